Background: an optimization exercise with open tools, aiming at small area. Do not read the settings as production practice.
Where RTL was checked, it was by simulation tests only, not by an equivalence proof against the original.
Order is by start time. A run may have started before the one above it ended, and the first run may already hold edits.
Not every run is shown, and edits may drop behaviour that the tests do not exercise.
The RTL of run 1 was laid out without a check of its function.

`design.v`:
```
`timescale 1ns / 1ps
module dff (
input logic clk, enable, 
input logic [15:0] inData,
output logic [15:0] outData
);
always_ff @(posedge clk)
begin
    if(enable)
        outData <= inData;
end
endmodule
`timescale 1ns / 1ps
(* use_dsp = "yes" *)
module filter (
input logic clk, enable,
input logic signed [15:0] inData,
output logic signed [15:0] outData
);
logic signed [15:0] b [0:31];
localparam logic [511:0] B_INIT = {16'h0063, 16'h008a, 16'h00da, 16'h0162, 16'h022c, 16'h033f, 16'h0499, 16'h0633, 
            16'h07ff, 16'h09e8, 16'h0bd4, 16'h0da9, 16'h0f4b, 16'h109e, 16'h118e, 16'h120a, 
            16'h120a, 16'h118e, 16'h109e, 16'h0f4b, 16'h0da9, 16'h0bd4, 16'h09e8, 16'h07ff, 
            16'h0633, 16'h0499, 16'h033f, 16'h022c, 16'h0162, 16'h00da, 16'h008a, 16'h0063};
genvar k;
generate
    for (k=0; k<32; k++)
        begin: Coef_Block
            assign b[k] = B_INIT[511-16*k -: 16];
        end
endgenerate
logic signed [15:0] x [0:31];
logic signed [31:0] mul [0:31];
logic signed [32:0] sumInt1 [0:7];
logic signed [33:0] sumInt2 [0:1];
logic signed [34:0] sum;
genvar i;
dff DFF(clk, enable, inData, x[0]);
generate
    for (i=1; i<32; i++) 
        begin: FlipFlop_Block
            dff DFF(clk, enable, x[i-1], x[i]);
        end
endgenerate
always @(posedge clk)
begin
    for(int i=0;i<32;i++)
        mul[i] <= x[i]*b[i];
end
always @(posedge clk)
begin
    sumInt1[0] <= mul[0]+mul[1]+mul[2]+mul[3];
    sumInt1[1] <= mul[4]+mul[5]+mul[6]+mul[7];
    sumInt1[2] <= mul[8]+mul[9]+mul[10]+mul[11];
    sumInt1[3] <= mul[12]+mul[13]+mul[14]+mul[15];
    sumInt1[4] <= mul[16]+mul[17]+mul[18]+mul[19];
    sumInt1[5] <= mul[20]+mul[21]+mul[22]+mul[23];
    sumInt1[6] <= mul[24]+mul[25]+mul[26]+mul[27];
    sumInt1[7] <= mul[28]+mul[29]+mul[30]+mul[31];
end
always @(posedge clk)
begin
    sumInt2[0] <= sumInt1[0]+sumInt1[1]+sumInt1[2]+sumInt1[3];
    sumInt2[1] <= sumInt1[4]+sumInt1[5]+sumInt1[6]+sumInt1[7];
end
always @(posedge clk)
begin
    sum <= sumInt2[0]+sumInt2[1];
end
assign outData = sum[31:16];
endmodule
```
`run.sh`:
```
#!/bin/bash
# synth_recipe.tcl (not shown) runs the flow's synth.tcl, then flattens the netlist and writes it again
# the make line also repeats each setting of config.mk as NAME=value (left out here)
make -C /OpenROAD-flow-scripts/flow DESIGN_CONFIG=/design/flow/config.mk WORK_HOME=/design/flow/orfs CLKGATE_MAP_FILE= SYNTH_SCRIPT=/design/flow/synth_recipe.tcl finish
```
`config.mk`:
```
export PLATFORM = sky130hd
export DESIGN_NAME = filter
export DESIGN_NICKNAME = filter
export VERILOG_FILES = /design/flow/design.v
export SDC_FILE = /design/flow/constraint.sdc
export NUM_CORES = 4
export LEC_CHECK = 0
export CAP_MARGIN = 20
export CORE_MARGIN = 2
export CORE_UTILIZATION = 45
export SLEW_MARGIN = 20
```
`constraint.sdc`:
```
create_clock -name core_clock -period 6.5 [get_ports {clk}]
set_input_delay 1.3000 -clock core_clock [delete_from_list [all_inputs] [get_ports {clk}]]
set_output_delay 1.3000 -clock core_clock [all_outputs]
set_load 0.01 [all_outputs]
```
==> flow_summary.ini, run 1 <==
[run_status]
status = complete, no violations

[clock_network]
ctsHtreeMaxLevel = 4
clk_latency_ps = 920
cts.sinks = 1710
cts-root-buf = clkbuf_16
cts_buffers = 208
clk_pin_slew_ps = 60
cts_tree = yes
cts_buffer_depth = 4

[synth]
synth_edf_count = 512
yosysSeqAreaShare_pct = 23.8
synthFlopType = dfxtp_1
synthTopCellsByArea = fa_1 27%, ha_1 22%, dfxtp_1 14%
yosysMostFrequentCell = inv_1
yosys.cell_types.count = 88
netlist_instances = 15400
synth_warnings = 11
yosysTopAreaCellShare_pct = 27.0
async_reset_ff_share_pct = 0
ys_ff_latch = 1710
syn_avg_cell_area_um2 = 10.8
synth_area_mm2 = 0.166
syn_nets = 20500
yosys.area.top_type = fa_1
synth_common_cells = 3475 x inv_1, 2878 x ha_1, 2237 x fa_1, 1198 x dfxtp_1, 829 x xnor2_1

[drt]
drc = 0
vias_per_cell = 4.98
first_pass_iters = 5
vias = 103000
finalWirelength_mm = 383
wl_per_cell_um = 18.5
drtAntennaViolNets = 0
drt_iter0_drc = 5023

[cells_and_area]
drive_gt1_share_pct = 3.43
post-route-util_pct = 49.0
nets = 20800
final_cells = 20600
synthToLayoutAreaGrowth_pct = 8.31

[timing]
fmax_mhz = 169
setup_tns_ps = 0
period_needed_ps = 5920
rsz0062_at_grt = no
setup-violations-final = 0
setup_ws_ps = 578
worst_slew_pin_slew_ps = 1130
slew_viol_final = 0
period_share_pct = 91.1
finalHoldViolations = 0
skew_ps = 55.3
worst_slew_margin_rel_pct = 24.4

[critical_path]
cpPeakStageDelay_ps = 680
path_max_fanout = 6
worstPathCellList = inv_1 -> fa_1 -> fa_1 -> fa_1 -> inv_1 -> fa_1 -> inv_1 -> fa_1 -> inv_1 -> ha_1 -> a21o_1 -> a21oi_1 -> a21bo_2 -> a31oi_1 -> o41ai_2 -> o21ai_0 -> o41ai_2 -> o21ai_0 -> a21oi_1 -> xor2_1
path_common_cell = fa_1
cp_slowest_cell = fa_1
crit_type = reg2reg
rr_worst_depth = 20
worstPathArrival_ps = 6750
cp-start-kind = flop
cp_data_required_time_ps = 7330
end_kind = flop

[placed_design]
io_buffers = 33
dp_slack_ps = 511
place_hpwl_mm = 320
place.gp.congestion = 0.877
place_inst = 20200

[global_routing]
grt_pass1_vias = 109000
grt_start_max_net_pins = 130
grt_overflow_total = 0
antenna_found_initial = 17
gr-usage-all-layers_pct = 21.2
grt_pass1_wl_mm = 617

[floorplan]
start_util_pct = 45.2
fp.dieH_um = 611
coreArea_mm2 = 0.366
dieArea_mm2 = 0.373
io_pins = 34
dieWidth_um = 611
rows = 222

[worst_hold_path]
worstHoldPathCells = 0
hold_class = reg2reg

[run]
max-cap-violations = 0
==> cell type report <==
type | count | area, um2
Fill cell | 33400 | 187000
Multi-Input combinational cell | 10200 | 113000
Sequential cell | 1710 | 39400
Inverter | 3478 | 13100
Tap cell | 4816 | 6030
Clock buffer | 271 | 5960
Clock inverter | 117 | 1110
Timing Repair Buffer | 84 | 756
Antenna cell | 6 | 15.0
==> critical path: cells and delay by family (launching register included) <==
family / cells / cell delay, ps
buffers and inverters: 4 / 310
adder cells (fa/ha/maj): 6 / 3030
XOR/XNOR: 1 / 160
flip-flops: 1 / 400
AO/OA/AOI/OAI: 9 / 1940
==> through the flow <==
stage                     hold slack [ps]  instance area [um2]
after floorplan                       310               166000
after global routing                  346               179000
final                                 327               179000
after detailed placement              316               172000
after CTS                             330               179000
after global placement                313               172000
==> registers in the layout (all words and copies together), names as in the netlist <==
register,count
mul,862
FlipFlop_Block.DFF.outData,496
sumInt1,256
sumInt2,64
DFF.outData,16
sum,16
==> layout by cell type (no fill, tap or decap), types with 25 or more instances in the layout <==
| cell | Yosys | layout |
|---|---|---|
| clkbuf_1 | 27 | 30 |
| a21boi_0 | 25 | 25 |
| a31oi_1 | 93 | 93 |
| or2_2 | 53 | 53 |
| buf_4 | 0 | 48 |
| nand2_1 | 375 | 375 |
| o21a_1 | 99 | 99 |
| nand3_1 | 152 | 152 |
| nand2b_1 | 98 | 98 |
| inv_1 | 3475 | 3475 |
| a21oi_1 | 683 | 683 |
| a21o_1 | 281 | 281 |
| fa_1 | 2237 | 2237 |
| a211oi_1 | 75 | 75 |
| nand4_1 | 36 | 36 |
| edfxtp_1 | 512 | 512 |
| nor2_1 | 518 | 518 |
| mux2i_1 | 38 | 38 |
| and2_1 | 40 | 40 |
| clkinv_2 | 0 | 31 |
| and3_1 | 114 | 114 |
| o21ai_0 | 357 | 357 |
| o31ai_1 | 29 | 29 |
| or3_1 | 75 | 75 |
| nor2b_1 | 109 | 109 |
| xnor2_1 | 829 | 829 |
| clkbuf_16 | 0 | 225 |
| clkdlybuf4s50_1 | 0 | 32 |
| xor2_1 | 251 | 251 |
| a31o_2 | 30 | 30 |
| o21bai_1 | 120 | 120 |
| ha_1 | 2878 | 2878 |
| dfxtp_1 | 1198 | 1198 |
| nor3_1 | 178 | 178 |
| o211ai_1 | 55 | 55 |
==> repair_timing <==
item,CTS,global route
setup endpoints to repair,0,1
setup buffers,0,0
hold buffers,0,0
resized for setup,0,1
hold endpoints to repair,0,0
==> final timing paths <==
| check | startpoint | endpoint | slack (ps) |
|---|---|---|---|
| setup / recovery | FlipFlop_Block[23].DFF.outData[5] | mul[23][27] | 580 |
| hold / removal | mul[0][0] | sumInt1[0][0] | 330 |
| setup reg to reg | FlipFlop_Block[23].DFF.outData[5] | mul[23][27] | 580 |
| hold reg to reg | mul[0][0] | sumInt1[0][0] | 330 |
==> cells by family after synthesis <==
logic type,Yosys count,synth area share (%)
adder cells (fa/ha/maj),5115,48.8
flip-flops,1710,23.8
AO/OA/AOI/OAI,2097,8.16
multiplexers,54,0.338
AND/OR/NAND/NOR,1815,5.31
XOR/XNOR,1080,5.71
buffers and inverters,3508,7.95
==> routing by layer <==
| layer | vias up | routed length (um) | track usage [%] |
|---|---|---|---|
| li1 | 50500 | - | - |
| met5 | - | 13 | 0 |
| met2 | 1414 | 177000 | 34.9 |
| met3 | 373 | 14200 | 2.25 |
| met4 | 2 | 8700 | 4.51 |
| met1 | 50500 | 182000 | 30.2 |
Power of run 1 is left out: the tool's default activity adds up to more than one toggle a clock period on the data nets, which glitch-free logic cannot reach.
## Run 2: large edit since run 1, in outline
design.v: 71 -> 2138 lines; modules unchanged: 1
  filter: edited, 57 -> 2122 lines, shown in part
  fa3: new, 4 lines
  code outside the modules changed too, not shown
==> module filter, changes in run 2, first 54 of 2170 lines <==
@@ -3,55 +3,2120 @@
 input logic signed [15:0] inData,
 output logic signed [15:0] outData
 );
-logic signed [15:0] b [0:31];
-localparam logic [511:0] B_INIT = {16'h0063, 16'h008a, 16'h00da, 16'h0162, 16'h022c, 16'h033f, 16'h0499, 16'h0633, 
-            16'h07ff, 16'h09e8, 16'h0bd4, 16'h0da9, 16'h0f4b, 16'h109e, 16'h118e, 16'h120a, 
-            16'h120a, 16'h118e, 16'h109e, 16'h0f4b, 16'h0da9, 16'h0bd4, 16'h09e8, 16'h07ff, 
-            16'h0633, 16'h0499, 16'h033f, 16'h022c, 16'h0162, 16'h00da, 16'h008a, 16'h0063};
-genvar k;
-generate
-    for (k=0; k<32; k++)
-        begin: Coef_Block
-            assign b[k] = B_INIT[511-16*k -: 16];
-        end
-endgenerate
-logic signed [15:0] x [0:31];
-logic signed [31:0] mul [0:31];
-logic signed [32:0] sumInt1 [0:7];
-logic signed [33:0] sumInt2 [0:1];
-logic signed [34:0] sum;
-genvar i;
-dff DFF(clk, enable, inData, x[0]);
-generate
-    for (i=1; i<32; i++) 
-        begin: FlipFlop_Block
-            dff DFF(clk, enable, x[i-1], x[i]);
-        end
-endgenerate
-always @(posedge clk)
-begin
-    for(int i=0;i<32;i++)
-        mul[i] <= x[i]*b[i];
+logic [15:0] din [0:1];
+logic en [0:1];
+always_ff @(posedge clk) begin
+    din[0] <= inData;
+    en[0] <= enable;
+    din[1] <= din[0];
+    en[1] <= en[0];
 end
-always @(posedge clk)
-begin
-    sumInt1[0] <= mul[0]+mul[1]+mul[2]+mul[3];
-    sumInt1[1] <= mul[4]+mul[5]+mul[6]+mul[7];
-    sumInt1[2] <= mul[8]+mul[9]+mul[10]+mul[11];
-    sumInt1[3] <= mul[12]+mul[13]+mul[14]+mul[15];
-    sumInt1[4] <= mul[16]+mul[17]+mul[18]+mul[19];
-    sumInt1[5] <= mul[20]+mul[21]+mul[22]+mul[23];
-    sumInt1[6] <= mul[24]+mul[25]+mul[26]+mul[27];
-    sumInt1[7] <= mul[28]+mul[29]+mul[30]+mul[31];
+logic [15:0] x [0:31];
+always_ff @(posedge clk)
+    if (en[1]) begin
==> module fa3 as of run 2 <==
module fa3 (input logic a, b, c, output logic s, co);
assign s = a ^ b ^ c;
assign co = (a & b) | (c & (a ^ b));
endmodule
--- a/config.mk
+++ b/config.mk
@@ -9,3 +9,4 @@
 export CORE_MARGIN = 2
 export CORE_UTILIZATION = 45
 export SLEW_MARGIN = 20
+export SYNTH_HIERARCHICAL = 1
==> run 2 against run 1 <==
Effect of this change: sequential cell count shrank 1062; cell count shrank 77%; critical endpoint is now q3496; global-route usage grew 15 points; clock skew shrank 10 ps; critical path depth shrank 8; register-to-register slack lost 520 ps; area after synthesis shrank 68%; routed wire length shrank 47%.
==> flow_summary.ini, run 2 <==
[critical_path]
end_kind = flop
cp-start-kind = flop
rr_worst_depth = 12
cp_data_required_time_ps = 7060
crit_type = reg2reg
rr_startpoint = x[5][0]
worstReg2RegEnd = q3496
rrSetupSlack_ps = 60
worstPathArrival_ps = 7000
path_max_fanout = 3

[drt]
first_pass_iters = 5
drt_iter0_drc = 2598
drtAntennaViolNets = 0
vias = 25800
drc = 0
wl_per_cell_um = 43.3
vias_per_cell = 5.53
finalWirelength_mm = 203

[timing]
rsz0062_at_grt = no
skew_ps = 45.3
worst_slew_margin_rel_pct = 26.2
setup-violations-final = 0
worst_slew_pin_slew_ps = 1110
period_share_pct = 99.0
slew_viol_final = 0
setup_tns_ps = 0
fmax_mhz = 155
period_needed_ps = 6440
finalHoldViolations = 0

[synth]
synth-xor-area-share_pct = 0.753
yosysMostFrequentCell = fa_1
synthFlopType = edfxtp_1
yosys.area.top_type = fa_1
yosys.cell_types.count = 41
yosysTopAreaCellShare_pct = 59.1
yosysSeqAreaShare_pct = 34.6
async_reset_ff_share_pct = 0
synth_compound_gate_area_share_pct = 0.495
yosys.area_share.simple_pct = 0.445
synthTopCellsByArea = fa_1 59%, edfxtp_1 29%, dfxtp_1 5.2%
synth_edf_count = 512
synth_warnings = 13
netlist_instances = 2733
syn_avg_cell_area_um2 = 19.1
synth.mux.area_fraction_pct = 0
syn_nets = 4391
ys_ff_latch = 648
synth_fa_ha_area_share_pct = 61.4
synth_common_cells = 1545 x fa_1, 512 x edfxtp_1, 321 x inv_1, 136 x dfxtp_1, 95 x ha_1
synth_top_family_by_area = adder cells
synth_area_mm2 = 0.0523

[global_routing]
grt_overflow_total = 0
grt_start_max_net_pins = 177
antenna_found_initial = 1
gr-usage-all-layers_pct = 35.9
grt_pass1_wl_mm = 270
grt_pass1_vias = 30700

[placed_design]
io_buffers = 33
place_hpwl_mm = 184
place.gp.congestion = 1.03

[worst_hold_path]
hold_end = din[1][2]
worstHoldPathCells = 0
hold_class = reg2reg
hp-start = din[0][2]

[floorplan]
coreArea_mm2 = 0.116
dieWidth_um = 345
rows = 125
dieArea_mm2 = 0.119
io_pins = 34
fp.dieH_um = 345
start_util_pct = 45.2

[clock_network]
cts_buffer_depth = 3
cts_buffers = 76
ctsHtreeMaxLevel = 3
clk_latency_ps = 700
cts-root-buf = clkbuf_16
cts.sinks = 648
cts_tree = yes
clk_pin_slew_ps = 60

[cells_and_area]
top_regs = x (512), din (32), outData (16)
final_cell_mix = 1539 x fa_1, 512 x edfxtp_1, 319 x inv_1, 241 x buf_4, 135 x dfxtp_1
drive_gt1_share_pct = 12.3
synthToLayoutAreaGrowth_pct = 12.9
nets = 4745
fillers = 9554
registers.top_by_ff_count = x
layout_commonest_cell = fa_1
largest_reg_flops = 512

[run_status]
status = complete, no violations

[run]
max-cap-violations = 0
==> run 2: cell count changes in the layout (fill, tap and decap cells not counted), sizes merged, moves of 175 or more <==
cell and change:
nand2 -368, fa -692, o21ai -373, ha -2783, inv -3182, xor2 -247, nor3 -175, buf +194
dfxtp -1062, a21oi -681, xnor2 -788, nor2 -511, a21o -275
==> run 2: worst max-delay path by stage <==
stage	startpoint	slack, ps	to
6_report	x[5][0]	60	q3496
5_1_grt	x[26][12]	9	q3538
4_1_cts	x[24][12]	20	q3538
3_5_place_dp	x[24][12]	60	q3538
3_3_place_gp	x[9][0]	90	q3526
2_1_floorplan	x[11][4]	790	q3538
==> run 2: critical path, cell delays in order (launching register included) <==
cell	delay [ps]
edfxtp_1	400
ha_1	250
fa_1	460
fa_1	510
fa_1	830
inv_1	250
fa_1	610
fa_1	450
fa_1	580
fa_1	470
fa_1	590
fa_1	450
fa_1	450
==> run 2: kinds of logic after synthesis <==
group,after synthesis
buf+inv,324
fa+ha+maj,1640
compound gates,34
simple gates,42
flops,648
xor+xnor,45
==> run 2: stage by stage <==
stage	setup slack [ps]	hold slack (ps)	instances	cell area (um2)	utilization, %
after floorplan	787	309	2733	52300	-
after global placement	89.4	310	4531	56400	48.8
after detailed placement	62.9	312	4531	56400	48.8
after CTS	24.8	326	4671	59000	51.0
after global routing	8.69	336	4673	59100	51.1
final	61.8	324	4674	59100	51.1
==> run 2: per-layer routing <==
metal / track usage, % / vias up / routed length, um
met1: 44.0 / 14900 / 72500
met3: 6.46 / 351 / 12400
met5: 0 / - / 0
met2: 59.7 / 1153 / 102000
li1: - / 9400 / -
met4: 21.7 / 0 / 15400
==> run 2: Yosys stat by module, one instance, submodules excluded <==
module | times used | cells
fa3 | 1545 | 1
filter | 1 | 1188
==> run 2: area by class of cell <==
cell class / instances / area [um2] / area share, %
antenna: 1 / 2.50 / 0.00423
clock buffer: 103 / 2090 / 3.54
inverter: 321 / 1210 / 2.05
multi-input combinational: 1761 / 33000 / 55.9
sequential: 648 / 18100 / 30.6
clock inverter: 37 / 488 / 0.826
tap: 1524 / 1910 / 3.23
timing repair buffer: 279 / 2240 / 3.79
==> run 2: what timing repair did <==
item                                    in CTS  in global routing
resized for setup                            0                 17
endpoints found under the setup margin       0                  6
hold buffers                                 0                  0
setup buffers                                0                  2
Power of run 2 is left out for the same reason.
==> run 3: changes to the inputs <==
--- a/config.mk
+++ b/config.mk
@@ -8,5 +8,7 @@
 export CAP_MARGIN = 20
 export CORE_MARGIN = 2
 export CORE_UTILIZATION = 45
+export CTS_BUF_LIST = sky130_fd_sc_hd__clkbuf_4
+export GPL_TIMING_DRIVEN = 0
 export SLEW_MARGIN = 20
 export SYNTH_HIERARCHICAL = 1
==> run 3 against run 2 <==
Effect of this change: clock skew grew 62 ps; register-to-register slack improved by 40 ps; maximum frequency up 0.58%; routed wire length is 4.4% lower; sequential share of layout area is 0.85 points higher; synthesized cell count did not move; area after synthesis stayed put; via count fell by 1.3%; critical endpoint is now q3506.
==> flow_summary.ini, run 3 <==
[timing]
period_needed_ps = 6400
worst_slew_margin_rel_pct = 33.9
finalHoldViolations = 0
setup_tns_ps = 0
period_share_pct = 98.5
worst_slew_pin_slew_ps = 984
setup_ws_ps = 98.8
fin_hold_ws_ps = 323
skew_ps = 108
fmax_mhz = 156
setup-violations-final = 0
rsz0062_at_grt = yes
slew_viol_final = 0

[clock_network]
cts_buffer_depth = 3
cts.sinks = 648
cts_tree = yes
cts-root-buf = clkbuf_4
ctsHtreeMaxLevel = 4
clk_pin_slew_ps = 60
cts_buffers = 176
clk_latency_ps = 1200

[critical_path]
cp_slowest_cell = fa_1
path_buf_inv = 1
rrSetupSlack_ps = 100
worstReg2RegEnd = q3506
rr_worst_depth = 11
cp-start-kind = flop
critPathCapture = q3506
cp_data_required_time_ps = 7530
crit_family = adder cells
crit_type = reg2reg
cp.depth = 11
rr_startpoint = x[14][4]
worstPathArrival_ps = 7430
path_common_cell = fa_1
cpPeakStageDelay_ps = 830
worstPathCellList = ha_1 -> fa_1 -> inv_1 -> fa_1 -> fa_1 -> fa_1 -> fa_1 -> fa_1 -> fa_1 -> fa_1 -> fa_1
critPathLaunch = x[14][4]
end_kind = flop
path_max_fanout = 4

[synth]
ys_ff_latch = 648
yosys.cell_types.count = 41
yosysMostFrequentCell = fa_1
synthTopCellsByArea = fa_1 59%, edfxtp_1 29%, dfxtp_1 5.2%
syn_nets = 4391
async_reset_ff_share_pct = 0
netlist_instances = 2733
synth_edf_count = 512
synth_area_mm2 = 0.0523
synth_warnings = 13
yosysTopAreaCellShare_pct = 59.1
synth_common_cells = 1545 x fa_1, 512 x edfxtp_1, 321 x inv_1, 136 x dfxtp_1, 95 x ha_1
yosys.area.top_type = fa_1
synthFlopType = edfxtp_1
syn_avg_cell_area_um2 = 19.1
yosysSeqAreaShare_pct = 34.6

[global_routing]
grt_pass1_wl_mm = 260
gr-usage-all-layers_pct = 34.4
antenna_found_initial = 4
grt_start_max_net_pins = 65
grt_overflow_total = 0
grt_pass1_vias = 30400

[drt]
drc = 0
vias = 25500
finalWirelength_mm = 194
vias_per_cell = 5.51
drt_iter0_drc = 2263
drtAntennaViolNets = 0
wl_per_cell_um = 41.8
first_pass_iters = 7

[floorplan]
rows = 125
coreArea_mm2 = 0.116
dieArea_mm2 = 0.119
io_pins = 34
fp.dieH_um = 345
dieWidth_um = 345
start_util_pct = 45.2

[cells_and_area]
top_regs = x (512), din (32), outData (16)
largest_reg_flops = 512
final_area_mm2 = 0.0575
synthToLayoutAreaGrowth_pct = 9.90
nets = 4625
layout_commonest_cell = fa_1
drive_gt1_share_pct = 13.0
final_cell_mix = 1487 x fa_1, 512 x edfxtp_1, 316 x inv_1, 257 x clkbuf_4, 135 x dfxtp_1
registers.top_by_ff_count = x

[run]
max-cap-violations = 0

[placed_design]
placed_cell_area_mm2 = 0.0548
dp_slack_ps = -317
place.gp.congestion = 1.00
place_hpwl_mm = 173
io_buffers = 33

[run_status]
status = complete, no violations

[worst_hold_path]
hold_class = reg2reg
run 3: cell types whose count changed in the layout (fill, tap and decap cells not counted), moves of 9 or more:
| cell | before | now |
|---|---|---|
| clkbuf_4 | 0 | 257 |
| clkbuf_1 | 18 | 2 |
| buf_4 | 241 | 14 |
| clkbuf_8 | 9 | 0 |
| ha_1 | 87 | 77 |
| clkbuf_16 | 76 | 0 |
| clkinv_1 | 9 | 29 |
| fa_1 | 1539 | 1487 |
| fa_2 | 6 | 58 |
run 3: per-stage QoR:
stage               std cells  util (%)
floorplan                2733         -
detailed placement       4299      47.4
CTS                      4610      49.4
global placement         4290      47.1
finish                   4632      49.7
global route             4631      49.7
run 3: worst min path at each step:
stage / from / to / slack [ps] / cells after the start
finish: en[0] / en[1] / 320 / 0
global route: din[0][14] / din[1][14] / 330 / 0
CTS: din[0][2] / din[1][2] / 320 / 0
detailed placement: din[0][12] / din[1][12] / 310 / 0
global placement: din[0][9] / din[1][9] / 310 / 0
floorplan: en[0] / en[1] / 310 / 0
run 3: cell families after synthesis:
logic type	Yosys count	share of synthesized area, %
XOR/XNOR	45	0.753
flip-flops	648	34.6
adder cells (fa/ha/maj)	1640	61.4
buffers and inverters	324	2.33
AO/OA/AOI/OAI	34	0.495
AND/OR/NAND/NOR	42	0.445
run 3: layout make-up:
type | count | area, um2
Antenna cell | 9 | 22.5
Buffer | 3 | 12.5
Clock buffer | 257 | 1930
Clock inverter | 53 | 352
Fill cell | 9583 | 58200
Inverter | 321 | 1220
Multi-Input combinational cell | 1761 | 33300
Sequential cell | 648 | 18100
Tap cell | 1524 | 1910
Timing Repair Buffer | 56 | 676
run 3: per-layer routing:
metal  global-route usage (%)  wire [um]  vias to the layer above
li1                         -          -                     9271
met5                        0         13                        -
met3                     6.44      11200                      395
met1                     42.1      69900                    14700
met4                     23.3      15700                        2
met2                     56.1      96900                     1167
run 3: repair_timing:
item | CTS | global route
pin swaps | 1 | 3
endpoints found under the setup margin | 21 | 17
hold buffers | 0 | 0
setup buffers | 1 | 13
gates resized for setup | 40 | 49
run 3: Yosys stat by module (local to each module, per instance):
module	flops+latches	cell area, um2
filter	648	21400
fa3	0	20.0
Power of run 3 is left out for the same reason.
--- run 4: outline of the changes from run 3 ---
design.v: 2138 -> 1957 lines; modules unchanged: 2
  filter: edited, 2122 -> 1941 lines, shown in part
==> module filter as of run 4, first 11 of 1941 lines <==
module filter (
input logic clk, enable,
input logic signed [15:0] inData,
output logic signed [15:0] outData
);
logic [15:0] x [0:31];
always_ff @(posedge clk)
    if (enable) begin
        x[0] <= inData;
        for (int k = 1; k < 32; k++) x[k] <= x[k-1];
    end
==> run 4 against run 3 <==
Effect of this change: clock-buffer cell count grew 16; global-route usage shrank 4.7 points; core utilization grew 0.15 points; synthesized cell count shrank 4.9%; clock skew shrank 14 ps; area after synthesis shrank 2.1%; hold slack lost 1.0 ps; setup slack lost 9.3 ps; critical path depth grew 1.
==> flow_summary.ini, run 4 <==
[worst_hold_path]
hold_class = reg2reg

[cells_and_area]
synthToLayoutAreaGrowth_pct = 9.62
nets = 4400
largest_reg_flops = 512
registers.top_by_ff_count = x
layout_commonest_cell = fa_1
top_regs = x (512), dout (32), outData (16)
fillers = 9329
final_cell_mix = 1440 x fa_1, 512 x edfxtp_1, 273 x clkbuf_4, 219 x inv_1, 175 x dfxtp_1
drive_gt1_share_pct = 12.2

[clock_network]
clk_pin_slew_ps = 70
ctsHtreeMaxLevel = 4
cts_tree = yes
cts_buffers = 188
cts.sinks = 687
clk_latency_ps = 1200
cts_buffer_depth = 3
cts-root-buf = clkbuf_4

[timing]
period_share_pct = 98.6
skew_ps = 93.6
worst_slew_margin_rel_pct = 35.1
worst_slew_pin_slew_ps = 970
fmax_mhz = 156
finalHoldViolations = 0
setup-violations-final = 0
slew_viol_final = 0
period_needed_ps = 6410
setup_ws_ps = 89.5

[floorplan]
io_pins = 34
fp.dieH_um = 341
rows = 123
coreArea_mm2 = 0.113
start_util_pct = 45.5
dieWidth_um = 341
dieArea_mm2 = 0.117

[global_routing]
grt_pass1_wl_mm = 228
gr-usage-all-layers_pct = 29.7
grt_overflow_total = 0
grt_pass1_vias = 29600
antenna_found_initial = 2
grt_start_max_net_pins = 105

[drt]
drt_iter0_drc = 1899
vias = 23800
drtAntennaViolNets = 0
wl_per_cell_um = 36.3
first_pass_iters = 5
finalWirelength_mm = 163
vias_per_cell = 5.31
drc = 0

[synth]
syn_avg_cell_area_um2 = 19.7
async_reset_ff_share_pct = 0
synth_common_cells = 1474 x fa_1, 512 x edfxtp_1, 219 x inv_1, 175 x dfxtp_1, 79 x ha_1
netlist_instances = 2598
synthTopCellsByArea = fa_1 58%, edfxtp_1 30%, dfxtp_1 6.8%
syn_nets = 4169
yosys.cell_types.count = 41
ys_ff_latch = 687
synth_warnings = 11
synth_area_mm2 = 0.0512
yosys.area.top_type = fa_1
yosysTopAreaCellShare_pct = 57.6
yosysMostFrequentCell = fa_1
synth_edf_count = 512
yosysSeqAreaShare_pct = 36.9
synthFlopType = edfxtp_1

[critical_path]
critPathCapture = q3183
rrSetupSlack_ps = 90
cp-start-kind = flop
cp_slowest_cell = fa_1
cp_data_required_time_ps = 7580
critPathLaunch = x[9][6]
path_common_cell = fa_1
worstReg2RegEnd = q3183
cpPeakStageDelay_ps = 550
worstPathCellList = ha_1 -> fa_1 -> fa_1 -> fa_1 -> fa_1 -> fa_1 -> fa_1 -> fa_1 -> fa_1 -> fa_1 -> fa_1 -> fa_1
crit_type = reg2reg
worstPathArrival_ps = 7490
rr_worst_depth = 12
end_kind = flop
path_max_fanout = 4
rr_startpoint = x[9][6]

[run_status]
status = complete, no violations

[placed_design]
dp_slack_ps = -609
place.gp.congestion = 0.944
place_hpwl_mm = 142
io_buffers = 33

[run]
max-cap-violations = 0
run 4: layout make-up:
type / count / area, um2 / area share (%)
Antenna cell: 4 / 10.0 / 0.0178
Clock buffer: 273 / 2050 / 3.65
Clock inverter: 60 / 342 / 0.608
Inverter: 220 / 826 / 1.47
Multi-Input combinational cell: 1691 / 31700 / 56.4
Sequential cell: 687 / 18900 / 33.6
Tap cell: 1500 / 1880 / 3.34
Timing Repair Buffer: 41 / 508 / 0.905
run 4: timing repair:
item	CTS	global route
setup buffers	3	0
hold endpoints to repair	0	0
hold buffers	0	0
setup endpoints to repair	55	9
resized for setup	22	25
pin swaps	3	0
run 4: worst min path at each step:
| stage | from | end | cells past startpoint | slack (ps) |
|---|---|---|---|---|
| after floorplan | dout[0][0] | dout[1][0] | 0 | 310 |
| after global placement | dout[0][0] | dout[1][0] | 0 | 310 |
| after detailed placement | dout[0][0] | dout[1][0] | 0 | 310 |
| after CTS | dout[0][5] | dout[1][5] | 0 | 320 |
| after global routing | dout[1][7] | outData[7] | 0 | 330 |
| final | dout[0][0] | dout[1][0] | 0 | 320 |
run 4: cell families after synthesis:
| group | share of synthesized area (%) |
|---|---|
| fa+ha+maj | 59.5 |
| flops | 36.9 |
| compound gates | 0.699 |
| simple gates | 0.479 |
| xor+xnor | 0.804 |
| buf+inv | 1.61 |
run 4: per-layer routing:
layer | vias up | part of all wire (%) | GRT usage, %
li1 | 8963 | - | -
met1 | 13800 | 37 | 36.2
met2 | 754 | 52 | 50.7
met3 | 261 | 4.4 | 4.90
met4 | 0 | 6.3 | 16.2
met5 | - | 0 | 0
run 4: per-module statistics from Yosys (local to each module, per instance):
module	area (um2)	times used	cells
fa3	20.0	1474	1
filter	21700	1	1124
run 4: critical path, delay by kind of cell, from the launching register on:
family,cells,cell delay (ps)
flops,1,420
fa+ha+maj,12,5900
run 4: stage by stage:
step,utilization [%],setup TNS (ps),hold WS (ps),cells,cell area [um2]
after CTS,49.8,0,323,4472,56100
after floorplan,-,0,310,2598,51200
after global placement,47.4,-6046440,310,4131,53400
after global routing,49.8,-4.40,332,4476,56100
after detailed placement,47.6,-10950,312,4136,53600
final,49.8,0,322,4476,56100
Power of run 4 is left out for the same reason.
==> run 5: changes to the inputs <==
--- a/config.mk
+++ b/config.mk
@@ -8,7 +8,9 @@
 export CAP_MARGIN = 20
 export CORE_MARGIN = 2
 export CORE_UTILIZATION = 45
-export CTS_BUF_LIST = sky130_fd_sc_hd__clkbuf_4
+export CTS_BUF_LIST = sky130_fd_sc_hd__clkbuf_16
+export CTS_CLUSTER_DIAMETER = 60
+export CTS_CLUSTER_SIZE = 30
 export GPL_TIMING_DRIVEN = 0
 export SLEW_MARGIN = 20
 export SYNTH_HIERARCHICAL = 1
==> run 5 against run 4 <==
Effect of this change: routed wire length down 1.2%; synthesized cell count unchanged; setup slack better by 17 ps.
==> flow_summary.ini, run 5 <==
[drt]
drt_iter0_drc = 1994
drtAntennaViolNets = 0
drc = 0
finalWirelength_mm = 161
wl_met1_mm = 58.9
highest_layer = met5
met2_length_mm = 85.9
first_pass_iters = 6
vias = 23300
dr_wl_met3_mm = 6.85
wl_per_cell_um = 37.6
vias_per_cell = 5.45

[synth]
synth_edf_count = 512
synth-xor-area-share_pct = 0.804
synth_fa_ha_area_share_pct = 59.5
yosys.area.top_type = fa_1
synthFlopType = edfxtp_1
syn_nets = 4169
synthTopCellsByArea = fa_1 58%, edfxtp_1 30%, dfxtp_1 6.8%
netlist_instances = 2598
synth.mux.area_fraction_pct = 0
yosysTopAreaCellShare_pct = 57.6
synth_compound_gate_area_share_pct = 0.699
syn_avg_cell_area_um2 = 19.7
yosys.cell_types.count = 41
yosysMostFrequentCell = fa_1
synth_area_mm2 = 0.0512
synth_common_cells = 1474 x fa_1, 512 x edfxtp_1, 219 x inv_1, 175 x dfxtp_1, 79 x ha_1
synth_warnings = 11
synth_top_family_by_area = adder cells
async_reset_ff_share_pct = 0
ys_ff_latch = 687
yosysSeqAreaShare_pct = 36.9
yosys.area_share.simple_pct = 0.479

[cells_and_area]
registers.top_by_ff_count = x
post-route-util_pct = 49.9
largest_reg_flops = 512
synthToLayoutAreaGrowth_pct = 9.80
num_antenna_cells = 0
layout_commonest_cell = fa_1
final_cell_mix = 1439 x fa_1, 512 x edfxtp_1, 220 x inv_1, 175 x dfxtp_1, 70 x clkbuf_16
final_area_mm2 = 0.0562
drive_gt1_share_pct = 6.90
fillers = 9246
nets = 4283
top_regs = x (512), dout (32), outData (16)

[run]
max-cap-violations = 0

[floorplan]
dieWidth_um = 341
io_pins = 34
fp.dieH_um = 341
dieArea_mm2 = 0.117
start_util_pct = 45.5
rows = 123
coreArea_mm2 = 0.113

[global_routing]
grt_pass1_wl_mm = 225
antenna_found_initial = 1
grt_start_max_net_pins = 105
grt_overflow_total = 0
gr-usage-all-layers_pct = 29.2
grt_pass1_vias = 28500

[critical_path]
rr_worst_depth = 12
crit_type = reg2reg
cp_slowest_cell = fa_1
worstReg2RegEnd = q3203
cp.depth = 12
path_common_cell = fa_1
worstPathArrival_ps = 6940
cpPeakStageDelay_ps = 960
rrSetupSlack_ps = 110
worstPathCellList = ha_2 -> fa_1 -> fa_1 -> fa_1 -> fa_1 -> fa_1 -> fa_1 -> fa_1 -> fa_1 -> fa_1 -> fa_1 -> fa_1
cp-start-kind = flop
crit_family = adder cells
rr_startpoint = x[7][6]
cp_data_required_time_ps = 7050
end_kind = flop
path_buf_inv = 0
critPathLaunch = x[7][6]
critPathCapture = q3203
path_max_fanout = 6

[placed_design]
placed_cell_area_mm2 = 0.0536
place_hpwl_mm = 142
place.gp.congestion = 0.944
io_buffers = 33

[timing]
rsz0062_at_grt = no
worst_slew_pin_slew_ps = 961
skew_ps = 32.7
fmax_mhz = 156
fin_hold_ws_ps = 320
finalHoldViolations = 0
period_share_pct = 98.4
worst_slew_margin_rel_pct = 35.6
period_needed_ps = 6390
setup-violations-final = 0
slew_viol_final = 0

[clock_network]
clk_pin_slew_ps = 80
hold_buffers = 0
ctsHtreeMaxLevel = 3
cts_tree = yes
cts.sinks = 687
cts-root-buf = clkbuf_16
clk_latency_ps = 670
cts_buffer_depth = 3
cts_buffers = 69

[run_status]
status = complete, no violations

[worst_hold_path]
hold_class = reg2reg
-- run 5: cell types whose count changed in the layout (fill, tap and decap cells not counted), sizes merged --
cell / change
clkbuf: -203
clkinv: -30
inv: +20
bufinv: +5
diode: -4
buf: +2
clkinvlp: +2
-- run 5: final cells by class --
cell class              count  area [um2]  share of cell area (%)
multi-input cells        1691       31700                    56.3
inverters                 220         826                    1.47
flip-flops and latches    687       18900                    33.6
repair buffers             43         523                   0.930
well taps                1500        1880                    3.34
clock inverters            57         726                    1.29
clock buffers              70        1750                    3.12
-- run 5: cell families after synthesis --
family,Yosys count
flops,687
buf+inv,220
simple gates,46
fa+ha+maj,1553
compound gates,45
xor+xnor,47
-- run 5: worst min-delay path by stage --
stage / startpoint / end / cells after the start
4_1_cts: dout[0][8] / dout[1][8] / 0
6_report: dout[0][8] / dout[1][8] / 0
3_5_place_dp: dout[0][0] / dout[1][0] / 0
3_3_place_gp: dout[0][0] / dout[1][0] / 0
5_1_grt: dout[0][8] / dout[1][8] / 0
2_1_floorplan: dout[0][0] / dout[1][0] / 0
-- run 5: routing by layer --
layer / up-vias / GRT usage [%]
met3: 228 / 3.78
met4: 2 / 13.1
met5: - / 0
met1: 13700 / 36.3
li1: 8603 / -
met2: 741 / 51.2
-- run 5: per-module statistics from Yosys (local to each module, per instance) --
module,flops+latches,cells,times used,cell area [um2]
fa3,0,1,1474,20.0
filter,687,1124,1,21700
-- run 5: what timing repair did --
| action | in CTS | in global routing |
|---|---|---|
| gates resized for setup | 21 | 26 |
| buffers inserted | 3 | 2 |
| endpoints found under the setup margin | 52 | 9 |
| pin swaps | 2 | 1 |
-- run 5: through the flow --
stage	cells	setup slack, ps	TNS (ps)
after floorplan	2598	654	0
after global placement	4131	-11960	-6046440
after detailed placement	4136	-609	-10950
after CTS	4266	0.612	0
after global routing	4268	0.513	0
final	4268	106	0
Power of run 5 is left out for the same reason.
==> run 6: changes to the inputs <==
--- a/config.mk
+++ b/config.mk
@@ -8,9 +8,9 @@
 export CAP_MARGIN = 20
 export CORE_MARGIN = 2
 export CORE_UTILIZATION = 45
-export CTS_BUF_LIST = sky130_fd_sc_hd__clkbuf_16
-export CTS_CLUSTER_DIAMETER = 60
-export CTS_CLUSTER_SIZE = 30
+export CTS_BUF_LIST = sky130_fd_sc_hd__clkbuf_8
+export CTS_CLUSTER_DIAMETER = 50
+export CTS_CLUSTER_SIZE = 20
 export GPL_TIMING_DRIVEN = 0
 export SLEW_MARGIN = 20
 export SYNTH_HIERARCHICAL = 1
==> run 6 against run 5 <==
Effect of this change: first-iteration DRC count decreased by 7.9%; setup slack got worse by 41 ps; global-route usage increased by 0.17 points; die area unchanged; maximum frequency decreased by 0.64%; register-to-register slack got worse by 40 ps; synthesized cell count unchanged; clock skew increased by 36 ps; hold slack improved by 1.0 ps; cell count increased by 0.63%; sequential share of layout area increased by 0.35 points; area after synthesis unchanged.
==> flow_summary.ini, run 6 <==
[timing]
setup-violations-final = 0
worst_slew_pin_slew_ps = 967
setup_ws_ps = 65.2
worst_slew_margin_rel_pct = 35.1
skew_ps = 69.1
period_needed_ps = 6430
fmax_mhz = 155
slew_viol_final = 0
rsz0062_at_grt = no
finalHoldViolations = 0
period_share_pct = 99.0

[global_routing]
grt_pass1_vias = 28600
grt_pass1_wl_mm = 225
antenna_found_initial = 2
grt_start_max_net_pins = 105
gr-usage-all-layers_pct = 29.4
grt_overflow_total = 0

[floorplan]
dieArea_mm2 = 0.117
dieWidth_um = 341
rows = 123
io_pins = 34
fp.dieH_um = 341
start_util_pct = 45.5
coreArea_mm2 = 0.113

[cells_and_area]
top_regs = x (512), dout (32), outData (16)
registers.top_by_ff_count = x
final_cell_mix = 1438 x fa_1, 512 x edfxtp_1, 222 x inv_1, 175 x dfxtp_1, 82 x clkbuf_8
nets = 4294
largest_reg_flops = 512
final_cells = 4295
synthToLayoutAreaGrowth_pct = 8.65
drive_gt1_share_pct = 7.71
layout_commonest_cell = fa_1

[synth]
async_reset_ff_share_pct = 0
syn_avg_cell_area_um2 = 19.7
synthFlopType = edfxtp_1
synthTopCellsByArea = fa_1 58%, edfxtp_1 30%, dfxtp_1 6.8%
syn_nets = 4169
synth_warnings = 11
yosys.cell_types.count = 41
yosysSeqAreaShare_pct = 36.9
yosys.area.top_type = fa_1
yosysTopAreaCellShare_pct = 57.6
synth_common_cells = 1474 x fa_1, 512 x edfxtp_1, 219 x inv_1, 175 x dfxtp_1, 79 x ha_1
ys_ff_latch = 687
netlist_instances = 2598
yosysMostFrequentCell = fa_1
synth_edf_count = 512
synth_area_mm2 = 0.0512

[critical_path]
path_max_fanout = 4
worstPathArrival_ps = 7190
cp_data_required_time_ps = 7250
crit_type = reg2reg
end_kind = flop
cp-start-kind = flop

[clock_network]
cts.sinks = 687
clk_latency_ps = 870
cts_buffer_depth = 3
cts_buffers = 80
cts-root-buf = clkbuf_8
clk_pin_slew_ps = 110
ctsHtreeMaxLevel = 3
cts_tree = yes

[drt]
vias = 23300
wl_per_cell_um = 37.6
drtAntennaViolNets = 0
first_pass_iters = 5
vias_per_cell = 5.42
finalWirelength_mm = 161
drt_iter0_drc = 1836
drc = 0

[placed_design]
dp_slack_ps = -609
io_buffers = 33
place_hpwl_mm = 142
place_inst = 4136
place.gp.congestion = 0.944

[worst_hold_path]
hold_class = reg2reg

[run]
max-cap-violations = 0

[run_status]
status = complete, no violations
-- run 6: cell counts after synthesis --
No cell type changed its count.
-- run 6: logic make-up (layout without fill, tap and decap cells) --
family,after synthesis,after routing,synth area share [%]
compound gates,45,45,0.699
flops,687,687,36.9
fa+ha+maj,1553,1553,59.5
simple gates,46,46,0.479
other cells,0,6,0
buf+inv,220,411,1.61
xor+xnor,47,47,0.804
-- run 6: through the flow --
step                      instance area [um2]  hold slack (ps)  utilization [%]  setup TNS (ps)
after detailed placement                53600              312             47.6          -10950
after CTS                               55500              327             49.3               0
final                                   55600              321             49.4               0
after global placement                  53400              310             47.4        -6046440
after floorplan                         51200              310                -               0
after global routing                    55600              329             49.4               0
-- run 6: final timing paths --
kind	slack (ps)	endpoint	startpoint	depth (start not counted)
max reg2reg	70	q3203	x[4][9]	12
max	70	q3203	x[4][9]	12
min	320	dout[1][6]	dout[0][6]	0
min reg2reg	320	dout[1][6]	dout[0][6]	0
-- run 6: per-layer routing --
metal / vias up / routed length (um) / global-route usage (%)
met1: 13600 / 59000 / 36.5
met3: 230 / 7220 / 4.07
met2: 759 / 86100 / 51.3
met5: - / 0 / 0
li1: 8641 / - / -
met4: 0 / 9050 / 13.6
-- run 6: modules after synthesis (local to each module, per instance) --
module,times used,cells inside
fa3,1474,1
filter,1,1124
-- run 6: repair_timing --
item                                    4_1_cts  5_1_grt
buffers inserted                              3        2
hold buffers                                  0        0
resized for setup                            19       29
pin swaps                                     2        1
endpoints found under the setup margin       52        9
-- run 6: critical path: stages, from the launching register on --
cell,delay (ps)
edfxtp_1,440
ha_1,230
fa_1,390
fa_1,490
fa_1,420
fa_1,1000
fa_1,570
fa_1,450
fa_1,500
fa_1,450
fa_1,470
fa_1,460
fa_1,450
-- run 6: cell type report --
| type | count | area [um2] |
|---|---|---|
| diodes | 6 | 15.0 |
| clock buffers | 82 | 1130 |
| clock inverters | 66 | 746 |
| fillers | 9312 | 57000 |
| inverters | 220 | 826 |
| multi-input cells | 1691 | 31700 |
| flip-flops and latches | 687 | 18900 |
| well taps | 1500 | 1880 |
| repair buffers | 43 | 523 |
Power of run 6 is left out for the same reason.
==> run 7: changes to the inputs <==
--- a/config.mk
+++ b/config.mk
@@ -9,8 +9,8 @@
 export CORE_MARGIN = 2
 export CORE_UTILIZATION = 45
 export CTS_BUF_LIST = sky130_fd_sc_hd__clkbuf_8
-export CTS_CLUSTER_DIAMETER = 50
-export CTS_CLUSTER_SIZE = 20
+export CTS_CLUSTER_DIAMETER = 60
+export CTS_CLUSTER_SIZE = 26
 export GPL_TIMING_DRIVEN = 0
 export SLEW_MARGIN = 20
 export SYNTH_HIERARCHICAL = 1
==> run 7 against run 6 <==
Effect of this change: still clean; setup slack improved by 28 ps; non-clock buffer count rose by 1; cell count fell by 0.56%; routed wire length fell by 0.31%; global-route usage fell by 0.20 points; sequential cell count did not move; first-iteration DRC count rose by 7.6%; area after synthesis did not move; synthesized cell count did not move; sequential share of layout area rose by 0.13 points; hold slack got worse by 7.6 ps; critical path type unchanged.
==> flow_summary.ini, run 7 <==
[clock_network]
cts.sinks = 687
ctsHtreeMaxLevel = 3
cts_buffer_depth = 3
clk_pin_slew_ps = 110
cts-root-buf = clkbuf_8
cts_buffers = 69
clk_latency_ps = 770
cts_tree = yes

[floorplan]
start_util_pct = 45.5
io_pins = 34
coreArea_mm2 = 0.113
dieArea_mm2 = 0.117
fp.dieH_um = 341
rows = 123
dieWidth_um = 341

[cells_and_area]
final_area_mm2 = 0.0554
nets = 4284
synthToLayoutAreaGrowth_pct = 8.25
post-route-util_pct = 49.2
fillers = 9340
final_cell_mix = 1440 x fa_1, 512 x edfxtp_1, 220 x inv_1, 175 x dfxtp_1, 72 x clkbuf_8
drive_gt1_share_pct = 6.97
top_regs = x (512), dout (32), outData (16)
registers.top_by_ff_count = x
largest_reg_flops = 512
layout_commonest_cell = fa_1

[timing]
period_share_pct = 98.6
skew_ps = 52.9
finalHoldViolations = 0
setup-violations-final = 0
worst_slew_margin_rel_pct = 35.9
period_needed_ps = 6410
rsz0062_at_grt = no
fmax_mhz = 156
setup_tns_ps = 0
worst_slew_pin_slew_ps = 955
slew_viol_final = 0

[synth]
synth_compound_gate_area_share_pct = 0.699
synth-xor-area-share_pct = 0.804
synthTopCellsByArea = fa_1 58%, edfxtp_1 30%, dfxtp_1 6.8%
synthFlopType = edfxtp_1
yosysMostFrequentCell = fa_1
yosysSeqAreaShare_pct = 36.9
ys_ff_latch = 687
synth_area_mm2 = 0.0512
synth_warnings = 11
yosys.area.top_type = fa_1
synth_top_family_by_area = adder cells
syn_nets = 4169
synth_common_cells = 1474 x fa_1, 512 x edfxtp_1, 219 x inv_1, 175 x dfxtp_1, 79 x ha_1
synth_fa_ha_area_share_pct = 59.5
netlist_instances = 2598
syn_avg_cell_area_um2 = 19.7
synth.mux.area_fraction_pct = 0
async_reset_ff_share_pct = 0
yosys.cell_types.count = 41
yosys.area_share.simple_pct = 0.479
synth_edf_count = 512
yosysTopAreaCellShare_pct = 57.6

[critical_path]
cp_slowest_cell = fa_1
critPathCapture = q3183
worstReg2RegEnd = q3183
crit_type = reg2reg
rr_startpoint = x[11][9]
cp_data_required_time_ps = 7150
worstPathArrival_ps = 7060
path_buf_inv = 0
rr_worst_depth = 12
crit_family = adder cells
cp.depth = 12
path_common_cell = fa_1
rrSetupSlack_ps = 90
path_max_fanout = 5
worstPathCellList = ha_2 -> fa_1 -> fa_1 -> fa_1 -> fa_1 -> fa_1 -> fa_1 -> fa_1 -> fa_1 -> fa_1 -> fa_1 -> fa_1
end_kind = flop
critPathLaunch = x[11][9]
cp-start-kind = flop
cpPeakStageDelay_ps = 930

[global_routing]
grt_overflow_total = 0
grt_pass1_wl_mm = 225
grt_start_max_net_pins = 105
gr-usage-all-layers_pct = 29.2
antenna_found_initial = 2
grt_pass1_vias = 28400

[drt]
wl_per_cell_um = 37.7
met2_length_mm = 85.7
drtAntennaViolNets = 0
vias = 23100
finalWirelength_mm = 161
dr_wl_met3_mm = 6.33
wl_met1_mm = 59.8
drt_iter0_drc = 1975
highest_layer = met5
first_pass_iters = 7
drc = 0
vias_per_cell = 5.40

[worst_hold_path]
hold_class = reg2reg
worstHoldPathCells = 0
hp-start = dout[0][8]

[placed_design]
placed_cell_area_mm2 = 0.0536
io_buffers = 33
place_hpwl_mm = 142
place.gp.congestion = 0.944

[run]
max-cap-violations = 0

[run_status]
status = complete, no violations
## run 7: cell counts after synthesis
No cell type changed its count.
## run 7: worst reg2reg max path, cell delays in order, from the launching register on
cell and delay, ps:
edfxtp_1 420, ha_2 250, fa_1 390, fa_1 450, fa_1 930, fa_1 570
fa_1 450, fa_1 470, fa_1 450, fa_1 560, fa_1 470, fa_1 440
fa_1 440
## run 7: timing repair
action / CTS / global route
setup endpoints to repair: 52 / 10
hold buffers: 0 / 0
buffers inserted: 3 / 3
gates resized for setup: 20 / 27
pin swaps: 2 / 2
## run 7: how the worst min path moves through the flow
stage	to	slack [ps]
after floorplan	dout[1][0]	310
after global placement	dout[1][0]	310
after detailed placement	dout[1][0]	310
after CTS	dout[1][8]	320
after global routing	dout[1][8]	320
final	dout[1][8]	310
## run 7: layout make-up
cell class	count	area [um2]	share of cell area [%]
well taps	1500	1880	3.39
repair buffers	44	531	0.957
inverters	220	826	1.49
flip-flops and latches	687	18900	34.1
multi-input cells	1691	31700	57.1
clock inverters	55	682	1.23
diodes	2	5.00	0.00903
clock buffers	72	991	1.79
## run 7: cells by family after synthesis
group,after synthesis
XOR/XNOR,47
adder cells (fa/ha/maj),1553
AND/OR/NAND/NOR,46
flip-flops,687
AO/OA/AOI/OAI,45
buffers and inverters,220
## run 7: stage by stage
step | hold slack (ps) | instances | setup WS [ps]
2_1_floorplan | 310 | 2598 | 654
3_3_place_gp | 310 | 4131 | -11960
3_5_place_dp | 312 | 4136 | -609
4_1_cts | 320 | 4266 | 14.4
5_1_grt | 319 | 4270 | 1.71
6_report | 314 | 4271 | 93.5
## run 7: Yosys stat by module, one instance, submodules excluded
module / times used / flip-flops and latches
fa3: 1474 / 0
filter: 1 / 687
## run 7: metal layers
metal	track usage (%)	vias up
li1	-	8601
met3	3.79	213
met4	13.5	2
met5	0	-
met2	51.0	663
met1	36.3	13600
Power of run 7 is left out for the same reason.
==> run 8: changes to the inputs <==
--- a/config.mk
+++ b/config.mk
@@ -7,10 +7,10 @@
 export LEC_CHECK = 0
 export CAP_MARGIN = 20
 export CORE_MARGIN = 2
-export CORE_UTILIZATION = 45
+export CORE_UTILIZATION = 65
 export CTS_BUF_LIST = sky130_fd_sc_hd__clkbuf_8
-export CTS_CLUSTER_DIAMETER = 60
-export CTS_CLUSTER_SIZE = 26
+export CTS_CLUSTER_DIAMETER = 50
+export CTS_CLUSTER_SIZE = 20
 export GPL_TIMING_DRIVEN = 0
 export SLEW_MARGIN = 20
 export SYNTH_HIERARCHICAL = 1
==> run 8 against run 7 <==
Effect of this change: setup slack got worse by 4.9 ps; critical path type unchanged; global-route usage up 11 points; cell area decreased by 0.64%.
==> flow_summary.ini, run 8 <==
[synth]
synth_area_mm2 = 0.0512
synth_common_cells = 1474 x fa_1, 512 x edfxtp_1, 219 x inv_1, 175 x dfxtp_1, 79 x ha_1
synth.mux.area_fraction_pct = 0
synth-xor-area-share_pct = 0.804
synthFlopType = edfxtp_1
yosysSeqAreaShare_pct = 36.9
synth_warnings = 11
synth_top_family_by_area = adder cells
async_reset_ff_share_pct = 0
ys_ff_latch = 687
synth_compound_gate_area_share_pct = 0.699
yosys.area_share.simple_pct = 0.479
synthTopCellsByArea = fa_1 58%, edfxtp_1 30%, dfxtp_1 6.8%
yosysMostFrequentCell = fa_1
yosys.cell_types.count = 41
syn_avg_cell_area_um2 = 19.7
synth_edf_count = 512
yosysTopAreaCellShare_pct = 57.6
synth_fa_ha_area_share_pct = 59.5
syn_nets = 4169
netlist_instances = 2598
yosys.area.top_type = fa_1

[critical_path]
path_common_cell = fa_1
cp-start-kind = flop
cpPeakStageDelay_ps = 1010
cp_slowest_cell = fa_1
cp_data_required_time_ps = 7110
worstPathArrival_ps = 7020
path_max_fanout = 4
worstPathCellList = ha_1 -> fa_1 -> fa_1 -> fa_1 -> fa_1 -> fa_1 -> fa_1 -> fa_1 -> fa_1 -> fa_1 -> fa_1 -> fa_1
end_kind = flop
crit_type = reg2reg

[worst_hold_path]
hold_class = reg2reg

[cells_and_area]
layout_commonest_cell = fa_1
nets = 4291
top_regs = x (512), dout (32), outData (16)
final_cell_mix = 1445 x fa_1, 512 x edfxtp_1, 223 x inv_1, 175 x dfxtp_1, 78 x clkbuf_8
final_cells = 3827
largest_reg_flops = 512
registers.top_by_ff_count = x
drive_gt1_share_pct = 7.15
synthToLayoutAreaGrowth_pct = 7.56

[clock_network]
ctsHtreeMaxLevel = 3
cts.sinks = 687
cts_buffers = 78
hold_buffers = 0
clk_pin_slew_ps = 90
cts_buffer_depth = 3
cts-root-buf = clkbuf_8
cts_tree = yes
clk_latency_ps = 760

[floorplan]
io_pins = 34
start_util_pct = 65.9
coreArea_mm2 = 0.0777
fp.dieH_um = 285
dieWidth_um = 285
dieArea_mm2 = 0.0811
rows = 102

[drt]
first_pass_iters = 5
vias = 24200
drc = 0
drt_iter0_drc = 2498
vias_per_cell = 6.32
finalWirelength_mm = 153
wl_per_cell_um = 39.9
drtAntennaViolNets = 0

[global_routing]
gr-usage-all-layers_pct = 40.5
antenna_found_initial = 2
grt_pass1_wl_mm = 216
grt_start_max_net_pins = 111
grt_pass1_vias = 29400
grt_overflow_total = 0

[timing]
period_needed_ps = 6410
slew_viol_final = 0
setup_tns_ps = 0
setup-violations-final = 0
rsz0062_at_grt = no
skew_ps = 49.2
worst_slew_pin_slew_ps = 1000
fmax_mhz = 156
period_share_pct = 98.6
finalHoldViolations = 0
worst_slew_margin_rel_pct = 32.7

[run]
max-cap-violations = 0

[placed_design]
place_hpwl_mm = 132
io_buffers = 33
place_inst = 3676
place.gp.congestion = 1.01

[run_status]
status = complete, no violations
## run 8: cell counts after synthesis
Identical to the previous run, type by type.
## run 8: layout make-up
cell class | instances | area (um2)
clock buffer | 78 | 1070
clock inverter | 66 | 855
timing repair buffer | 42 | 515
inverter | 220 | 826
multi-input combinational | 1691 | 31600
fill | 4727 | 22600
tap | 1040 | 1300
sequential | 687 | 18900
antenna | 3 | 7.51
## run 8: metal layers
layer / part of all wire [%] / track usage (%) / vias to the layer above
met5: 0.0052 / 0 / -
met4: 9.8 / 29.7 / 2
met3: 7.6 / 7.58 / 502
met2: 50 / 65.3 / 1465
met1: 32 / 49.9 / 13600
li1: - / - / 8621
## run 8: cell families after synthesis
family          count (synthesis)
xor+xnor                       47
flops                         687
fa+ha+maj                    1553
simple gates                   46
buf+inv                       220
compound gates                 45
## run 8: modules after synthesis (local to each module, per instance)
module,copies in the design,flip-flops and latches,area (um2),cells
filter,1,687,21700,1124
fa3,1474,0,20.0,1
## run 8: worst paths after layout
path | cells past startpoint | endpoint | from | slack, ps
setup / recovery | 12 | q3176 | x[0][7] | 90
hold / removal | 0 | dout[1][14] | dout[0][14] | 330
setup reg to reg | 12 | q3176 | x[0][7] | 90
hold reg to reg | 0 | dout[1][14] | dout[0][14] | 330
## run 8: through the flow
stage | hold slack [ps] | worst slack, ps | area, um2 | utilization (%)
after floorplan | 310 | 654 | 51200 | -
after global routing | 340 | 3.13 | 55100 | 70.9
after detailed placement | 312 | -429 | 53000 | 68.2
final | 329 | 88.6 | 55100 | 70.9
after global placement | 309 | -11600 | 52800 | 68.0
after CTS | 332 | 0.883 | 55000 | 70.7
## run 8: critical path, delay by kind of cell (launching register included)
kind	cells	cell delay [ps]
adders and majority gates	12	5890
DFF	1	400
## run 8: timing repair
action,CTS,global route
setup buffers,2,2
gates resized for setup,14,27
endpoints found under the setup margin,34,11
pin swaps,2,2
Power of run 8 is left out for the same reason.
## Run 9: large edit since run 8, in outline
design.v: 1957 -> 1916 lines; modules unchanged: 2
  filter: edited, 1941 -> 1900 lines, shown in part
==> module filter as of run 9, first 11 of 1900 lines <==
module filter (
input logic clk, enable,
input logic signed [15:0] inData,
output logic signed [15:0] outData
);
logic [15:0] x [0:31];
always_ff @(posedge clk)
    if (enable) begin
        x[0] <= inData;
        for (int k = 1; k < 32; k++) x[k] <= x[k-1];
    end
--- a/config.mk
+++ b/config.mk
@@ -7,7 +7,7 @@
 export LEC_CHECK = 0
 export CAP_MARGIN = 20
 export CORE_MARGIN = 2
-export CORE_UTILIZATION = 65
+export CORE_UTILIZATION = 45
 export CTS_BUF_LIST = sky130_fd_sc_hd__clkbuf_8
 export CTS_CLUSTER_DIAMETER = 50
 export CTS_CLUSTER_SIZE = 20
==> run 9 against run 8 <==
Effect of this change: hold slack gained 1.2 ps; non-clock buffer count grew 26; global-route usage shrank 14 points; area after synthesis shrank 1.3%; setup slack lost 54 ps; sequential cell count grew 2; highest routed layer unchanged; critical path depth grew 2.
==> flow_summary.ini, run 9 <==
[drt]
vias = 22800
finalWirelength_mm = 147
first_pass_iters = 5
drt_iter0_drc = 1864
vias_per_cell = 5.36
wl_per_cell_um = 34.5
drc = 0
drtAntennaViolNets = 0

[critical_path]
path_max_fanout = 4
worstPathCellList = ha_4 -> fa_2 -> fa_2 -> fa_2 -> buf_4 -> inv_1 -> fa_1 -> fa_1 -> fa_1 -> fa_1 -> fa_1 -> fa_1 -> fa_1 -> fa_1
end_kind = flop
cp_data_required_time_ps = 7110
cp-start-kind = flop
crit_type = reg2reg
cpPeakStageDelay_ps = 800
path_common_cell = fa_1
worstPathArrival_ps = 7080
cp_slowest_cell = fa_2

[global_routing]
grt_pass1_wl_mm = 209
gr-usage-all-layers_pct = 26.9
antenna_found_initial = 3
grt_pass1_vias = 28000
grt_overflow_total = 0
grt_start_max_net_pins = 110

[cells_and_area]
synthToLayoutAreaGrowth_pct = 9.88
final-seq-area_mm2 = 0.0189
largest_reg_flops = 512
final_cell_mix = 1344 x fa_1, 512 x edfxtp_1, 210 x inv_1, 177 x dfxtp_1, 107 x fa_2
nets = 4237
drive_gt1_share_pct = 11.7
fillers = 9122
multi_input_area_mm2 = 0.0314
top_regs = x (512), dout (32), outData (16)
final_cells = 4255
registers.top_by_ff_count = x
layout_commonest_cell = fa_1

[clock_network]
clk_latency_ps = 790
cts.sinks = 689
clk_pin_slew_ps = 90
cts_tree = yes
cts_buffer_depth = 3
cts_buffers = 79
cts-root-buf = clkbuf_8
ctsHtreeMaxLevel = 3

[timing]
slew_viol_final = 0
skew_ps = 61.8
worst_slew_pin_slew_ps = 1200
period_share_pct = 99.5
worst_slew_margin_rel_pct = 19.5
rsz0062_at_grt = yes
setup_ws_ps = 34.9
fmax_mhz = 155
setup-violations-final = 0
setup_tns_ps = 0
period_needed_ps = 6470
finalHoldViolations = 0

[synth]
yosys.area.top_type = fa_1
synth_edf_count = 512
synth_common_cells = 1451 x fa_1, 512 x edfxtp_1, 208 x inv_1, 177 x dfxtp_1, 70 x ha_1
yosysSeqAreaShare_pct = 37.4
synthFlopType = edfxtp_1
synth_warnings = 11
yosysMostFrequentCell = fa_1
yosysTopAreaCellShare_pct = 57.5
ys_ff_latch = 689
synth_area_mm2 = 0.0505
netlist_instances = 2550
syn_nets = 4089
synthTopCellsByArea = fa_1 57%, edfxtp_1 30%, dfxtp_1 7.0%
yosys.cell_types.count = 41
async_reset_ff_share_pct = 0
syn_avg_cell_area_um2 = 19.8

[floorplan]
fp.dieH_um = 339
dieArea_mm2 = 0.115
start_util_pct = 45.5
dieWidth_um = 339
coreArea_mm2 = 0.111
io_pins = 34
rows = 122

[placed_design]
place.gp.congestion = 0.944
place_inst = 4075
io_buffers = 33
dp_slack_ps = -598
place_hpwl_mm = 129

[run]
max-cap-violations = 0

[run_status]
status = complete, no violations

[worst_hold_path]
hold_class = reg2reg
==> run 9: cell types whose count changed after synthesis, sizes merged, moves of 3 or more <==
cell	delta
fa	-23
inv	-12
ha	-9
a21oi	-6
xnor2	-5
a211oi	-4
a31oi	+4
nor2	-4
and2	+3
nand2	+3
nor3	+3
==> run 9: worst paths after layout <==
| kind | start | end | slack [ps] | depth (start not counted) |
|---|---|---|---|---|
| worst max-delay path | x[19][6] | q3132 | 30 | 14 |
| worst min-delay path | dout[0][1] | dout[1][1] | 330 | 0 |
| worst min register to register | dout[0][1] | dout[1][1] | 330 | 0 |
| worst max register to register | x[19][6] | q3132 | 30 | 14 |
==> run 9: worst max-delay path: cells and delay by family, from the launching register on <==
kind	cells	cell delay [ps]
flip-flops	1	450
buffers and inverters	2	270
adder cells (fa/ha/maj)	12	5580
==> run 9: cell families after synthesis <==
group / after synthesis / synth area share [%]
buf+inv: 209 / 1.55
compound gates: 40 / 0.579
flops: 689 / 37.4
fa+ha+maj: 1521 / 59.2
xor+xnor: 43 / 0.745
mux: 1 / 0.0198
simple gates: 47 / 0.473
==> run 9: metrics by stage <==
| step | util (%) | hold slack [ps] | instance area (um2) |
|---|---|---|---|
| after floorplan | - | 310 | 50500 |
| after global placement | 47.5 | 309 | 52700 |
| after detailed placement | 47.6 | 312 | 52900 |
| after CTS | 49.7 | 333 | 55200 |
| after global routing | 50.0 | 341 | 55500 |
| final | 50.0 | 330 | 55500 |
==> run 9: final cells by class <==
type,count,share of cell area [%]
antenna,3,0.0135
tap,1488,3.35
buffer,1,0.00676
clock inverter,61,1.29
inverter,208,1.41
multi-input combinational,1652,56.5
timing repair buffer,67,1.24
clock buffer,86,2.13
sequential,689,34.1
==> run 9: routing by layer <==
metal  global-route usage (%)  vias up  wire (um)
li1                         -     8514          -
met1                     35.0    13300      55500
met2                     45.4      762      76400
met3                     4.50      202       7580
met4                     11.1        2       7450
met5                        0        -         12
==> run 9: Yosys stat by module (local to each module, per instance) <==
module | flip-flops and latches | times used | area (um2)
fa3 | 0 | 1451 | 20.0
filter | 689 | 1 | 21500
==> run 9: what timing repair did <==
item,in CTS,in global routing
pin swaps,15,11
gates resized for setup,107,48
hold buffers,0,0
setup buffers,13,17
endpoints found under the setup margin,82,29
Power of run 9 is left out for the same reason.
==> run 10: changes to the inputs <==
--- a/config.mk
+++ b/config.mk
@@ -5,6 +5,7 @@
 export SDC_FILE = /design/flow/constraint.sdc
 export NUM_CORES = 4
 export LEC_CHECK = 0
+export ABC_AREA = 1
 export CAP_MARGIN = 20
 export CORE_MARGIN = 2
 export CORE_UTILIZATION = 45
==> run 10 against run 9 <==
Effect of this change: setup slack improved by 29 ps; via count rose by 6.3%; sequential share of layout area fell by 0.50 points; largest cell class unchanged; clock-buffer cell count fell by 3; critical endpoint unchanged; core utilization fell by 0.54 points; clock skew barely moved.
==> flow_summary.ini, run 10 <==
[run_status]
status = complete, no violations

[worst_hold_path]
hold_end = dout[1][5]
hold_class = reg2reg
worstHoldPathCells = 0
hp-start = dout[0][5]

[timing]
fmax_mhz = 155
finalHoldViolations = 0
worst_slew_pin_slew_ps = 1070
period_needed_ps = 6440
worst_slew_margin_rel_pct = 28.2
rsz0062_at_grt = no
setup-violations-final = 0
period_share_pct = 99.0
slew_viol_final = 0
skew_ps = 61.8

[floorplan]
io_pins = 34
rows = 124
coreArea_mm2 = 0.114
start_util_pct = 45.2
fp.dieH_um = 342
dieArea_mm2 = 0.117
dieWidth_um = 342

[synth]
synthTopCellsByArea = fa_1 56%, edfxtp_1 30%, dfxtp_1 6.9%
netlist_instances = 2824
yosys.area.top_type = fa_1
yosys.cell_types.count = 21
synth_edf_count = 512
async_reset_ff_share_pct = 0
yosysMostFrequentCell = fa_1
synth_common_cells = 1451 x fa_1, 512 x edfxtp_1, 296 x inv_1, 181 x nand2_1, 177 x dfxtp_1
yosysSeqAreaShare_pct = 36.8
synthFlopType = edfxtp_1
ys_ff_latch = 689
syn_avg_cell_area_um2 = 18.2
synth_area_mm2 = 0.0514
yosysTopAreaCellShare_pct = 56.5
synth_warnings = 11
syn_nets = 4363

[critical_path]
rr_worst_depth = 14
critPathLaunch = x[5][8]
crit_type = reg2reg
rrSetupSlack_ps = 60
cp_data_required_time_ps = 7140
rr_startpoint = x[5][8]
worstReg2RegEnd = q3132
end_kind = flop
path_max_fanout = 3
cp-start-kind = flop
worstPathArrival_ps = 7080

[cells_and_area]
final_cells = 4542
final_cell_mix = 1362 x fa_1, 512 x edfxtp_1, 302 x inv_1, 181 x nand2_1, 177 x dfxtp_1
top_regs = x (512), dout (32), outData (16)
registers.top_by_ff_count = x
largest_reg_flops = 512
nets = 4497
final_area_mm2 = 0.0564
layout_commonest_cell = fa_1
synthToLayoutAreaGrowth_pct = 9.57
drive_gt1_share_pct = 9.73

[drt]
drtAntennaViolNets = 0
first_pass_iters = 5
vias_per_cell = 5.34
drc = 0
drt_iter0_drc = 2205
finalWirelength_mm = 150
vias = 24200
wl_per_cell_um = 33.1

[clock_network]
cts_buffers = 79
clk_pin_slew_ps = 90
cts-root-buf = clkbuf_8
ctsHtreeMaxLevel = 3
cts_buffer_depth = 3
clk_latency_ps = 810
cts_tree = yes
cts.sinks = 689

[global_routing]
gr-usage-all-layers_pct = 27.1
grt_overflow_total = 0
grt_pass1_wl_mm = 213
grt_start_max_net_pins = 104
grt_pass1_vias = 28900
antenna_found_initial = 4

[placed_design]
place_inst = 4375
placed_cell_area_mm2 = 0.0538
io_buffers = 33
place.gp.congestion = 0.934
place_hpwl_mm = 133

[run]
max-cap-violations = 0
## run 10: worst max-delay path by stage
stage	endpoint	slack, ps	cells after the start
final	q3132	60	14
after global routing	q3104	2	13
after CTS	q3111	-20	12
after detailed placement	q3111	-590	12
after global placement	x[13][8]	-12230	1
after floorplan	q3111	490	12
## run 10: modules after synthesis, one instance, submodules excluded
module | cells | cell area, um2 | flops+latches | times used
filter | 1373 | 22400 | 689 | 1
fa3 | 1 | 20.0 | 0 | 1451
## run 10: metal layers
layer	track usage (%)	vias to the layer above	share of wire, %	wire [um]
li1	-	9181	-	-
met1	35.9	14000	38	57800
met2	44.2	805	50	75500
met3	5.35	253	6.0	9050
met4	11.7	2	5.4	8070
met5	0	-	0.0053	8
## run 10: metrics by stage
| stage | hold slack (ps) | setup TNS, ps | utilization, % | worst slack [ps] |
|---|---|---|---|---|
| after floorplan | 310 | 0 | - | 494 |
| after global placement | 310 | -6176380 | 47.1 | -12230 |
| after detailed placement | 312 | -17830 | 47.3 | -594 |
| after CTS | 320 | -17.9 | 49.3 | -16.2 |
| after global routing | 323 | 0 | 49.5 | 1.78 |
| final | 321 | 0 | 49.5 | 63.9 |
## run 10: cell families after synthesis
family / Yosys count / share of synthesized area [%]
AO/OA/AOI/OAI: 18 / 0.180
XOR/XNOR: 35 / 0.596
adder cells (fa/ha/maj): 1521 / 58.2
buffers and inverters: 296 / 2.16
flip-flops: 689 / 36.8
AND/OR/NAND/NOR: 265 / 2.13
## run 10: final cells by class
type	instances	area, um2
inverters	296	1110
well taps	1512	1890
diodes	7	17.5
multi-input cells	1839	31900
flip-flops and latches	689	18900
fillers	9487	57500
clock buffers	83	1140
repair buffers	53	611
clock inverters	63	803
## run 10: critical path, stage by stage, from the launching register on
cell and delay [ps]:
edfxtp_1 430, ha_2 440, inv_1 180, ha_1 330
inv_1 80, fa_1 430, fa_1 410, fa_1 540
fa_1 540, fa_1 480, fa_1 440, fa_1 530
fa_1 450, fa_1 560, fa_1 440
## run 10: repair_timing
item,4_1_cts,5_1_grt
hold buffers,0,0
endpoints found under the setup margin,73,25
pin swaps,7,10
buffers inserted,7,7
resized for setup,83,52
Power of run 10 is left out for the same reason.
--- run 11: outline of the changes from run 10 ---
design.v: 1916 -> 1875 lines; modules unchanged: 2
  filter: edited, 1900 -> 1859 lines, shown in part
==> module filter as of run 11, first 11 of 1859 lines <==
module filter (
input logic clk, enable,
input logic signed [15:0] inData,
output logic signed [15:0] outData
);
logic [15:0] x [0:31];
always_ff @(posedge clk)
    if (enable) begin
        x[0] <= inData;
        for (int k = 1; k < 32; k++) x[k] <= x[k-1];
    end
--- a/config.mk
+++ b/config.mk
@@ -5,7 +5,6 @@
 export SDC_FILE = /design/flow/constraint.sdc
 export NUM_CORES = 4
 export LEC_CHECK = 0
-export ABC_AREA = 1
 export CAP_MARGIN = 20
 export CORE_MARGIN = 2
 export CORE_UTILIZATION = 45
==> run 11 against run 10 <==
Effect of this change: maximum frequency up 1.2%; cell area fell by 6.2%; sequential cell count increased by 2; core utilization fell by 0.25 points; setup slack better by 76 ps; critical path type unchanged.
==> flow_summary.ini, run 11 <==
[placed_design]
place_hpwl_mm = 126
io_buffers = 33
place.gp.congestion = 1.03
dp_slack_ps = 119

[global_routing]
grt_pass1_vias = 26300
gr-usage-all-layers_pct = 26.9
grt_overflow_total = 0
antenna_found_initial = 1
grt_pass1_wl_mm = 200
grt_start_max_net_pins = 107

[floorplan]
fp.dieH_um = 334
coreArea_mm2 = 0.107
io_pins = 34
dieArea_mm2 = 0.111
start_util_pct = 45.5
rows = 120
dieWidth_um = 334

[synth]
synth.mux.area_fraction_pct = 0
synth_common_cells = 1356 x fa_1, 512 x edfxtp_1, 242 x inv_1, 179 x dfxtp_1, 86 x ha_1
yosys.cell_types.count = 40
yosys.area.top_type = fa_1
async_reset_ff_share_pct = 0
yosys.area_share.simple_pct = 0.386
yosysTopAreaCellShare_pct = 55.5
synthFlopType = edfxtp_1
yosysSeqAreaShare_pct = 38.8
synth_compound_gate_area_share_pct = 0.668
synthTopCellsByArea = fa_1 56%, edfxtp_1 31%, dfxtp_1 7.3%
syn_avg_cell_area_um2 = 19.7
netlist_instances = 2482
synth_top_family_by_area = adder cells
synth_edf_count = 512
ys_ff_latch = 691
synth_fa_ha_area_share_pct = 57.7
synth-xor-area-share_pct = 0.571
synth_warnings = 11
synth_area_mm2 = 0.0489
syn_nets = 3942
yosysMostFrequentCell = fa_1

[critical_path]
rr_startpoint = x[14][4]
rrSetupSlack_ps = 140
worstReg2RegEnd = q2999
cp_data_required_time_ps = 7160
cp-start-kind = flop
path_max_fanout = 4
worstPathArrival_ps = 7020
end_kind = flop
rr_worst_depth = 12
crit_type = reg2reg

[timing]
setup_ws_ps = 140
period_needed_ps = 6360
fmax_mhz = 157
worst_slew_margin_rel_pct = 24.3
finalHoldViolations = 0
rsz0062_at_grt = no
setup-violations-final = 0
worst_slew_pin_slew_ps = 1130
skew_ps = 58.1
setup_tns_ps = 0
slew_viol_final = 0
period_share_pct = 97.8

[run_status]
status = complete, no violations

[cells_and_area]
registers.top_by_ff_count = x
multi_input_area_mm2 = 0.0290
final_cell_mix = 1355 x fa_1, 512 x edfxtp_1, 246 x inv_1, 179 x dfxtp_1, 86 x ha_1
final-seq-area_mm2 = 0.0190
drive_gt1_share_pct = 6.15
largest_reg_flops = 512
synthToLayoutAreaGrowth_pct = 8.17
nets = 4062
top_regs = x (512), dout (32), outData (16)
layout_commonest_cell = fa_1
fillers = 8792

[clock_network]
cts-root-buf = clkbuf_8
cts_setup_buffers = 0
ctsHtreeMaxLevel = 3
hold_buffers = 0
cts.sinks = 691
cts_buffer_depth = 3
clk_pin_slew_ps = 100
cts_buffers = 80
clk_latency_ps = 790
cts_tree = yes

[drt]
vias_per_cell = 5.33
drtAntennaViolNets = 0
first_pass_iters = 5
finalWirelength_mm = 142
drt_iter0_drc = 1699
drc = 0
wl_per_cell_um = 34.8
vias = 21700

[worst_hold_path]
hold_class = reg2reg
hp-start = dout[0][5]
worstHoldPathCells = 0
hold_end = dout[1][5]

[run]
max-cap-violations = 0
## run 11: Yosys stat by module (local to each module, per instance)
module	cells	copies in the design	flops+latches
fa3	1	1356	0
filter	1126	1	691
## run 11: critical path: stages (launching register included)
cell and delay [ps]:
edfxtp_1 490, fa_1 640, fa_1 510, ha_1 240, fa_1 700, fa_1 540
fa_1 480, fa_1 450, fa_1 440, fa_1 450, fa_1 460, fa_1 400
fa_1 450
## run 11: worst max-delay path by stage
stage	slack, ps	cells past startpoint	startpoint	end
2_1_floorplan	690	12	x[14][12]	q2999
3_3_place_gp	-12490	1	enable	x[15][4]
3_5_place_dp	120	13	x[12][12]	q3008
4_1_cts	130	12	x[24][5]	q2950
5_1_grt	10	12	x[24][0]	q2912
6_report	140	12	x[14][4]	q2999
## run 11: kinds of logic (layout without fill, tap and decap cells)
kind of cell / count (synthesis) / count (layout)
AOI/OAI and AO/OA: 40 / 40
xor gates and xnor gates: 31 / 31
adders and majority gates: 1442 / 1442
buffers and inverters: 242 / 428
DFF: 691 / 691
other: 0 / 1
and+or+nand+nor: 36 / 36
## run 11: area by class of cell
cell class | count | share of cell area (%)
tap | 1403 | 3.32
sequential | 691 | 35.9
inverter | 242 | 1.72
multi-input combinational | 1549 | 54.9
clock buffer | 81 | 2.11
timing repair buffer | 38 | 0.894
antenna | 1 | 0.00473
clock inverter | 67 | 1.22
## run 11: repair_timing
action,CTS,global route
setup endpoints to repair,0,1
endpoints found under the hold margin,0,0
gates resized for setup,0,1
## run 11: per-stage QoR
stage | cells | utilization [%] | hold WS (ps) | cell area (um2)
3_5_place_dp | 3923 | 47.6 | 312 | 51100
3_3_place_gp | 3918 | 47.5 | 310 | 51000
4_1_cts | 4071 | 49.3 | 307 | 52900
2_1_floorplan | 2482 | - | 310 | 48900
6_report | 4072 | 49.3 | 317 | 52900
5_1_grt | 4072 | 49.3 | 309 | 52900
## run 11: per-layer routing
metal / global-route usage [%] / routed length (um)
met1: 33.5 / 52300
met4: 13.9 / 8460
met2: 45.5 / 73700
met5: 0 / 0
met3: 4.66 / 7360
Power of run 11 is left out for the same reason.
==> run 12: changes to the inputs <==
--- a/config.mk
+++ b/config.mk
@@ -5,12 +5,12 @@
 export SDC_FILE = /design/flow/constraint.sdc
 export NUM_CORES = 4
 export LEC_CHECK = 0
-export CAP_MARGIN = 20
+export CAP_MARGIN = 5
 export CORE_MARGIN = 2
 export CORE_UTILIZATION = 45
 export CTS_BUF_LIST = sky130_fd_sc_hd__clkbuf_8
 export CTS_CLUSTER_DIAMETER = 50
 export CTS_CLUSTER_SIZE = 20
 export GPL_TIMING_DRIVEN = 0
-export SLEW_MARGIN = 20
+export SLEW_MARGIN = 5
 export SYNTH_HIERARCHICAL = 1
==> run 12 against run 11 <==
Effect of this change: cell count unchanged; register-to-register slack hardly changed; area after synthesis unchanged; core utilization hardly changed; non-clock buffer count shrank 1; synthesized cell count did not move; global-route usage hardly changed; maximum frequency rose by 0.21%; hold slack worse by 22 ps; largest cell class unchanged.
==> flow_summary.ini, run 12 <==
[clock_network]
cts_tree = yes
clk_latency_ps = 790
clk_pin_slew_ps = 100
cts_buffer_depth = 3
ctsHtreeMaxLevel = 3
hold_buffers = 0
cts-root-buf = clkbuf_8
cts_buffers = 80
cts.sinks = 691

[timing]
period_share_pct = 97.6
skew_ps = 55.5
worst_slew_pin_slew_ps = 1180
period_needed_ps = 6350
worst_slew_margin_rel_pct = 20.5
rsz0062_at_grt = no
finalHoldViolations = 0
setup-violations-final = 0
fin_hold_ws_ps = 295
fmax_mhz = 158
slew_viol_final = 0

[critical_path]
end_kind = flop
rr_worst_depth = 11
cp_data_required_time_ps = 7130
cp-start-kind = flop
rrSetupSlack_ps = 150
worstPathCellList = fa_1 -> fa_1 -> ha_1 -> fa_1 -> fa_1 -> fa_1 -> fa_1 -> fa_1 -> fa_1 -> fa_1 -> fa_1
path_max_fanout = 4
cpPeakStageDelay_ps = 630
crit_type = reg2reg
critPathLaunch = x[14][4]
cp_slowest_cell = fa_1
critPathCapture = q2974
path_common_cell = fa_1
rr_startpoint = x[14][4]
worstReg2RegEnd = q2974
worstPathArrival_ps = 6980

[floorplan]
dieArea_mm2 = 0.111
fp.dieH_um = 334
start_util_pct = 45.5
coreArea_mm2 = 0.107
dieWidth_um = 334
rows = 120
io_pins = 34

[cells_and_area]
layout_commonest_cell = fa_1
drive_gt1_share_pct = 6.07
nets = 4061
synthToLayoutAreaGrowth_pct = 8.26
top_regs = x (512), dout (32), outData (16)
registers.top_by_ff_count = x
final_cells = 4072
final_cell_mix = 1354 x fa_1, 512 x edfxtp_1, 248 x inv_1, 179 x dfxtp_1, 86 x ha_1
largest_reg_flops = 512

[synth]
ys_ff_latch = 691
syn_nets = 3942
synthFlopType = edfxtp_1
syn_avg_cell_area_um2 = 19.7
yosysMostFrequentCell = fa_1
synth_warnings = 11
synth_edf_count = 512
synth_common_cells = 1356 x fa_1, 512 x edfxtp_1, 242 x inv_1, 179 x dfxtp_1, 86 x ha_1
synth_area_mm2 = 0.0489
yosysSeqAreaShare_pct = 38.8
synthTopCellsByArea = fa_1 56%, edfxtp_1 31%, dfxtp_1 7.3%
yosysTopAreaCellShare_pct = 55.5
yosys.cell_types.count = 40
async_reset_ff_share_pct = 0
netlist_instances = 2482
yosys.area.top_type = fa_1

[global_routing]
grt_overflow_total = 0
grt_pass1_wl_mm = 200
grt_pass1_vias = 26400
antenna_found_initial = 2
gr-usage-all-layers_pct = 26.9
grt_start_max_net_pins = 121

[drt]
first_pass_iters = 7
drt_iter0_drc = 1916
finalWirelength_mm = 142
vias = 21800
vias_per_cell = 5.35
drtAntennaViolNets = 0
wl_per_cell_um = 34.9
drc = 0

[placed_design]
place_hpwl_mm = 126
place.gp.congestion = 1.03
io_buffers = 33
place_inst = 3922

[run_status]
status = complete, no violations

[worst_hold_path]
hold_class = reg2reg

[run]
max-cap-violations = 0
==> run 12: Yosys stat by module (local to each module, per instance) <==
| module | cell area [um2] | flip-flops and latches |
|---|---|---|
| filter | 21700 | 691 |
| fa3 | 20.0 | 0 |
==> run 12: logic make-up after synthesis <==
logic type	share of synthesized area, %
AO/OA/AOI/OAI	0.668
XOR/XNOR	0.571
adder cells (fa/ha/maj)	57.7
buffers and inverters	1.86
flip-flops	38.8
AND/OR/NAND/NOR	0.387
==> run 12: worst min-delay path by stage <==
stage / from / endpoint / slack (ps) / cells past startpoint
detailed placement: dout[0][0] / dout[1][0] / 310 / 0
global placement: dout[1][8] / outData[8] / 310 / 0
floorplan: dout[0][0] / dout[1][0] / 310 / 0
CTS: dout[0][5] / dout[1][5] / 290 / 0
finish: dout[0][5] / dout[1][5] / 300 / 0
global route: dout[0][5] / dout[1][5] / 300 / 0
==> run 12: routing by layer <==
metal  routed length (um)  track usage (%)
met5                   11                0
met4                 8440             13.5
met3                 7410             4.50
met2                73900             45.7
met1                52200             33.4
==> run 12: area by class of cell <==
cell class                 count  area (um2)
antenna                        2        5.00
clock buffer                  81        1110
clock inverter                67         713
fill                        8803       54400
inverter                     242         908
multi-input combinational   1549       29000
sequential                   691       19000
tap                         1403        1760
timing repair buffer          37         445
==> run 12: per-stage QoR <==
stage	setup TNS [ps]	setup slack [ps]	area [um2]	utilization [%]
floorplan	0	689	48900	-
global placement	-6360800	-12490	51000	47.5
detailed placement	0	116	51100	47.6
CTS	0	104	52900	49.3
global route	0	10.3	52900	49.3
finish	0	153	52900	49.3
==> run 12: repair_timing <==
| action | in CTS | in global routing |
|---|---|---|
| resized for setup | 0 | 2 |
| setup endpoints to repair | 0 | 2 |
| buffers inserted | 0 | 0 |
==> run 12: critical path, delay by kind of cell (launching register included) <==
kind / cells / cell delay, ps
adder cells (fa/ha/maj): 11 / 5720
flip-flops: 1 / 490
Power of run 12 is left out for the same reason.
==> run 13: changes to the inputs <==
==> config.mk (replaced) <==
export PLATFORM = sky130hd
export DESIGN_NAME = filter
export DESIGN_NICKNAME = filter
export VERILOG_FILES = /design/flow/design.v
export SDC_FILE = /design/flow/constraint.sdc
export NUM_CORES = 4
export LEC_CHECK = 0
export CAP_MARGIN = 20
export CORE_MARGIN = 2
export CORE_UTILIZATION = 45
export CTS_BUF_LIST = sky130_fd_sc_hd__clkbuf_8
export CTS_CLUSTER_DIAMETER = 55
export CTS_CLUSTER_SIZE = 22
export GPL_TIMING_DRIVEN = 0
export SLEW_MARGIN = 20
export SYNTH_HIERARCHICAL = 1
==> run 13 against run 12 <==
Effect of this change: register-to-register slack lost 30 ps; cell count fell by 0.25%; area after synthesis stayed put; highest routed layer is now met4.
==> flow_summary.ini, run 13 <==
[placed_design]
io_buffers = 33
place_inst = 3923
place_hpwl_mm = 126
place.gp.congestion = 1.03

[synth]
yosys.area.top_type = fa_1
synthTopCellsByArea = fa_1 56%, edfxtp_1 31%, dfxtp_1 7.3%
yosysTopAreaCellShare_pct = 55.5
syn_nets = 3942
synth_edf_count = 512
synth_area_mm2 = 0.0489
synth_warnings = 11
syn_avg_cell_area_um2 = 19.7
yosys.cell_types.count = 40
synth_common_cells = 1356 x fa_1, 512 x edfxtp_1, 242 x inv_1, 179 x dfxtp_1, 86 x ha_1
async_reset_ff_share_pct = 0
netlist_instances = 2482
yosysSeqAreaShare_pct = 38.8
ys_ff_latch = 691
synthFlopType = edfxtp_1
yosysMostFrequentCell = fa_1

[global_routing]
grt_pass1_vias = 26300
grt_pass1_wl_mm = 200
gr-usage-all-layers_pct = 26.9
grt_start_max_net_pins = 107
antenna_found_initial = 1
grt_overflow_total = 0

[cells_and_area]
synthToLayoutAreaGrowth_pct = 7.88
final_cell_mix = 1354 x fa_1, 512 x edfxtp_1, 245 x inv_1, 179 x dfxtp_1, 85 x ha_1
largest_reg_flops = 512
layout_commonest_cell = fa_1
top_regs = x (512), dout (32), outData (16)
nets = 4056
drive_gt1_share_pct = 5.87
registers.top_by_ff_count = x
final_cells = 4062

[critical_path]
path_common_cell = fa_1
crit_family = adder cells
cp-start-kind = flop
rr_worst_depth = 12
rr_startpoint = x[14][4]
worstPathArrival_ps = 7010
cp_data_required_time_ps = 7130
critPathLaunch = x[14][4]
cp_slowest_cell = fa_1
path_buf_inv = 0
end_kind = flop
rrSetupSlack_ps = 120
worstPathCellList = fa_1 -> fa_1 -> ha_1 -> fa_1 -> fa_1 -> fa_1 -> fa_1 -> fa_1 -> fa_1 -> fa_1 -> fa_1 -> fa_1
worstReg2RegEnd = q2999
cp.depth = 12
crit_type = reg2reg
critPathCapture = q2999
cpPeakStageDelay_ps = 700
path_max_fanout = 4

[timing]
worst_slew_pin_slew_ps = 1110
worst_slew_margin_rel_pct = 25.7
period_share_pct = 98.1
rsz0062_at_grt = no
setup-violations-final = 0
setup_tns_ps = 0
fin_hold_ws_ps = 326
fmax_mhz = 157
finalHoldViolations = 0
skew_ps = 45.0
period_needed_ps = 6380
slew_viol_final = 0

[floorplan]
start_util_pct = 45.5
fp.dieH_um = 334
dieArea_mm2 = 0.111
dieWidth_um = 334
rows = 120
coreArea_mm2 = 0.107
io_pins = 34

[clock_network]
cts_buffer_depth = 3
cts_buffers = 74
hold_buffers = 0
cts_tree = yes
cts-root-buf = clkbuf_8
ctsHtreeMaxLevel = 3
clk_pin_slew_ps = 90
cts_setup_buffers = 0
clk_latency_ps = 760
cts.sinks = 691

[drt]
drc = 0
vias_per_cell = 5.33
vias = 21700
finalWirelength_mm = 142
first_pass_iters = 5
wl_per_cell_um = 34.9
drt_iter0_drc = 1760
drtAntennaViolNets = 0

[worst_hold_path]
hold_class = reg2reg

[run_status]
status = complete, no violations

[run]
max-cap-violations = 0
==> run 13: kinds of logic after synthesis <==
group	Yosys count	share of synthesized area, %
compound gates	40	0.668
xor+xnor	31	0.571
fa+ha+maj	1442	57.7
buf+inv	242	1.86
flops	691	38.8
simple gates	36	0.387
==> run 13: per-stage QoR <==
stage               util [%]  instance area (um2)  setup slack [ps]
finish                  49.1                52700               121
global route            49.1                52700              24.6
CTS                     49.1                52700              89.7
detailed placement      47.6                51100               119
global placement        47.5                51000            -12490
floorplan                  -                48900               689
==> run 13: layout make-up <==
class / instances / area (um2)
fillers: 8799 / 54600
multi-input cells: 1549 / 29000
flip-flops and latches: 691 / 19000
well taps: 1403 / 1760
clock buffers: 74 / 1020
inverters: 242 / 908
clock inverters: 63 / 591
repair buffers: 38 / 473
diodes: 2 / 5.00
==> run 13: layer usage <==
metal,vias to the layer above,global-route usage [%],share of wire [%]
met4,0,12.9,5.6
met1,12500,33.4,37
met2,717,45.9,52
li1,8212,-,-
met3,216,4.99,5.6
met5,-,0,0
==> run 13: modules after synthesis (local to each module, per instance) <==
module	copies in the design	area, um2
filter	1	21700
fa3	1356	20.0
==> run 13: worst min path at each step <==
stage / from / to / slack (ps) / depth (start not counted)
4_1_cts: dout[0][0] / dout[1][0] / 330 / 0
2_1_floorplan: dout[0][0] / dout[1][0] / 310 / 0
6_report: dout[0][4] / dout[1][4] / 330 / 0
3_3_place_gp: dout[1][8] / outData[8] / 310 / 0
3_5_place_dp: dout[0][0] / dout[1][0] / 310 / 0
5_1_grt: dout[0][4] / dout[1][4] / 330 / 0
==> run 13: worst register-to-register path, stage by stage (launching register included) <==
cell,delay (ps)
edfxtp_1,480
fa_1,660
fa_1,520
ha_1,240
fa_1,700
fa_1,540
fa_1,480
fa_1,450
fa_1,450
fa_1,450
fa_1,460
fa_1,400
fa_1,450
==> run 13: timing repair <==
item,4_1_cts,5_1_grt
setup endpoints to repair,0,2
resized for setup,0,3
endpoints found under the hold margin,0,0
Power of run 13 is left out for the same reason.
## Run 14: large edit since run 13, in outline
design.v: 1875 -> 1867 lines; modules unchanged: 2
  filter: edited, 1859 -> 1851 lines, shown in part
==> module filter as of run 14, first 11 of 1851 lines <==
module filter (
input logic clk, enable,
input logic signed [15:0] inData,
output logic signed [15:0] outData
);
logic [15:0] x [0:31];
always_ff @(posedge clk)
    if (enable) begin
        x[0] <= inData;
        for (int k = 1; k < 32; k++) x[k] <= x[k-1];
    end
==> run 14 against run 13 <==
Effect of this change: non-clock buffer count up 15; core utilization up 0.31 points; maximum frequency down 0.32%; routed wire length up 2.0%; cell area up 0.49%; largest cell class unchanged.
==> flow_summary.ini, run 14 <==
[critical_path]
rr_worst_depth = 12
path_max_fanout = 3
rrSetupSlack_ps = 100
cp_data_required_time_ps = 7100
cp-start-kind = flop
worstPathArrival_ps = 7000
worstReg2RegEnd = q3027
rr_startpoint = x[13][5]
crit_type = reg2reg
critPathLaunch = x[13][5]
end_kind = flop
critPathCapture = q3027

[clock_network]
cts-root-buf = clkbuf_8
cts.sinks = 675
ctsHtreeMaxLevel = 3
clk_latency_ps = 770
clk_pin_slew_ps = 80
cts_buffer_depth = 3
cts_buffers = 73
cts_tree = yes
hold_buffers = 0

[worst_hold_path]
hold_class = reg2reg
worstHoldPathCells = 0

[cells_and_area]
multi_input_area_mm2 = 0.0294
top_regs = x (512), dout (32), outData (16)
registers.top_by_ff_count = x
synthToLayoutAreaGrowth_pct = 8.82
fillers = 8836
layout_commonest_cell = fa_1
final-seq-area_mm2 = 0.0186
drive_gt1_share_pct = 8.75
nets = 4081
final_cell_mix = 1307 x fa_1, 512 x edfxtp_1, 253 x inv_1, 163 x dfxtp_1, 74 x clkbuf_8
largest_reg_flops = 512

[timing]
finalHoldViolations = 0
fmax_mhz = 156
skew_ps = 74.2
worst_slew_pin_slew_ps = 903
worst_slew_margin_rel_pct = 39.7
setup_ws_ps = 101
slew_viol_final = 0
rsz0062_at_grt = no
period_share_pct = 98.4
setup-violations-final = 0
period_needed_ps = 6400

[floorplan]
rows = 120
dieArea_mm2 = 0.111
coreArea_mm2 = 0.107
dieWidth_um = 333
io_pins = 34
fp.dieH_um = 333
start_util_pct = 45.4

[synth]
yosys.area.top_type = fa_1
synth_warnings = 11
synth_area_mm2 = 0.0487
synth_edf_count = 512
synthTopCellsByArea = fa_1 56%, edfxtp_1 32%, dfxtp_1 6.7%
async_reset_ff_share_pct = 0
yosys.cell_types.count = 40
netlist_instances = 2489
yosysTopAreaCellShare_pct = 55.8
synth_common_cells = 1357 x fa_1, 512 x edfxtp_1, 248 x inv_1, 163 x dfxtp_1, 90 x ha_1
yosysSeqAreaShare_pct = 38.3
ys_ff_latch = 675
synthFlopType = edfxtp_1
yosysMostFrequentCell = fa_1
syn_avg_cell_area_um2 = 19.6
syn_nets = 3954

[placed_design]
place_hpwl_mm = 128
dp_slack_ps = -137
io_buffers = 33
place.gp.congestion = 0.985

[drt]
first_pass_iters = 5
vias_per_cell = 5.28
drtAntennaViolNets = 0
wl_per_cell_um = 35.5
finalWirelength_mm = 145
drc = 0
drt_iter0_drc = 1823
vias = 21600

[global_routing]
grt_pass1_wl_mm = 202
met1_usage_pct = 32.8
grt_util_met3_pct = 6.43
grt_overflow_total = 0
antenna_found_initial = 2
use_met2_pct = 47.0
grt_start_max_net_pins = 109
grt_pass1_vias = 26400
top_usage_layer = met2
gr-usage-all-layers_pct = 27.5

[run_status]
status = complete, no violations

[run]
max-cap-violations = 0
-- run 14: cell types whose count changed after synthesis, moves of 4 or more --
cell,previous run,this run
dfxtp_1,179,163
a21oi_1,6,13
xor2_1,5,11
inv_1,242,248
ha_1,86,90
xnor2_1,25,21
nand2_1,9,13
-- run 14: timing repair --
item / in CTS / in global routing
pin swaps: 0 / 4
buffers inserted: 1 / 13
setup endpoints to repair: 13 / 18
resized for setup: 21 / 61
-- run 14: through the flow --
stage          cells  instance area, um2  hold slack [ps]  utilization, %   TNS, ps
2_1_floorplan   2489               48700              310               -         0
3_3_place_gp    3925               50800              310            47.4  -6370220
3_5_place_dp    3930               50900              312            47.5      -594
4_1_cts         4065               52700              331            49.2         0
5_1_grt         4080               53000              337            49.4         0
6_report        4080               53000              329            49.4         0
-- run 14: routing by layer --
metal  routed length (um)  vias up
met5                    0        -
met4                 8720        0
met3                 8870      248
met2                75800      732
met1                51300    12300
li1                     -     8245
-- run 14: modules after synthesis (local to each module, per instance) --
module  area [um2]  times used
filter       21500           1
fa3           20.0        1357
-- run 14: how the worst min path moves through the flow --
stage                startpoint          end  slack [ps]
finish               dout[1][1]   outData[1]         330
detailed placement  dout[0][11]  dout[1][11]         310
floorplan            dout[0][0]   dout[1][0]         310
CTS                  dout[1][1]   outData[1]         330
global route        dout[0][11]  dout[1][11]         340
global placement     dout[1][7]   outData[7]         310
-- run 14: kinds of logic (layout without fill, tap and decap cells) --
group	after synthesis	count (layout)	synth area share [%]
XOR/XNOR	32	32	0.576
other	0	2	0
AO/OA/AOI/OAI	47	47	0.712
flip-flops	675	675	38.3
buffers and inverters	249	435	1.93
adder cells (fa/ha/maj)	1447	1447	58.1
AND/OR/NAND/NOR	39	39	0.409
-- run 14: final cells by class --
| class | count | share of cell area [%] |
|---|---|---|
| Multi-Input combinational cell | 1565 | 55.4 |
| Buffer | 1 | 0.0212 |
| Antenna cell | 2 | 0.00944 |
| Timing Repair Buffer | 52 | 1.09 |
| Inverter | 248 | 1.76 |
| Tap cell | 1403 | 3.31 |
| Clock buffer | 74 | 1.92 |
| Clock inverter | 60 | 1.30 |
| Sequential cell | 675 | 35.2 |
-- run 14: worst max-delay path, stage by stage (launching register included) --
cell	delay, ps
edfxtp_1	550
fa_1	600
fa_1	420
ha_1	430
fa_1	470
fa_1	430
fa_1	490
fa_1	440
fa_1	470
fa_1	450
fa_1	550
fa_1	450
fa_1	480
Power of run 14 is left out for the same reason.
==> run 15: changes to the inputs <==
==> design.v: back to that of run 11 <==
--- a/config.mk
+++ b/config.mk
@@ -12,5 +12,6 @@
 export CTS_CLUSTER_DIAMETER = 55
 export CTS_CLUSTER_SIZE = 22
 export GPL_TIMING_DRIVEN = 0
+export PLACE_DENSITY = 0.88
 export SLEW_MARGIN = 20
 export SYNTH_HIERARCHICAL = 1
==> run 15 against run 14 <==
Effect of this change: cell count shrank 0.86%; sequential cell count grew 16; routed wire length shrank 10%; setup slack gained 79 ps; synthesized cell count shrank 0.28%.
==> flow_summary.ini, run 15 <==
[critical_path]
cp-start-kind = flop
crit_type = reg2reg
end_kind = flop
cp_data_required_time_ps = 7090
rr_worst_depth = 12
worstPathArrival_ps = 6910
path_max_fanout = 4

[timing]
setup_ws_ps = 181
worst_slew_pin_slew_ps = 1120
period_share_pct = 97.2
worst_slew_margin_rel_pct = 24.8
skew_ps = 67.6
setup_tns_ps = 0
rsz0062_at_grt = no
setup-violations-final = 0
finalHoldViolations = 0
slew_viol_final = 0
period_needed_ps = 6320
fmax_mhz = 158

[cells_and_area]
final_cell_mix = 1356 x fa_1, 512 x edfxtp_1, 243 x inv_1, 179 x dfxtp_1, 86 x ha_1
layout_commonest_cell = fa_1
synthToLayoutAreaGrowth_pct = 7.63
registers.top_by_ff_count = x
nets = 4048
num_antenna_cells = 0
drive_gt1_share_pct = 5.34
largest_reg_flops = 512
top_regs = x (512), dout (32), outData (16)

[synth]
syn_avg_cell_area_um2 = 19.7
yosys.area.top_type = fa_1
yosysMostFrequentCell = fa_1
yosys.area_share.simple_pct = 0.386
synthTopCellsByArea = fa_1 56%, edfxtp_1 31%, dfxtp_1 7.3%
synth_common_cells = 1356 x fa_1, 512 x edfxtp_1, 242 x inv_1, 179 x dfxtp_1, 86 x ha_1
synth.mux.area_fraction_pct = 0
yosysTopAreaCellShare_pct = 55.5
async_reset_ff_share_pct = 0
yosys.cell_types.count = 40
synth_fa_ha_area_share_pct = 57.7
synth_area_mm2 = 0.0489
synthFlopType = edfxtp_1
synth_edf_count = 512
synth_compound_gate_area_share_pct = 0.668
syn_nets = 3942
netlist_instances = 2482
synth_top_family_by_area = adder cells
yosysSeqAreaShare_pct = 38.8
synth-xor-area-share_pct = 0.571
ys_ff_latch = 691
synth_warnings = 11

[drt]
drtAntennaViolNets = 0
first_pass_iters = 5
vias_per_cell = 5.53
vias = 22400
finalWirelength_mm = 130
drt_iter0_drc = 2679
wl_per_cell_um = 32.1
drc = 0

[global_routing]
grt_start_max_net_pins = 106
gr-usage-all-layers_pct = 24.6
antenna_found_initial = 2
grt_pass1_vias = 26700
grt_pass1_wl_mm = 188
grt_overflow_total = 0

[clock_network]
postCtsResizedCells = 0
ctsHtreeMaxLevel = 3
clk_latency_ps = 750
cts-root-buf = clkbuf_8
clk_pin_slew_ps = 120
cts_buffer_depth = 3
cts.sinks = 691
cts_tree = yes
cts_buffers = 66
cts_setup_buffers = 0
hold_buffers = 0

[floorplan]
start_util_pct = 45.5
coreArea_mm2 = 0.107
io_pins = 34
dieWidth_um = 334
fp.dieH_um = 334
dieArea_mm2 = 0.111
rows = 120

[placed_design]
io_buffers = 33
dp_slack_ps = 166
place_hpwl_mm = 115
place.gp.congestion = 1.06

[run]
max-cap-violations = 0

[worst_hold_path]
worstHoldPathCells = 0
hold_class = reg2reg

[run_status]
status = complete, no violations
run 15: critical path, cell delays in order, from the launching register on:
cell      delay [ps]
edfxtp_1         490
fa_1             510
fa_1             480
ha_1             500
fa_1             540
fa_1             490
fa_1             470
fa_1             450
fa_1             430
fa_1             440
fa_1             470
fa_1             420
fa_1             490
run 15: per-module statistics from Yosys, one instance, submodules excluded:
module	flip-flops and latches	times used	cells inside	area (um2)
fa3	0	1356	1	20.0
filter	691	1	1126	21700
run 15: kinds of logic (layout without fill, tap and decap cells):
| logic type | count (synthesis) | in the layout |
|---|---|---|
| compound gates | 40 | 40 |
| xor+xnor | 31 | 31 |
| fa+ha+maj | 1442 | 1442 |
| buf+inv | 242 | 402 |
| flops | 691 | 691 |
| simple gates | 36 | 36 |
run 15: area by class of cell:
class | count | area, um2
tap | 1403 | 1760
fill | 8495 | 54700
sequential | 691 | 19000
clock buffer | 67 | 922
multi-input combinational | 1549 | 29000
clock inverter | 55 | 581
timing repair buffer | 38 | 473
inverter | 242 | 908
run 15: path summary, 6_finish.rpt:
kind,slack [ps],end,start
max,180,q2999,x[14][11]
min,310,outData[15],dout[1][15]
max reg2reg,180,q2999,x[14][11]
min reg2reg,310,outData[15],dout[1][15]
run 15: per-stage QoR:
step | hold WS (ps) | area, um2 | utilization [%] | std cells
after detailed placement | 312 | 51100 | 47.6 | 3923
after floorplan | 310 | 48900 | - | 2482
final | 313 | 52600 | 49.0 | 4045
after global placement | 312 | 51000 | 47.5 | 3918
after CTS | 313 | 52600 | 49.0 | 4045
after global routing | 312 | 52600 | 49.0 | 4045
run 15: routing by layer:
layer	up-vias	track usage, %	routed length [um]
met2	1233	38.9	63200
met3	305	6.29	12500
met1	12600	31.4	45500
met5	-	0	34
li1	8181	-	-
met4	4	13.4	8620
Power of run 15 is left out for the same reason.
==> run 16: changes to the inputs <==
--- a/config.mk
+++ b/config.mk
@@ -7,11 +7,11 @@
 export LEC_CHECK = 0
 export CAP_MARGIN = 20
 export CORE_MARGIN = 2
-export CORE_UTILIZATION = 45
+export CORE_UTILIZATION = 58
 export CTS_BUF_LIST = sky130_fd_sc_hd__clkbuf_8
 export CTS_CLUSTER_DIAMETER = 55
 export CTS_CLUSTER_SIZE = 22
 export GPL_TIMING_DRIVEN = 0
-export PLACE_DENSITY = 0.88
+export PLACE_DENSITY = 0.8
 export SLEW_MARGIN = 20
 export SYNTH_HIERARCHICAL = 1
==> run 16 against run 15 <==
Effect of this change: still clean; core utilization is 14 points higher; sequential cell count unchanged; via count fell by 1.3%; clock skew decreased by 16 ps; setup slack got worse by 53 ps; first-iteration DRC count decreased by 23%; global-route usage rose by 9.2 points; routed wire length is 4.7% higher.
==> flow_summary.ini, run 16 <==
[cells_and_area]
registers.top_by_ff_count = x
fillers = 5737
drive_gt1_share_pct = 5.28
layout_commonest_cell = fa_1
top_regs = x (512), dout (32), outData (16)
synthToLayoutAreaGrowth_pct = 6.86
nets = 4043
largest_reg_flops = 512
final_cell_mix = 1354 x fa_1, 512 x edfxtp_1, 243 x inv_1, 179 x dfxtp_1, 86 x ha_1

[global_routing]
antenna_found_initial = 1
gr-usage-all-layers_pct = 33.8
grt_pass1_vias = 26500
grt_start_max_net_pins = 114
grt_overflow_total = 0
grt_pass1_wl_mm = 194

[drt]
vias = 22100
first_pass_iters = 7
drc = 0
drtAntennaViolNets = 0
drt_iter0_drc = 2059
wl_per_cell_um = 36.6
vias_per_cell = 5.94
finalWirelength_mm = 136

[clock_network]
clk_latency_ps = 780
cts_setup_buffers = 0
cts_buffer_depth = 3
cts.sinks = 691
cts_tree = yes
postCtsResizedCells = 0
hold_buffers = 0
clk_pin_slew_ps = 120
cts-root-buf = clkbuf_8
cts_buffers = 61
ctsHtreeMaxLevel = 2

[placed_design]
dp_slack_ps = 120
place_hpwl_mm = 121
place.gp.congestion = 1.04
io_buffers = 33

[synth]
netlist_instances = 2482
yosys.area_share.simple_pct = 0.386
yosys.cell_types.count = 40
synth-xor-area-share_pct = 0.571
syn_avg_cell_area_um2 = 19.7
synthFlopType = edfxtp_1
synthTopCellsByArea = fa_1 56%, edfxtp_1 31%, dfxtp_1 7.3%
synth_warnings = 11
synth_top_family_by_area = adder cells
synth_edf_count = 512
synth_common_cells = 1356 x fa_1, 512 x edfxtp_1, 242 x inv_1, 179 x dfxtp_1, 86 x ha_1
yosysSeqAreaShare_pct = 38.8
syn_nets = 3942
synth_fa_ha_area_share_pct = 57.7
synth.mux.area_fraction_pct = 0
synth_area_mm2 = 0.0489
ys_ff_latch = 691
async_reset_ff_share_pct = 0
synth_compound_gate_area_share_pct = 0.668
yosys.area.top_type = fa_1
yosysMostFrequentCell = fa_1
yosysTopAreaCellShare_pct = 55.5

[critical_path]
worstReg2RegEnd = q2950
rrSetupSlack_ps = 130
critPathCapture = q2950
end_kind = flop
cp_data_required_time_ps = 7150
rr_worst_depth = 11
worstPathArrival_ps = 7020
critPathLaunch = x[11][6]
path_max_fanout = 5
cp-start-kind = flop
rr_startpoint = x[11][6]
crit_type = reg2reg

[run]
max-cap-violations = 0

[floorplan]
coreArea_mm2 = 0.0836
fp.dieH_um = 294
start_util_pct = 58.5
dieArea_mm2 = 0.0866
rows = 106
dieWidth_um = 294
io_pins = 34

[timing]
worst_slew_margin_rel_pct = 26.3
setup-violations-final = 0
rsz0062_at_grt = no
fmax_mhz = 157
slew_viol_final = 0
period_needed_ps = 6370
period_share_pct = 98.0
finalHoldViolations = 0
skew_ps = 51.8
setup_ws_ps = 128
worst_slew_pin_slew_ps = 1100

[worst_hold_path]
hold_class = reg2reg
worstHoldPathCells = 0
hp-start = dout[0][5]

[run_status]
status = complete, no violations
==> run 16: cell counts after synthesis <==
Identical to the previous run, type by type.
==> run 16: modules after synthesis (local to each module, per instance) <==
module	cell area (um2)	flops+latches	cells
fa3	20.0	0	1
filter	21700	691	1126
==> run 16: routing by layer <==
metal	GRT usage [%]	vias to the layer above	part of all wire, %
met4	22.6	0	8.4
met3	6.76	356	6.9
met5	0	-	0
li1	-	8172	-
met1	41.7	12500	34
met2	54.9	1028	51
==> run 16: final cells by class <==
cell class,instances,area (um2),share of cell area (%)
antenna,2,5.00,0.00958
clock buffer,61,840,1.61
inverter,242,908,1.74
timing repair buffer,38,473,0.905
tap,1080,1350,2.59
multi-input combinational,1549,29000,55.6
sequential,691,19000,36.3
clock inverter,53,682,1.31
==> run 16: worst max-delay path: stages, from the launching register on <==
cell,delay (ps)
edfxtp_1,490
fa_1,590
fa_1,410
ha_1,730
fa_1,560
fa_1,490
fa_1,450
fa_1,420
fa_1,520
fa_1,560
fa_1,440
fa_1,550
==> run 16: through the flow <==
stage                     std cells  utilization (%)  area, um2  setup TNS (ps)  hold WS, ps
final                          3716             62.5      52200               0          302
after global routing           3715             62.5      52200               0          302
after CTS                      3714             62.5      52200               0          285
after detailed placement       3600             60.7      50700               0          312
after global placement         3595             60.5      50600        -6043020          310
after floorplan                2482                -      48900               0          310
==> run 16: kinds of logic after synthesis <==
family                   after synthesis
adder cells (fa/ha/maj)             1442
flip-flops                           691
buffers and inverters                242
AO/OA/AOI/OAI                         40
AND/OR/NAND/NOR                       36
XOR/XNOR                              31
==> run 16: how the worst min path moves through the flow <==
stage,to,slack [ps]
3_3_place_gp,outData[6],310
4_1_cts,dout[1][5],280
3_5_place_dp,dout[1][10],310
5_1_grt,outData[6],300
2_1_floorplan,dout[1][0],310
6_report,dout[1][5],300
Power of run 16 is left out for the same reason.
==> run 17: changes to the inputs <==
--- a/config.mk
+++ b/config.mk
@@ -7,11 +7,11 @@
 export LEC_CHECK = 0
 export CAP_MARGIN = 20
 export CORE_MARGIN = 2
-export CORE_UTILIZATION = 58
+export CORE_UTILIZATION = 45
 export CTS_BUF_LIST = sky130_fd_sc_hd__clkbuf_8
 export CTS_CLUSTER_DIAMETER = 55
 export CTS_CLUSTER_SIZE = 22
 export GPL_TIMING_DRIVEN = 0
-export PLACE_DENSITY = 0.8
+export PLACE_DENSITY = 0.75
 export SLEW_MARGIN = 20
 export SYNTH_HIERARCHICAL = 1
==> run 17 against run 16 <==
Effect of this change: sequential cell count unchanged; register-to-register slack better by 40 ps; sequential share of layout area fell by 0.28 points; global-route usage fell by 7.1 points; critical path type unchanged; critical endpoint is now q2974; highest routed layer unchanged.
==> flow_summary.ini, run 17 <==
[timing]
skew_ps = 78.5
period_share_pct = 97.4
period_needed_ps = 6330
finalHoldViolations = 0
rsz0062_at_grt = no
worst_slew_margin_rel_pct = 41.7
slew_viol_final = 0
worst_slew_pin_slew_ps = 874
setup-violations-final = 0
setup_ws_ps = 167
fmax_mhz = 158

[clock_network]
cts.sinks = 691
cts-root-buf = clkbuf_8
cts_setup_buffers = 0
cts_buffer_depth = 3
clk_latency_ps = 760
hold_buffers = 0
cts_tree = yes
ctsHtreeMaxLevel = 3
cts_buffers = 69
clk_pin_slew_ps = 110
postCtsResizedCells = 1

[placed_design]
io_buffers = 33
place.gp.congestion = 1.01
dp_slack_ps = 13.0
place_hpwl_mm = 125

[critical_path]
end_kind = flop
cp_data_required_time_ps = 7100
path_max_fanout = 4
cp-start-kind = flop
worstPathArrival_ps = 6940
rr_worst_depth = 11
crit_type = reg2reg
rrSetupSlack_ps = 170

[drt]
finalWirelength_mm = 141
vias_per_cell = 5.44
first_pass_iters = 5
drc = 0
drtAntennaViolNets = 0
drt_iter0_drc = 1935
wl_per_cell_um = 34.7
vias = 22000

[floorplan]
io_pins = 34
start_util_pct = 45.5
dieWidth_um = 334
fp.dieH_um = 334
dieArea_mm2 = 0.111
coreArea_mm2 = 0.107
rows = 120

[global_routing]
gr-usage-all-layers_pct = 26.7
grt_pass1_vias = 26600
grt_start_max_net_pins = 114
grt_overflow_total = 0
antenna_found_initial = 1
grt_pass1_wl_mm = 200

[worst_hold_path]
hold_class = reg2reg
worstHoldPathCells = 0

[synth]
synth_area_mm2 = 0.0489
ys_ff_latch = 691
yosysSeqAreaShare_pct = 38.8
netlist_instances = 2482
yosysTopAreaCellShare_pct = 55.5
synth_edf_count = 512
yosys.cell_types.count = 40
synth_warnings = 11
yosysMostFrequentCell = fa_1
synthTopCellsByArea = fa_1 56%, edfxtp_1 31%, dfxtp_1 7.3%
synthFlopType = edfxtp_1
async_reset_ff_share_pct = 0
synth_common_cells = 1356 x fa_1, 512 x edfxtp_1, 242 x inv_1, 179 x dfxtp_1, 86 x ha_1
syn_avg_cell_area_um2 = 19.7
yosys.area.top_type = fa_1
syn_nets = 3942

[run]
max-cap-violations = 0

[cells_and_area]
final_cell_mix = 1355 x fa_1, 512 x edfxtp_1, 246 x inv_1, 179 x dfxtp_1, 85 x ha_1
post-route-util_pct = 49.0
fillers = 8666
layout_commonest_cell = fa_1
synthToLayoutAreaGrowth_pct = 7.69
largest_reg_flops = 512
drive_gt1_share_pct = 5.48
nets = 4050
top_regs = x (512), dout (32), outData (16)
registers.top_by_ff_count = x

[run_status]
status = complete, no violations
## run 17: cells by family after synthesis
group / after synthesis / synth area share [%]
flops: 691 / 38.8
buf+inv: 242 / 1.86
xor+xnor: 31 / 0.571
fa+ha+maj: 1442 / 57.7
simple gates: 36 / 0.387
compound gates: 40 / 0.668
## run 17: critical path: stages (launching register included)
cell and delay (ps):
edfxtp_1 550, fa_1 660, fa_1 500, ha_2 540, fa_1 510, fa_1 540
fa_1 500, fa_1 510, fa_1 420, fa_1 470, fa_1 470, fa_1 520
## run 17: Yosys stat by module (local to each module, per instance)
| module | flops+latches | cells | cell area [um2] | times used |
|---|---|---|---|---|
| filter | 691 | 1126 | 21700 | 1 |
| fa3 | 0 | 1 | 20.0 | 1356 |
## run 17: layout make-up
| type | instances | area [um2] | area share [%] |
|---|---|---|---|
| diodes | 1 | 2.50 | 0.00475 |
| clock buffers | 72 | 991 | 1.88 |
| clock inverters | 53 | 554 | 1.05 |
| inverters | 242 | 908 | 1.73 |
| multi-input cells | 1549 | 29000 | 55.1 |
| flip-flops and latches | 691 | 19000 | 36.0 |
| well taps | 1403 | 1760 | 3.33 |
| repair buffers | 37 | 445 | 0.846 |
## run 17: through the flow
| stage | instances | instance area, um2 | setup TNS (ps) | hold slack [ps] |
|---|---|---|---|---|
| global placement | 3918 | 51000 | -6060640 | 316 |
| finish | 4048 | 52600 | 0 | 336 |
| floorplan | 2482 | 48900 | 0 | 310 |
| detailed placement | 3922 | 51100 | 0 | 313 |
| global route | 4048 | 52600 | 0 | 343 |
| CTS | 4047 | 52600 | 0 | 339 |
## run 17: routing by layer
metal  share of wire (%)  global-route usage, %  vias up
met5                   0                      0        -
met4                 6.2                   13.7        0
met3                 5.5                   4.12      271
met2                  51                   44.2      838
met1                  38                   34.5    12800
li1                    -                      -     8173
## run 17: path summary, 6_finish.rpt
kind	start	endpoint
worst min-delay path	dout[0][10]	dout[1][10]
worst max-delay path	x[14][4]	q2974
worst max register to register	x[14][4]	q2974
worst min register to register	dout[0][10]	dout[1][10]
Power of run 17 is left out for the same reason.

[what the ideal ports hide]
The flow's constraints put no driver on any port. The routed layouts listed below were extracted and timed again, unchanged, in two steps. Step 1, drivers: a clkbuf_16 drives clk and a buf_2 each remaining input, both assumed. Step 2 adds t to the input delays and takes it off the output delays; t is the mean of the earliest and latest rising clock arrival at the registers after step 1. Input paths then give back, and output paths get back, about the clock's delay inside the block. a / b / c = no drivers / after step 1 / after step 2; a / b = the first two.
run	shift t [ns]	setup slack, ns	worst hold slack (ns)	worst slew at a driven data input, ns	cell pins on the clock port's net
run 1	1.000	0.578 / 0.578 / 0.578	0.327 / 0.327 / 0.327	0.05	1
run 2	0.754	0.062 / 0.062 / 0.062	0.324 / 0.324 / 0.324	0.05	1
run 3	1.218	0.099 / 0.099 / 0.099	0.323 / 0.323 / 0.323	0.04	1
run 4	1.224	0.090 / 0.090 / 0.090	0.322 / 0.322 / 0.322	0.05	1
run 5	0.738	0.106 / 0.106 / 0.106	0.320 / 0.320 / 0.320	0.05	1
run 6	0.904	0.065 / 0.065 / 0.065	0.321 / 0.321 / 0.321	0.05	1
run 7	0.820	0.094 / 0.094 / 0.094	0.314 / 0.314 / 0.314	0.05	1
run 8	0.804	0.089 / 0.089 / 0.089	0.329 / 0.329 / 0.329	0.05	1
run 9	0.825	0.035 / 0.035 / 0.035	0.330 / 0.330 / 0.330	0.06	1
run 10	0.850	0.064 / 0.064 / 0.064	0.321 / 0.321 / 0.321	0.05	1
run 11	0.821	0.140 / 0.140 / 0.140	0.317 / 0.317 / 0.317	0.05	1
run 12	0.828	0.153 / 0.153 / 0.153	0.295 / 0.295 / 0.295	0.05	1
run 13	0.810	0.121 / 0.121 / 0.121	0.326 / 0.326 / 0.326	0.05	1
run 14	0.804	0.101 / 0.101 / 0.101	0.329 / 0.329 / 0.329	0.05	1
run 15	0.786	0.181 / 0.181 / 0.181	0.313 / 0.313 / 0.313	0.05	1
run 16	0.822	0.128 / 0.128 / 0.128	0.302 / 0.302 / 0.302	0.05	1
run 17	0.786	0.167 / 0.167 / 0.167	0.336 / 0.336 / 0.336	0.05	1
After both steps setup and hold are still met in every run listed.
